What follows belongs to an exercise in optimizing a design on an open flow for small area; a production flow would make more cautious choices. RTL that was checked went through simulation tests only; none was proved equivalent to the original. The runs stand in the order in which they began. Some may have run side by side, so a run need not build on the results above it, and the first need not be the original design. The series may have gaps, and a smaller design here may also do less where the tests do not look. No functional check of the RTL was part of runs 1 and 2. In runs 6 and 8 to 13 the design's own scripts or RTL, not TritonCTS, make the clock network. The flow treats the clock pin as an ideal source. Dropping or thinning the clock tree relies on that and would not hold on a real chip. Power figures rest on the tool's default switching activity, not on a simulated workload.

--- flow/run.sh ---
#!/bin/bash
# synth_recipe.tcl (not shown) runs the flow's synth.tcl, then flattens the netlist and writes it again
# the make line also repeats each setting of config.mk as NAME=value (left out here)
make -C /OpenROAD-flow-scripts/flow DESIGN_CONFIG=/design/flow/config.mk WORK_HOME=/design/flow/orfs CLKGATE_MAP_FILE= SYNTH_SCRIPT=/design/flow/synth_recipe.tcl finish
--- flow/config.mk ---
export PLATFORM = sky130hd
export DESIGN_NAME = fifo
export DESIGN_NICKNAME = fifo
export VERILOG_FILES = /design/flow/design.v
export SDC_FILE = /design/flow/constraint.sdc
export NUM_CORES = 4
export LEC_CHECK = 0
export CAP_MARGIN = 20
export CORE_MARGIN = 2
export CORE_UTILIZATION = 40
export SLEW_MARGIN = 20
export SYNTH_HIERARCHICAL = 1
export SYNTH_MINIMUM_KEEP_SIZE = 0
--- flow/constraint.sdc ---
create_clock -name core_clock -period 4.0 [get_ports {clk}]
set_input_delay 0.8000 -clock core_clock [delete_from_list [all_inputs] [get_ports {clk}]]
set_output_delay 0.8000 -clock core_clock [all_outputs]
set_load 0.01 [all_outputs]
--- flow/design.v ---
module fifo_rsel (
  input        rd,
  input  [3:0] rp,
  output [15:0] s,
  output       h
);
  genvar i;
  generate
    for (i = 0; i < 16; i = i + 1) begin : g
      assign s[i] = rd & (rp == i);
    end
  endgenerate
  assign h = ~rd;
endmodule
module fifo_rbit (
  input  [15:0] s,
  input         h,
  input  [15:0] d,
  input         q,
  output        y
);
  assign y = (|(s & d)) | (h & q);
endmodule
module fifo_wdec (
  input        wr,
  input  [3:0] wp,
  output [15:0] we
);
  genvar i;
  generate
    for (i = 0; i < 16; i = i + 1) begin : g
      assign we[i] = wr & (wp == i);
    end
  endgenerate
endmodule
module fifo_inc (
  input        en,
  input  [3:0] p,
  output [3:0] pn
);
  assign pn = p + {3'd0, en};
endmodule
module fifo_flags (
  input  [3:0] wpn,
  input  [3:0] rpn,
  input        wr,
  input        rd,
  input        full,
  input        empty,
  output       full_n,
  output       empty_n
);
  wire eq = (wpn == rpn);
  assign full_n  = eq & ~rd & (wr | full);
  assign empty_n = eq & ~wr & (rd | empty);
endmodule
module fifo (
  clk,
  resetN,
  write_en,
  read_en,
  data_in,
  data_out,
  full,
  empty
);
  input        clk;
  input        resetN;
  input        write_en;
  input        read_en;
  input  [7:0] data_in;
  output [7:0] data_out;
  output       full;
  output       empty;
  reg [7:0] data_out;
  reg       full;
  reg       empty;
  reg [127:0] ram;
  reg [3:0]   wp;
  reg [3:0]   rp;
  wire wr = write_en & ~full;
  wire rd = read_en & ~empty;
  wire [15:0] we;
  wire [15:0] s;
  wire        h;
  wire [3:0]  wpn;
  wire [3:0]  rpn;
  wire        full_n;
  wire        empty_n;
  wire [7:0]  dnext;
  fifo_wdec  u_wdec  (.wr(wr), .wp(wp), .we(we));
  fifo_rsel  u_rsel  (.rd(rd), .rp(rp), .s(s), .h(h));
  fifo_inc   u_winc  (.en(wr), .p(wp), .pn(wpn));
  fifo_inc   u_rinc  (.en(rd), .p(rp), .pn(rpn));
  fifo_flags u_flags (.wpn(wpn), .rpn(rpn), .wr(wr), .rd(rd), .full(full), .empty(empty),
                      .full_n(full_n), .empty_n(empty_n));
  genvar i, b;
  generate
    for (b = 0; b < 8; b = b + 1) begin : g_bit
      wire [15:0] col;
      for (i = 0; i < 16; i = i + 1) begin : g_col
        assign col[i] = ram[8*i + b];
      end
      fifo_rbit u_rbit (.s(s), .h(h), .d(col), .q(data_out[b]), .y(dnext[b]));
    end
    for (i = 0; i < 16; i = i + 1) begin : g_row
      always @(posedge clk) begin
        if (we[i]) ram[8*i +: 8] <= data_in;
      end
    end
  endgenerate
  always @(posedge clk or negedge resetN) begin
    if (!resetN) begin
      data_out <= 8'd0;
      full     <= 1'b0;
      empty    <= 1'b1;
      wp       <= 4'd0;
      rp       <= 4'd0;
    end else begin
      data_out <= dnext;
      full     <= full_n;
      empty    <= empty_n;
      wp       <= wpn;
      rp       <= rpn;
    end
  end
endmodule
==> results.txt, run 1 <==
Core area: 13200 sq um
WP data arrival: 3080 ps
CP Max Fanout: 8
Period utilization: 68.6%
Count leader, synth: edfxtp_1
Nets: 364
Final hold violation count: 0
Top_reg_cell synth: edfxtp_1
Critical path launch point type: input port
DR vias/cell: 5.58
Worst-Skew Late Latency: 410 ps
Max H-tree Level: 4
Initial Utilization: 41.0%
Num rows: 42
CTS Buf Count: 17
Leakage: 2.11 nW
Antenna violations before repair: 0
Required time of the critical path: 4340 ps
Avg WL per Cell: 22.5 um
Seq cells post-synth: 146
# hold bufs at CTS: 0
Peak supply drop: 0.304 mV
Post-CTS setup repair buffer count: 0
RSZ-0062 raised after global routing: false
Synth warn: 7
CP max stage cell: nor2_1
TritonCTS clock tree: done
Final min period: 2740 ps
Synth top area cells: edfxtp_1 71%, dfrtp_1 7.8%, a22oi_1 4.4%
Vias: 2997
Die W: 120 um
Antenna viol nets, final: 0
Mapped Cells: 302
# clock sinks: 146
Placer Congestion: 0.787
IO Port Bufs: 21
Post-Syn Nets: 318
DP HPWL: 7790 um
Placed Area: 5900 sq um
Final instance area: 6460 sq um
Worst setup EP type: flip-flop
EDFF count, synth: 128
Slew headroom: 28.0%
Final Max Slew Viols: 0
Final WS setup: 1260 ps
Post-synth cell types: 24
Max Buffers Root-to-Sink: 2
Post-Syn Area per Cell: 18.0 sq um
Diodes inserted: 0
Syn-to-layout area delta: 19.1%
Status: complete, no violations
Max-Cap Viols: 0
Synth async-reset ratio: 12.3%
I/O pins: 22
Gr ovfl total: 0
Top cells by count, synth: 128 x edfxtp_1, 32 x a22oi_1, 26 x nor2_1, 17 x dfrtp_1
GRT Total Usage: 17.9%
Iter 0 DRT Violations: 310
Register area share after synthesis: 79.2%
Buf+Inv Stages, Crit Path: 1
Final setup fails: 0
Largest net degree at the start of global routing: 19
Synth area leader: edfxtp_1
Routed WL: 12100 um
Die ar.: 14500 sq um
CP top delay family: simple AND/OR/NAND/NOR gates
Setup tns final: 0 ps
Vias in the first global route: 3002
Drt pass-1 iters: 5
Least-Margin Pin Slew: 1070 ps
Crit-path cells: clkdlybuf4s50_1 -> nor2b_4 -> or3b_4 -> nor2_1 -> a22oi_1 -> and3_1 -> nand3_1
Synth top area share: 70.8%
Die extent in y: 120 um
CTS Root Cell: clkbuf_16
CP max stage delay: 610 ps
Power density over cell area: 680 nW/um^2
Final Skew: 12.3 ps
Achievable Freq: 365 MHz
Post-cts resize count: 0
Crit Path Class: input port to flip-flop
Dpl ws: 858 ps
Hold Crit Class: flip-flop to flip-flop
Share of layout cells above drive strength 1: 14.4%
Global-route wire length before repair: 18400 um
Drt drc: 0
Synthesized cell area: 5430 sq um
Clock transition at the registers of the reported paths: 60 ps
==> worst paths after layout <==
kind | from | to | slack (ps) | cells after the start
min | ram[113] | data_out[1] | 490 | 2
min reg2reg | ram[113] | data_out[1] | 490 | 2
max | read_en | data_out[5] | 1260 | 7
min in group asynchronous | resetN | wp[2] | 930 | 1
max reg2reg | empty | data_out[5] | 1750 | 6
max in group asynchronous | resetN | data_out[1] | 2470 | 1
==> per-layer routing <==
layer / GRT usage, % / wire [um] / vias to the layer above
li1: - / - / 1351
met1: 23.7 / 5410 / 1548
met2: 29.2 / 5990 / 89
met3: 4.76 / 554 / 9
met4: 5.23 / 95 / 0
met5: 0 / 0 / -
==> flip-flops by register name, summed over array words and instances, names as in the netlist <==
name / flops
full: 1
wp: 4
rp: 4
empty: 1
ram: 128
data_out: 8
==> modules after synthesis (local to each module, per instance) <==
module	flip-flops and latches	cells inside	copies in the design
fifo_rsel	0	24	1
fifo_inc	0	5	2
fifo	146	148	1
fifo_wdec	0	23	1
fifo_flags	0	9	1
fifo_rbit	0	11	8
==> final cells by class <==
cell class,count,area (sq um)
clock inverters,9,83.8
repair buffers,27,255
flip-flops and latches,146,4300
fillers,1131,6780
well taps,176,220
multi-input cells,155,1130
inverters,1,3.75
clock buffers,23,478
==> per-stage QoR <==
step                hold WS, ps  util [%]  total power, W  std cells
CTS                         490      48.8         0.00442        537
detailed placement          478      44.6         0.00295        505
global placement            473      44.6         0.00293        505
global route                520      48.8         0.00459        537
floorplan                   447         -         0.00258        302
finish                      491      48.8         0.00439        537
==> placed cells by master, fill, tap and decap left out, types with 3 or more instances in the layout <==
master,Yosys,routed
a221oi_2,8,8
a222oi_1,8,8
a22oi_1,32,32
xnor2_1,6,6
a22o_1,8,8
nand3_1,10,10
buf_4,0,6
nand3b_1,4,4
clkinv_2,0,3
clkinvlp_4,0,4
dfrtp_1,17,17
clkbuf_8,0,3
edfxtp_1,128,128
a221oi_1,8,8
nor2_1,26,26
clkbuf_1,0,3
nor3_1,8,8
and3_1,8,8
clkbuf_16,0,17
clkdlybuf4s50_1,0,21
ha_1,4,4
nand2b_1,4,4
nand2_1,10,10
==> tightest hold or removal path: stages (launching register included) <==
cell,delay [ps]
edfxtp_1,320
a221oi_1,70
nand3_1,70
==> where the power goes <==
group / internal, W / switching, W
Combinational: 0.000363 / 0.000497
Sequential: 0.00190 / 0.000153
Clock: 0.000902 / 0.000579
==> cell families after synthesis <==
logic type | after synthesis | synth area share [%]
flops | 146 | 79.2
simple gates | 79 | 7.86
compound gates | 64 | 10.7
xor+xnor | 8 | 1.29
fa+ha+maj | 4 | 0.922
buf+inv | 1 | 0.0691
==> run 2, diff against run 1 <==
--- a/flow/config.mk
+++ b/flow/config.mk
@@ -10,2 +10,5 @@
 export CORE_UTILIZATION = 40
+export CTS_BUF_LIST = sky130_fd_sc_hd__clkbuf_4 sky130_fd_sc_hd__clkbuf_8
+export CTS_CLUSTER_DIAMETER = 100
+export CTS_CLUSTER_SIZE = 40
 export SLEW_MARGIN = 20
==> results.txt, run 2 <==
Status: complete, no violations
# clock sinks: 146 (unchanged)
Max-Cap Viols: 0 (unchanged)
# hold bufs at CTS: 0 (unchanged)
Hold Path Depth: 2 (unchanged)
Initial Utilization: 41.0% (unchanged)
WHS: 487 ps (-4.68 ps)
Worst r2r src: empty
CP most frequent cell: nand3_1
CP max stage delay: 920 ps (+310 ps)
Final Skew: 11.7 ps (-0.657 ps)
CTS Buf Count: 17 (unchanged)
Post-Syn Area per Cell: 18.0 sq um (unchanged)
GRT Total Usage: 17.7% (-0.19 points)
Post-CTS setup repair buffer count: 0 (unchanged)
Mapped Cells: 302 (unchanged)
Iter 0 DRT Violations: 319 (+2.9%)
Synth top area cells: edfxtp_1 71%, dfrtp_1 7.8%, a22oi_1 4.4%
Clock transition at the registers of the reported paths: 80 ps (+20 ps)
CTS Root Cell: clkbuf_8
Most frequent cells in the layout: 128 x edfxtp_1, 32 x a22oi_1, 26 x nor2_1, 21 x clkdlybuf4s50_1, 20 x clkbuf_8
Max H-tree Level: 4 (unchanged)
Final setup fails: 0 (unchanged)
Synth top area share: 70.8% (unchanged)
Reg2reg path depth: 7 (+1)
Top_reg_cell synth: edfxtp_1
Crit-path cells: clkdlybuf4s50_1 -> nor2b_4 -> nand3_1 -> nor3_1 -> a22oi_1 -> nand2_1 -> a221oi_1 -> nand3_1
Largest net degree at the start of global routing: 19 (unchanged)
Achievable Freq: 365 MHz (about the same)
Antenna viol nets, final: 0 (unchanged)
Nets: 364 (unchanged)
Die W: 120 um (unchanged)
CP top delay family: simple AND/OR/NAND/NOR gates
Final hold violation count: 0 (unchanged)
Post-synth cell types: 24 (unchanged)
Leakage: 2.03 nW (-3.6%)
Register area share after synthesis: 79.2% (unchanged)
Drt pass-1 iters: 5 (unchanged)
Period utilization: 68.5% (about the same)
Hold path start: ram[114]
Die extent in y: 120 um (unchanged)
Top cells by count, synth: 128 x edfxtp_1, 32 x a22oi_1, 26 x nor2_1, 17 x dfrtp_1
Final min period: 2740 ps (-1.93 ps)
EDFF count, synth: 128 (unchanged)
TritonCTS clock tree: done
Synth area leader: edfxtp_1
Placed Area: 5900 sq um (unchanged)
Syn-to-layout area delta: 15.8%
Num rows: 42 (unchanged)
Required time of the critical path: 4370 ps (+30 ps)
Worst setup EP type: flip-flop
Biggest register: ram
DP HPWL: 7790 um (unchanged)
Synth warn: 7 (unchanged)
Top Registers: ram: 128 flops, data_out: 8 flops
Met2 usage: 28.7% (-0.46 points)
Routed WL: 12100 um (+0.60%)
Worst-Skew Late Latency: 430 ps (+20 ps)
Peak supply drop: 0.282 mV (-7.2%)
WHS Endpoint: data_out[2]
Drt drc: 0 (unchanged)
Most Crowded Layer GR: met2
Placer Congestion: 0.787 (unchanged)
CP max stage cell: nor3_1
Synthesized cell area: 5430 sq um (unchanged)
Final Max Slew Viols: 0 (unchanged)
Setup tns final: 0 ps (unchanged)
Synth async-reset ratio: 12.3% (unchanged)
Diodes inserted: 0 (unchanged)
Antenna violations before repair: 0 (unchanged)
Share of layout cells above drive strength 1: 15.2% (+0.83 points)
Vias: 3007 (+0.33%)
Worst Setup SP: read_en
Power density over cell area: 637 nW/um^2 (-6.3%)
Least-Margin Pin Slew: 1170 ps (+100 ps)
Gr ovfl total: 0 (unchanged)
CP Max Fanout: 8 (unchanged)
I/O pins: 22 (unchanged)
Seq cells post-synth: 146 (unchanged)
Core area: 13200 sq um (unchanged)
Count leader, synth: edfxtp_1
RSZ-0062 raised after global routing: false
Critical path launch point type: input port
IO Port Bufs: 21 (unchanged)
GR met1 Demand/Resource: 23.9% (+0.22 points)
Die ar.: 14500 sq um (unchanged)
Avg WL per Cell: 22.6 um (+0.60%)
Commonest non-fill, non-tap cell in the layout: edfxtp_1
R2r setup slk: 1720 ps (-30 ps)
Hold Crit Class: flip-flop to flip-flop
DR vias/cell: 5.60 (+0.33%)
Slew headroom: 21.3% (-6.7 points)
Crit Path Class: input port to flip-flop
Max Buffers Root-to-Sink: 2 (unchanged)
WP data arrival: 3110 ps (+30 ps)
Vias in the first global route: 2974 (-0.93%)
Overall Power: 0.00400 W (-9.0%)
Post-Syn Nets: 318 (unchanged)
Max FFs per register: 128 (unchanged)
FF-to-FF End: data_out[6]
GR Util met3: 4.20% (-0.57 points)
Buf+Inv Stages, Crit Path: 1 (unchanged)
Post-cts resize count: 0 (unchanged)
Final instance area: 6280 sq um (-2.8%)
Global-route wire length before repair: 18300 um (-0.75%)
run 2: cell counts after synthesis:
Identical to the previous run, type by type.
run 2: worst max-delay path by stage:
stage / endpoint / slack [ps] / cells after the start
floorplan: data_out[0] / 1540 / 6
global placement: data_out[5] / 860 / 7
detailed placement: data_out[5] / 860 / 7
CTS: data_out[5] / 1320 / 7
global route: data_out[3] / 1200 / 8
finish: data_out[6] / 1260 / 8
run 2: kinds of logic (layout without fill, tap and decap cells):
family,after synthesis,count (layout),share of synthesized area [%]
flip-flops,146,146,79.2
XOR/XNOR,8,8,1.29
adder cells (fa/ha/maj),4,4,0.922
AO/OA/AOI/OAI,64,64,10.7
AND/OR/NAND/NOR,79,79,7.86
buffers and inverters,1,60,0.0691
run 2: per-stage QoR:
step / setup WS (ps) / utilization [%] / std cells
floorplan: 1540 / - / 302
global placement: 861 / 44.6 / 505
detailed placement: 858 / 44.6 / 505
CTS: 1320 / 47.4 / 537
global route: 1200 / 47.4 / 537
finish: 1260 / 47.4 / 537
run 2: per-module statistics from Yosys (local to each module, per instance):
module | cell area (sq um) | flip-flops and latches | cells inside
fifo | 4320 | 146 | 148
fifo_flags | 58.8 | 0 | 9
fifo_inc | 52.6 | 0 | 5
fifo_rbit | 87.6 | 0 | 11
fifo_rsel | 121 | 0 | 24
fifo_wdec | 118 | 0 | 23
run 2: final cells by class:
class	count	area, sq um
Timing Repair Buffer	27	255
Inverter	1	3.75
Sequential cell	146	4300
Fill cell	1146	6960
Clock buffer	23	298
Tap cell	176	220
Clock inverter	9	83.8
Multi-Input combinational cell	155	1130
run 2: where the power goes:
part	internal, W	total, W	switching (W)	leakage (nW)
logic	0.000363	0.000864	0.000501	0.473
clock network	0.000559	0.00109	0.000527	0.188
registers	0.00190	0.00205	0.000153	1.37
total	0.00282	0.00400	0.00118	2.03
run 2: worst reg2reg max path, cell delays in order, from the launching register on:
cell      delay (ps)
dfstp_2          390
nor2b_4          200
nand3_1          170
nor3_1           920
a22oi_1          220
nand2_1          120
a221oi_1          50
nand3_1          140
run 2: metal layers:
metal / wire, um / part of all wire, %
met5: 0 / 0
met1: 5380 / 44
met3: 714 / 5.9
met2: 5930 / 49
met4: 102 / 0.84
==> run 3, diff against run 2 <==
--- a/flow/design.v
+++ b/flow/design.v
@@ -14,2 +14,20 @@
 endmodule
+module fifo_aoi222 (
+  input  a1, a2, b1, b2, c1, c2,
+  output y
+);
+  assign y = ~((a1 & a2) | (b1 & b2) | (c1 & c2));
+endmodule
+module fifo_aoi22 (
+  input  a1, a2, b1, b2,
+  output y
+);
+  assign y = ~((a1 & a2) | (b1 & b2));
+endmodule
+module fifo_nand6 (
+  input  [5:0] a,
+  output       y
+);
+  assign y = ~&a;
+endmodule
 module fifo_rbit (
@@ -21,3 +39,12 @@
 );
-  assign y = (|(s & d)) | (h & q);
+  wire [5:0] n;
+  genvar k;
+  generate
+    for (k = 0; k < 5; k = k + 1) begin : g
+      fifo_aoi222 u_aoi (.a1(s[3*k]), .a2(d[3*k]), .b1(s[3*k+1]), .b2(d[3*k+1]),
+                         .c1(s[3*k+2]), .c2(d[3*k+2]), .y(n[k]));
+    end
+  endgenerate
+  fifo_aoi22 u_last (.a1(s[15]), .a2(d[15]), .b1(h), .b2(q), .y(n[5]));
+  fifo_nand6 u_or (.a(n), .y(y));
 endmodule
@@ -35,2 +62,9 @@
 endmodule
+module fifo_ha (
+  input  a, b,
+  output s, c
+);
+  assign s = a ^ b;
+  assign c = a & b;
+endmodule
 module fifo_inc (
@@ -40,3 +74,7 @@
 );
-  assign pn = p + {3'd0, en};
+  wire c0, c1, c2;
+  fifo_ha u0 (.a(p[0]), .b(en), .s(pn[0]), .c(c0));
+  fifo_ha u1 (.a(p[1]), .b(c0), .s(pn[1]), .c(c1));
+  fifo_ha u2 (.a(p[2]), .b(c1), .s(pn[2]), .c(c2));
+  assign pn[3] = p[3] ^ c2;
 endmodule
--- a/flow/config.mk
+++ b/flow/config.mk
@@ -9,6 +9,3 @@
 export CORE_MARGIN = 2
-export CORE_UTILIZATION = 40
-export CTS_BUF_LIST = sky130_fd_sc_hd__clkbuf_4 sky130_fd_sc_hd__clkbuf_8
-export CTS_CLUSTER_DIAMETER = 100
-export CTS_CLUSTER_SIZE = 40
+export CORE_UTILIZATION = 60
 export SLEW_MARGIN = 20
==> results.txt, run 3 <==
I/O pins: 22 (unchanged)
Switching Share: 27.7% (-1.8 points)
Iter 0 DRT Violations: 427 (+34%)
Synth area leader: edfxtp_1
Syn-to-layout area delta: 18.2%
Post-CTS setup repair buffer count: 0 (unchanged)
Buf+Inv Stages, Crit Path: 1 (unchanged)
Die extent in y: 98.2 um (-18%)
WP data arrival: 2980 ps (-130 ps)
Top_reg_cell synth: edfxtp_1
Post-Syn Nets: 294 (-7.5%)
Vias in the first global route: 2967 (-0.24%)
CP most frequent cell: nand3_1
Max FFs per register: 128 (unchanged)
Flop pwr share: 46.4% (-4.8 points)
Worst-Skew Late Latency: 510 ps (+80 ps)
Power density over cell area: 702 nW/um^2 (+10%)
Initial Utilization: 61.3% (+20 points)
Status: complete, no violations
Share of layout cells above drive strength 1: 15.0% (-0.27 points)
Max Buffers Root-to-Sink: 2 (unchanged)
Final min period: 2540 ps (-203 ps)
Critical path launch point type: input port
RSZ-0062 raised after global routing: false
Crit Path Class: input port to flip-flop
TritonCTS clock tree: done
Final setup fails: 0 (unchanged)
Synth top area cells: edfxtp_1 72%, dfrtp_1 8.0%, a222oi_1 7.5%
Synth top area share: 72.2% (+1.4 points)
Die ar.: 9640 sq um (-34%)
DR vias/cell: 6.76 (+21%)
Post-Syn Area per Cell: 19.3 sq um (+7.4%)
DP HPWL: 7400 um (-5.0%)
Final Max Slew Viols: 0 (unchanged)
CTS Buf Count: 17 (unchanged)
Final hold violation count: 0 (unchanged)
Register area share after synthesis: 80.7% (+1.5 points)
Largest net degree at the start of global routing: 19 (unchanged)
Achievable Freq: 394 MHz (+8.0%)
Internal Pwr Total: 0.00320 W (+13%)
CTS Root Cell: clkbuf_8
Period utilization: 63.4% (-5.1 points)
Least-Margin Pin Slew: 960 ps (-211 ps)
Vias: 2987 (-0.67%)
Max-Cap Viols: 0 (unchanged)
Die W: 98.2 um (-18%)
Synth async-reset ratio: 12.3% (unchanged)
Routed WL: 11600 um (-4.4%)
Worst setup EP type: flip-flop
Final instance area: 6290 sq um (+0.18%)
CP top delay family: simple AND/OR/NAND/NOR gates
CP max stage cell: nor2_1
Mapped Cells: 276 (-8.6%)
Layout fillers: 560 (-51%)
Global-route wire length before repair: 17400 um (-4.8%)
Biggest register: ram
Slew headroom: 35.8% (+14 points)
Leakage: 2.05 nW (+0.68%)
Gr ovfl total: 0 (unchanged)
Top cells by count, synth: 128 x edfxtp_1, 40 x a222oi_1, 26 x nor2_1, 17 x dfrtp_1, 10 x nand3_1
Drt drc: 0 (unchanged)
Antenna viol nets, final: 0 (unchanged)
Num rows: 34 (-19%)
Required time of the critical path: 4440 ps (+70 ps)
Peak supply drop: 0.384 mV (+36%)
Hold Crit Class: flip-flop to flip-flop
Antenna violations before repair: 0 (unchanged)
Nets: 339 (-6.9%)
Seq cells post-synth: 146 (unchanged)
CP Max Fanout: 8 (unchanged)
Post-cts resize count: 0 (unchanged)
Setup tns final: 0 ps (unchanged)
EDFF count, synth: 128 (unchanged)
Clock transition at the registers of the reported paths: 60 ps (-20 ps)
GRT Total Usage: 25.5% (+7.8 points)
Crit-path cells: clkdlybuf4s50_1 -> nor2b_4 -> nand3_1 -> nor2_1 -> a22oi_2 -> and4_1 -> nand3_1
Synthesized cell area: 5320 sq um (-1.9%)
Top Registers: ram: 128 flops, data_out: 8 flops
Net load switching power: 0.00123 W (+3.7%)
Avg WL per Cell: 26.2 um (+16%)
Logic pwr share: 18.9% (-2.7 points)
Drt pass-1 iters: 6 (+1)
Commonest non-fill, non-tap cell in the layout: edfxtp_1
Final Skew: 5.17 ps (-6.50 ps)
Count leader, synth: edfxtp_1
Clock power share: 34.7% (+7.5 points)
Most frequent cells in the layout: 128 x edfxtp_1, 40 x a222oi_1, 26 x nor2_1, 21 x clkdlybuf4s50_1, 17 x dfrtp_1
CP max stage delay: 720 ps (-200 ps)
Post-synth cell types: 20 (-17%)
# hold bufs at CTS: 0 (unchanged)
Synth warn: 7 (unchanged)
Core area: 8680 sq um (-34%)
IO Port Bufs: 21 (unchanged)
Placed Area: 5710 sq um (-3.3%)
# clock sinks: 146 (unchanged)
Diodes inserted: 0 (unchanged)
Placer Congestion: 0.817 (+3.7%)
Max H-tree Level: 4 (unchanged)
[run 3: cell type report]
| cell class | count | area [sq um] | share of cell area, % |
|---|---|---|---|
| Clock buffer | 19 | 422 | 6.70 |
| Inverter | 1 | 3.75 | 0.0596 |
| Timing Repair Buffer | 26 | 248 | 3.94 |
| Clock inverter | 13 | 161 | 2.56 |
| Tap cell | 108 | 135 | 2.15 |
| Multi-Input combinational cell | 129 | 1030 | 16.4 |
| Sequential cell | 146 | 4300 | 68.2 |
[run 3: worst paths after layout]
| kind | startpoint | end | slack [ps] | cells after the start |
|---|---|---|---|---|
| min in group asynchronous | resetN | data_out[6] | 820 | 1 |
| worst max register to register | empty | data_out[4] | 1830 | 7 |
| worst min-delay path | ram[33] | data_out[1] | 470 | 2 |
| worst min register to register | ram[33] | data_out[1] | 470 | 2 |
| worst max-delay path | read_en | data_out[1] | 1460 | 7 |
| max in group asynchronous | resetN | wp[3] | 2590 | 1 |
[run 3: cells by family (layout without fill, tap and decap cells)]
| logic type | count (synthesis) | after routing | synth area share [%] |
|---|---|---|---|
| fa+ha+maj | 6 | 6 | 1.41 |
| simple gates | 69 | 69 | 7.45 |
| flops | 146 | 146 | 80.7 |
| xor+xnor | 6 | 6 | 0.987 |
| buf+inv | 1 | 59 | 0.0704 |
| compound gates | 48 | 48 | 9.40 |
[run 3: per-layer routing]
metal / wire [um] / global-route usage, %
met1: 4560 / 36.8
met2: 5650 / 38.0
met3: 1120 / 7.59
met4: 265 / 8.85
met5: 0 / 0
[run 3: modules after synthesis, one instance, submodules excluded, a selection]
module       cells  flip-flops and latches  area [sq um]  times used
fifo_rsel       24                       0           121           1
fifo_aoi222      1                       0          10.0          40
fifo_ha          1                       0          12.5           6
fifo_flags       9                       0          58.8           1
fifo_inc         1                       0          8.76           2
fifo_aoi22       1                       0          12.5           8
fifo_nand6       2                       0          13.8           8
fifo           148                     146          4320           1
fifo_wdec       23                       0           118           1
[run 3: power groups by stage]
stage / clock [W] / sequential [W] / combinational (W)
final: 0.00154 / 0.00205 / 0.000835
after global routing: 0.00161 / 0.00207 / 0.000902
after CTS: 0.00155 / 0.00205 / 0.000834
after detailed placement: 0 / 0.00207 / 0.000831
after global placement: 0 / 0.00207 / 0.000821
after floorplan: 0 / 0.00205 / 0.000486
[run 3: tightest hold or removal path: stages, from the launching register on]
cell,delay [ps]
edfxtp_1,320
a222oi_1,50
nand3_1,70
[run 3: stage by stage]
stage / power [W] / std cells / utilization [%] / setup WS, ps / hold slack (ps)
final: 0.00442 / 442 / 72.5 / 1460 / 474
after global placement: 0.00289 / 410 / 65.8 / 929 / 455
after detailed placement: 0.00290 / 410 / 65.8 / 817 / 465
after CTS: 0.00443 / 442 / 72.5 / 1340 / 477
after global routing: 0.00459 / 442 / 72.5 / 1410 / 499
after floorplan: 0.00254 / 276 / - / 1850 / 447
==> run 4, diff against run 3 <==
==> flow/flow/run.sh (new file) <==
#!/bin/bash
# Standard ORFS layout, with single-size port buffers and a clock tree
# built without dummy loads.
set -euo pipefail
bash standard.sh \
  BUFFER_PORTS_ARGS="-buffer_cell sky130_fd_sc_hd__buf_1" \
  CTS_ARGS="-sink_clustering_enable -repair_clock_nets -dont_use_dummy_load -buf_list {sky130_fd_sc_hd__clkbuf_4 sky130_fd_sc_hd__clkbuf_8} -sink_clustering_size 40 -sink_clustering_max_diameter 150" \
  finish > orfs_flow.log 2>&1
==> flow/standard.sh (new file) <==
#!/bin/bash
# synth_recipe.tcl (not shown) runs the flow's synth.tcl, then flattens the netlist and writes it again
# the make line also repeats each setting of config.mk as NAME=value (left out here)
make -C /OpenROAD-flow-scripts/flow DESIGN_CONFIG=/design/flow/config.mk WORK_HOME=/design/flow/orfs CLKGATE_MAP_FILE= SYNTH_SCRIPT=/design/flow/synth_recipe.tcl "${@:-finish}"
--- a/flow/config.mk
+++ b/flow/config.mk
@@ -9,3 +9,3 @@
 export CORE_MARGIN = 2
-export CORE_UTILIZATION = 60
+export CORE_UTILIZATION = 75
 export SLEW_MARGIN = 20
removed: flow/run.sh
==> results.txt, run 4 <==
DP HPWL: 7960 um (+7.6%)
Die W: 88.3 um (-10%)
Final setup fails: 0 (unchanged)
Final min period: 2320 ps (-219 ps)
Required time of the critical path: 4340 ps (-100 ps)
Syn-to-layout area delta: 8.53%
Drt pass-1 iters: 8 (+2)
Global-route wire length before repair: 17300 um (-0.56%)
CP max stage cell: nor3_1
Net load switching power: 0.00106 W (-14%)
Avg WL per Cell: 28.1 um (+7.1%)
Crit-path cells: buf_1 -> nor2b_4 -> nand3b_1 -> nor3_1 -> a222oi_1 -> and4_1 -> nand3_1
Iter 0 DRT Violations: 644 (+51%)
Final Skew: 19.3 ps (+14.2 ps)
Antenna viol nets, final: 0 (unchanged)
Post-Syn Nets: 294 (unchanged)
RSZ-0062 raised after global routing: false
CP top delay family: simple AND/OR/NAND/NOR gates
Seq cells post-synth: 146 (unchanged)
CTS Buf Count: 17 (unchanged)
Post-Syn Area per Cell: 19.3 sq um (unchanged)
Mapped Cells: 276 (unchanged)
# clock sinks: 146 (unchanged)
Register area share after synthesis: 80.7% (unchanged)
Max-Cap Viols: 0 (unchanged)
Peak supply drop: 0.530 mV (+38%)
Synthesized cell area: 5320 sq um (unchanged)
Buf+Inv Stages, Crit Path: 1 (unchanged)
Post-route insts no fill: 412 (-6.8%)
Clock transition at the registers of the reported paths: 60 ps (about the same)
Die ar.: 7790 sq um (-19%)
IO Port Bufs: 21 (unchanged)
Synth warn: 7 (unchanged)
Vias: 3060 (+2.4%)
Post-cts resize count: 0 (unchanged)
Diodes inserted: 0 (unchanged)
Power density over cell area: 626 nW/um^2 (-11%)
Synth async-reset ratio: 12.3% (unchanged)
Achievable Freq: 431 MHz (+9.4%)
Overall Power: 0.00362 W (-18%)
Gr ovfl total: 0 (unchanged)
Internal Pwr Total: 0.00256 W (-20%)
Max FFs per register: 128 (unchanged)
Top Registers: ram: 128 flops, data_out: 8 flops
# hold bufs at CTS: 0 (unchanged)
Final hold violation count: 0 (unchanged)
TritonCTS clock tree: done
I/O pins: 22 (unchanged)
Top_reg_cell synth: edfxtp_1
Leakage: 1.83 nW (-11%)
Largest net degree at the start of global routing: 19 (unchanged)
Core area: 6830 sq um (-21%)
Num rows: 30 (-12%)
Drt drc: 0 (unchanged)
Antenna violations before repair: 0 (unchanged)
CP Max Fanout: 8 (unchanged)
Final instance area: 5780 sq um (-8.2%)
Synth top area cells: edfxtp_1 72%, dfrtp_1 8.0%, a222oi_1 7.5%
CTS Root Cell: clkbuf_8
Count leader, synth: edfxtp_1
Worst setup EP type: flip-flop
Placed cell count: 395 (-3.7%)
DR vias/cell: 7.43 (+9.9%)
Flop pwr share: 57.0% (+11 points)
Logic pwr share: 20.9% (+2.0 points)
Placed Area: 5540 sq um (-3.0%)
Routed WL: 11600 um (-0.21%)
Max H-tree Level: 4 (unchanged)
Final Max Slew Viols: 0 (unchanged)
Status: complete, no violations
GRT Total Usage: 33.0% (+7.5 points)
Die extent in y: 88.3 um (-10%)
Post-synth cell types: 20 (unchanged)
Setup tns final: 0 ps (unchanged)
Worst-Skew Late Latency: 430 ps (-80 ps)
EDFF count, synth: 128 (unchanged)
Synth area leader: edfxtp_1
Synth top area share: 72.2% (unchanged)
Most frequent cells in the layout: 128 x edfxtp_1, 40 x a222oi_1, 26 x nor2_1, 20 x buf_1
WP data arrival: 2660 ps (-320 ps)
Share of layout cells above drive strength 1: 11.4% (-3.6 points)
Clock power share: 22.1% (-13 points)
Biggest register: ram
Period utilization: 58.0% (-5.5 points)
Switching Share: 29.3% (+1.6 points)
Placer Congestion: 0.972 (+19%)
Critical path launch point type: input port
Slew headroom: 24.1% (-12 points)
Initial Utilization: 77.9% (+17 points)
Nets: 336 (-0.88%)
Layout fillers: 343 (-39%)
Hold Crit Class: input port to async pin
Top cells by count, synth: 128 x edfxtp_1, 40 x a222oi_1, 26 x nor2_1, 17 x dfrtp_1, 10 x nand3_1
Least-Margin Pin Slew: 1130 ps (+170 ps)
Max Buffers Root-to-Sink: 2 (unchanged)
Crit Path Class: input port to flip-flop
CP max stage delay: 790 ps (+70 ps)
Vias in the first global route: 2931 (-1.2%)
Post-CTS setup repair buffer count: 0 (unchanged)
Commonest non-fill, non-tap cell in the layout: edfxtp_1
run 4: cell count changes in the layout (fill, tap and decap cells not counted), sizes merged:
cell,change
bufinv,-3
buf,+17
clkinvlp,-3
clkdlybuf4s50,-21
clkinv,-6
inv,-1
clkbuf,-1
run 4: through the flow:
stage	hold slack (ps)	utilization [%]	worst slack, ps
floorplan	447	-	1850
global placement	467	81.1	1420
detailed placement	474	81.1	1350
CTS	511	84.5	1730
global route	351	84.6	1540
finish	328	84.6	1680
run 4: worst register-to-register path, cell delays in order, from the launching register on:
cell	delay (ps)
dfstp_2	390
nor2b_4	200
nand3b_1	160
nor3_1	790
a222oi_1	250
and4_1	270
nand3_1	80
run 4: power by group through the flow:
stage / Combinational (W) / Clock, W / Sequential [W]
floorplan: 0.000486 / 0 / 0.00205
CTS: 0.000748 / 0.000807 / 0.00205
global route: 0.000815 / 0.000863 / 0.00208
finish: 0.000755 / 0.000801 / 0.00206
detailed placement: 0.000739 / 0 / 0.00208
global placement: 0.000709 / 0 / 0.00208
run 4: cell families (layout without fill, tap and decap cells):
logic type | after synthesis | after routing | share of synthesized area (%)
adders and majority gates | 6 | 6 | 1.41
buffers and inverters | 1 | 41 | 0.0704
and+or+nand+nor | 69 | 69 | 7.45
AOI/OAI and AO/OA | 48 | 48 | 9.40
DFF | 146 | 146 | 80.7
xor gates and xnor gates | 6 | 6 | 0.987
run 4: area by class of cell:
cell class | count | area, sq um | area share (%)
clock buffers | 17 | 234 | 4.05
multi-input cells | 129 | 1030 | 17.8
inverters | 1 | 3.75 | 0.0650
repair buffers | 23 | 95.1 | 1.65
well taps | 96 | 120 | 2.08
flip-flops and latches | 146 | 4300 | 74.3
run 4: layer usage:
layer / share of wire [%] / GRT usage (%) / up-vias
met5: 0 / 0 / -
met4: 2.5 / 11.7 / 0
met3: 12 / 11.2 / 38
met2: 50 / 50.6 / 239
met1: 36 / 45.6 / 1512
li1: - / - / 1271
run 4: path summary, 6_finish.rpt:
| check | from | slack [ps] | to | depth (start not counted) |
|---|---|---|---|---|
| min in group core_clock | ram[39] | 500 | data_out[7] | 2 |
| max | read_en | 1680 | data_out[0] | 7 |
| max in group asynchronous | resetN | 3310 | empty | 1 |
| min | resetN | 330 | data_out[3] | 1 |
| min reg2reg | ram[39] | 500 | data_out[7] | 2 |
| max reg2reg | empty | 1780 | data_out[0] | 6 |
run 4: per-module statistics from Yosys (local to each module, per instance), excerpt:
module	cells inside	flip-flops and latches
fifo_inc	1	0
fifo_flags	9	0
fifo_ha	1	0
fifo_wdec	23	0
fifo_aoi222	1	0
fifo_aoi22	1	0
fifo_nand6	2	0
==> run 5, diff against run 4 <==
==> flow/flow/run.sh (replaced) <==
#!/bin/bash
# Standard ORFS layout, with single-size port buffers and a clock tree
# built without dummy loads.
set -euo pipefail
bash standard.sh \
  BUFFER_PORTS_ARGS="-buffer_cell sky130_fd_sc_hd__buf_1" \
  CTS_ARGS="-sink_clustering_enable -repair_clock_nets -dont_use_dummy_load -buf_list sky130_fd_sc_hd__clkbuf_8 -sink_clustering_size 40 -sink_clustering_max_diameter 150" \
  finish > orfs_flow.log 2>&1
--- a/flow/config.mk
+++ b/flow/config.mk
@@ -9,3 +9,3 @@
 export CORE_MARGIN = 2
-export CORE_UTILIZATION = 75
+export CORE_UTILIZATION = 60
 export SLEW_MARGIN = 20
==> results.txt, run 5 <==
Status: complete, no violations
CP Max Fanout: 8 (unchanged)
Initial Utilization: 61.3% (-17 points)
Iter 0 DRT Violations: 337 (-48%)
Critical path launch point type: input port
Gr ovfl total: 0 (unchanged)
Max-Cap Viols: 0 (unchanged)
Core area: 8680 sq um (+27%)
Worst-Skew Late Latency: 440 ps (about the same)
Required time of the critical path: 4350 ps (about the same)
Top cells by count, synth: 128 x edfxtp_1, 40 x a222oi_1, 26 x nor2_1, 17 x dfrtp_1, 10 x nand3_1
Final Skew: 28.6 ps (+9.24 ps)
Max Buffers Root-to-Sink: 2 (unchanged)
Setup tns final: 0 ps (unchanged)
CP max stage cell: nor3_1
Largest net degree at the start of global routing: 19 (unchanged)
Post-synth cell types: 20 (unchanged)
Clock transition at the registers of the reported paths: 90 ps (+30 ps)
Post-Syn Area per Cell: 19.3 sq um (unchanged)
Period utilization: 59.4% (+1.4 points)
Switching Share: 29.6% (+0.31 points)
Register area share after synthesis: 80.7% (unchanged)
Buf+Inv Stages, Crit Path: 1 (unchanged)
Achievable Freq: 421 MHz (-2.4%)
Least-Margin Pin Slew: 1080 ps (-49.6 ps)
Crit-path cells: buf_1 -> nor2b_4 -> nand3b_1 -> nor3_1 -> a222oi_1 -> and4_1 -> nand3_1
Final hold violation count: 0 (unchanged)
Final setup fails: 0 (unchanged)
Share of layout cells above drive strength 1: 11.6% (+0.24 points)
Syn-to-layout area delta: 9.00%
# hold bufs at CTS: 0 (unchanged)
Mapped Cells: 276 (unchanged)
Count leader, synth: edfxtp_1
Net load switching power: 0.00107 W (+1.5%)
Die ar.: 9640 sq um (+24%)
Highest routed layer: met4
Num rows: 34 (+13%)
IO Port Bufs: 21 (unchanged)
I/O pins: 22 (unchanged)
WP data arrival: 2730 ps (+70 ps)
Seq cells post-synth: 146 (unchanged)
Worst setup EP type: flip-flop
Placer Congestion: 0.798 (-18%)
Routed WL: 11400 um (-1.1%)
Met3 wire length: 1150 um (-18%)
Met2 wire len: 5480 um (-4.5%)
Logic pwr share: 21.2% (+0.3 points)
Post-cts resize count: 0 (unchanged)
Top_reg_cell synth: edfxtp_1
Synthesized cell area: 5320 sq um (unchanged)
Synth area leader: edfxtp_1
CTS Root Cell: clkbuf_8
CP max stage delay: 850 ps (+60 ps)
Die W: 98.2 um (+11%)
TritonCTS clock tree: done
Top Registers: ram: 128 flops, data_out: 8 flops
Synth async-reset ratio: 12.3% (unchanged)
Antenna viol nets, final: 0 (unchanged)
Crit Path Class: input port to flip-flop
DR vias/cell: 6.94 (-6.5%)
Synth top area share: 72.2% (unchanged)
Biggest register: ram
Hold Crit Class: input port to async pin
Internal Pwr Total: 0.00256 W (about the same)
Final Max Slew Viols: 0 (unchanged)
Vias in the first global route: 2854 (-2.6%)
EDFF count, synth: 128 (unchanged)
DP HPWL: 7360 um (-7.5%)
Peak supply drop: 0.369 mV (-30%)
Synth top area cells: edfxtp_1 72%, dfrtp_1 8.0%, a222oi_1 7.5%
CTS Buf Count: 17 (unchanged)
Drt drc: 0 (unchanged)
Synth warn: 7 (unchanged)
Die extent in y: 98.2 um (+11%)
Drt pass-1 iters: 5 (-3)
Diodes inserted: 0 (unchanged)
WHS: 321 ps (-7.07 ps)
Post-CTS setup repair buffer count: 0 (unchanged)
Most frequent cells in the layout: 128 x edfxtp_1, 40 x a222oi_1, 26 x nor2_1, 20 x buf_1
Final instance area: 5800 sq um (+0.43%)
Finished Core Util: 66.9% (-18 points)
Placed Area: 5570 sq um (+0.56%)
Max H-tree Level: 4 (unchanged)
Slew headroom: 27.4% (+3.3 points)
Power density over cell area: 626 nW/um^2 (about the same)
Commonest non-fill, non-tap cell in the layout: edfxtp_1
Global-route wire length before repair: 17200 um (-0.76%)
Antenna violations before repair: 0 (unchanged)
Post-Syn Nets: 294 (unchanged)
Vias: 2957 (-3.4%)
CP top delay family: simple AND/OR/NAND/NOR gates
GRT Total Usage: 25.3% (-7.7 points)
Max FFs per register: 128 (unchanged)
Avg WL per Cell: 26.9 um (-4.4%)
Nets: 338 (+0.60%)
Flop pwr share: 56.6% (-0.4 points)
Leakage: 1.84 nW (+0.51%)
Clock power share: 22.2% (about the same)
RSZ-0062 raised after global routing: false
Routed met1 length: 4620 um (+12%)
# clock sinks: 146 (unchanged)
Final min period: 2370 ps (+56.3 ps)
run 5: cell counts after synthesis:
Identical to the previous run, type by type.
run 5: final cells by class:
cell class / count / area, sq um
flip-flops and latches: 146 / 4300
fillers: 619 / 2880
multi-input cells: 129 / 1020
clock buffers: 17 / 234
well taps: 108 / 135
repair buffers: 25 / 110
inverters: 1 / 3.75
run 5: Yosys stat by module, one instance, submodules excluded, excerpt:
module       cell area (sq um)  cells inside
fifo_nand6                13.8             2
fifo_inc                  8.76             1
fifo_ha                   12.5             1
fifo_flags                58.8             9
fifo_aoi22                12.5             1
fifo_rsel                  121            24
fifo_wdec                  118            23
fifo                      4320           148
fifo_aoi222               10.0             1
run 5: per-layer routing:
metal / vias up / GRT usage [%]
met5: - / 0
met4: 0 / 7.69
met1: 1518 / 38.1
met3: 19 / 7.09
li1: 1274 / -
met2: 146 / 36.8
run 5: worst paths after layout:
kind	start	endpoint	slack [ps]	depth (start not counted)
max	read_en	data_out[3]	1630	7
min	resetN	rp[2]	320	1
max reg2reg	empty	data_out[3]	1720	6
min reg2reg	ram[32]	data_out[0]	470	2
max in group asynchronous	resetN	empty	3310	1
min in group core_clock	ram[32]	data_out[0]	470	2
run 5: cell families (layout without fill, tap and decap cells):
| family | Yosys count | after routing | share of synthesized area, % |
|---|---|---|---|
| buf+inv | 1 | 43 | 0.0704 |
| compound gates | 48 | 48 | 9.40 |
| simple gates | 69 | 69 | 7.45 |
| flops | 146 | 146 | 80.7 |
| fa+ha+maj | 6 | 6 | 1.41 |
| xor+xnor | 6 | 6 | 0.987 |
run 5: power by group through the flow:
| stage | clock [W] | sequential (W) | combinational, W |
|---|---|---|---|
| final | 0.000806 | 0.00206 | 0.000770 |
| after floorplan | 0 | 0.00205 | 0.000486 |
| after CTS | 0.000822 | 0.00205 | 0.000778 |
| after global routing | 0.000882 | 0.00207 | 0.000843 |
| after global placement | 0 | 0.00208 | 0.000767 |
| after detailed placement | 0 | 0.00209 | 0.000771 |
run 5: through the flow:
step,std cells,setup slack (ps),power (W)
after global placement,409,1240,0.00285
after global routing,426,1490,0.00380
after CTS,426,1650,0.00366
after detailed placement,409,1240,0.00286
final,426,1630,0.00363
after floorplan,276,1850,0.00254
==> run 6, diff against run 5 <==
==> flow/design.v (replaced) <==
module fifo_inv (input a, output y);
  assign y = ~a;
endmodule
module fifo_nor2 (input a, b, output y);
  assign y = ~(a | b);
endmodule
module fifo_nand2 (input a, b, output y);
  assign y = ~(a & b);
endmodule
module fifo_or2 (input a, b, output y);
  assign y = a | b;
endmodule
module fifo_nand2b (input an, b, output y);
  assign y = ~(~an & b);
endmodule
module fifo_nand3 (input a, b, c, output y);
  assign y = ~(a & b & c);
endmodule
module fifo_nand3b (input an, b, c, output y);
  assign y = ~(~an & b & c);
endmodule
module fifo_or3b (input a, b, cn, output y);
  assign y = a | b | ~cn;
endmodule
module fifo_and4 (input a, b, c, d, output y);
  assign y = a & b & c & d;
endmodule
module fifo_nand4 (input a, b, c, d, output y);
  assign y = ~(a & b & c & d);
endmodule
module fifo_aoi222 (input a1, a2, b1, b2, c1, c2, output y);
  assign y = ~((a1 & a2) | (b1 & b2) | (c1 & c2));
endmodule
module fifo_ha (input a, b, output s, c);
  assign s = a ^ b;
  assign c = a & b;
endmodule
module fifo_xor2 (input a, b, output y);
  assign y = a ^ b;
endmodule
module fifo_dec (
  input         en,
  input  [3:0]  p,
  output [15:0] o
);
  wire [3:0] a;   
  wire [3:0] b;   
  fifo_or2    u_a0 (.a(p[1]), .b(p[0]), .y(a[0]));
  fifo_nand2b u_a1 (.an(p[1]), .b(p[0]), .y(a[1]));
  fifo_nand2b u_a2 (.an(p[0]), .b(p[1]), .y(a[2]));
  fifo_nand2  u_a3 (.a(p[1]), .b(p[0]), .y(a[3]));
  fifo_or3b   u_b0 (.a(p[3]), .b(p[2]), .cn(en), .y(b[0]));
  fifo_nand3b u_b1 (.an(p[3]), .b(p[2]), .c(en), .y(b[1]));
  fifo_nand3b u_b2 (.an(p[2]), .b(p[3]), .c(en), .y(b[2]));
  fifo_nand3  u_b3 (.a(p[3]), .b(p[2]), .c(en), .y(b[3]));
  genvar k, j;
  generate
    for (k = 0; k < 4; k = k + 1) begin : g_k
      for (j = 0; j < 4; j = j + 1) begin : g_j
        fifo_nor2 u_o (.a(a[j]), .b(b[k]), .y(o[4*k + j]));
      end
    end
  endgenerate
endmodule
module fifo_rbit (
  input  [15:0] s,
  input         h,
  input  [15:0] d,
  input         q,
  output        y
);
  wire [4:0] n;
  wire       n15, nh, m;
  genvar k;
  generate
    for (k = 0; k < 5; k = k + 1) begin : g
      fifo_aoi222 u_aoi (.a1(s[3*k]), .a2(d[3*k]), .b1(s[3*k+1]), .b2(d[3*k+1]),
                         .c1(s[3*k+2]), .c2(d[3*k+2]), .y(n[k]));
    end
  endgenerate
  fifo_nand2 u_n15 (.a(s[15]), .b(d[15]), .y(n15));
  fifo_nand2 u_nh  (.a(h), .b(q), .y(nh));
  fifo_and4  u_m   (.a(n[0]), .b(n[1]), .c(n[2]), .d(n[3]), .y(m));
  fifo_nand4 u_y   (.a(m), .b(n[4]), .c(n15), .d(nh), .y(y));
endmodule
module fifo_inc (
  input        en,
  input  [3:0] p,
  output [3:0] pn
);
  wire c0, c1, c2;
  fifo_ha   u0 (.a(p[0]), .b(en), .s(pn[0]), .c(c0));
  fifo_ha   u1 (.a(p[1]), .b(c0), .s(pn[1]), .c(c1));
  fifo_ha   u2 (.a(p[2]), .b(c1), .s(pn[2]), .c(c2));
  fifo_xor2 u3 (.a(p[3]), .b(c2), .y(pn[3]));
endmodule
module fifo_flags (
  input  [3:0] wpn,
  input  [3:0] rpn,
  input        write_en,
  input        read_en,
  input        nwr,       
  input        nrd,       
  input        full,
  input        empty,
  output       full_n,
  output       empty_n
);
  wire eq = (wpn == rpn);
  assign full_n  = eq & nrd & (write_en | full);
  assign empty_n = eq & nwr & (read_en | empty);
endmodule
module fifo (
  clk,
  resetN,
  write_en,
  read_en,
  data_in,
  data_out,
  full,
  empty
);
  input        clk;
  input        resetN;
  input        write_en;
  input        read_en;
  input  [7:0] data_in;
  output [7:0] data_out;
  output       full;
  output       empty;
  reg [7:0] data_out;
  reg       full;
  reg       empty;
  reg [127:0] ram;    
  reg [3:0]   wp;
  reg [3:0]   rp;
  wire        nwr, wr;    
  wire        nrd, rd;    
  wire [15:0] we;
  wire [15:0] s;
  wire [3:0]  wpn;
  wire [3:0]  rpn;
  wire        full_n;
  wire        empty_n;
  wire [7:0]  dnext;
  fifo_nand2b u_nwr (.an(full), .b(write_en), .y(nwr));
  fifo_inv    u_wr  (.a(nwr), .y(wr));
  fifo_nand2b u_nrd (.an(empty), .b(read_en), .y(nrd));
  fifo_inv    u_rd  (.a(nrd), .y(rd));
  fifo_dec   u_wdec (.en(wr), .p(wp), .o(we));
  fifo_dec   u_rdec (.en(rd), .p(rp), .o(s));
  fifo_inc   u_winc (.en(wr), .p(wp), .pn(wpn));
  fifo_inc   u_rinc (.en(rd), .p(rp), .pn(rpn));
  fifo_flags u_flags (.wpn(wpn), .rpn(rpn), .write_en(write_en), .read_en(read_en),
                      .nwr(nwr), .nrd(nrd), .full(full), .empty(empty),
                      .full_n(full_n), .empty_n(empty_n));
  genvar i, b;
  generate
    for (b = 0; b < 8; b = b + 1) begin : g_bit
      wire [15:0] col;
      for (i = 0; i < 16; i = i + 1) begin : g_col
        assign col[i] = ram[8*i + b];
      end
      fifo_rbit u_rbit (.s(s), .h(nrd), .d(col), .q(data_out[b]), .y(dnext[b]));
    end
    for (i = 0; i < 16; i = i + 1) begin : g_row
      always @(posedge clk) begin
        if (we[i]) ram[8*i +: 8] <= data_in;
      end
    end
  endgenerate
  always @(posedge clk or negedge resetN) begin
    if (!resetN) begin
      data_out <= 8'd0;
      full     <= 1'b0;
      empty    <= 1'b1;
      wp       <= 4'd0;
      rp       <= 4'd0;
    end else begin
      data_out <= dnext;
      full     <= full_n;
      empty    <= empty_n;
      wp       <= wpn;
      rp       <= rpn;
    end
  end
endmodule
==> flow/flow/run.sh (replaced) <==
#!/bin/bash
# ORFS layout with single-size port buffers and a hand-built clock tree
# (flow/cts.tcl) in place of ORFS's clock tree step.
set -euo pipefail
here=$(pwd)
ARGS=(BUFFER_PORTS_ARGS="-buffer_cell sky130_fd_sc_hd__buf_1")
bash standard.sh "${ARGS[@]}" place > orfs_place.log 2>&1
RESULTS_DIR=$here/orfs/results/sky130hd/fifo/base \
CTS_LEAF_CELL=sky130_fd_sc_hd__clkbuf_4 CTS_LEAF_DEPTH=4 \
CTS_ROOT_CELL=sky130_fd_sc_hd__clkbuf_8 CTS_ROOT_DEPTH=1 \
  openroad -no_init -exit flow/cts.tcl > openroad_cts.log 2>&1
bash standard.sh "${ARGS[@]}" finish > orfs_finish.log 2>&1
==> flow/flow/cts.tcl (new file) <==
# Clock tree step, in place of ORFS's 4_1_cts: reads the placed design, builds
# the clock tree of manual_cts.tcl, legalizes, repairs timing, and writes the
# files ORFS's cts step writes.
set results $::env(RESULTS_DIR)
set platform_dir $::env(FLOW_HOME)/platforms/sky130hd
read_lib $platform_dir/lib/sky130_fd_sc_hd__tt_025C_1v80.lib
read_db $results/3_place.odb
read_sdc $results/3_place.sdc
source $platform_dir/setRC.tcl
source [file dirname [info script]]/manual_cts.tcl

manual_cts clk $::env(CTS_LEAF_CELL) $::env(CTS_LEAF_DEPTH) $::env(CTS_ROOT_CELL) $::env(CTS_ROOT_DEPTH)

set_propagated_clock [all_clocks]
detailed_placement
estimate_parasitics -placement
report_clock_skew
repair_timing -setup -hold
detailed_placement
check_placement -verbose
estimate_parasitics -placement
report_worst_slack -min
report_worst_slack -max
report_check_types -max_slew -max_capacitance -violators

write_db $results/4_1_cts.odb
write_sdc -no_timestamp $results/4_cts.sdc
file copy -force $results/4_1_cts.odb $results/4_cts.odb
==> flow/flow/manual_cts.tcl (new file) <==
# Manual clock tree. The flip-flops are split into 2^LEAF_DEPTH groups at the
# median of x or y (whichever spread is larger), recursively; each group gets a
# leaf clock buffer at its centroid. The leaf buffers are split the same way
# into 2^ROOT_DEPTH groups, each driven by a root buffer that the clock port
# drives.
proc cts_split {items depth} {
  if {$depth == 0 || [llength $items] < 2} { return [list $items] }
  set xs [lsort -real [lmap i $items {lindex $i 1}]]
  set ys [lsort -real [lmap i $items {lindex $i 2}]]
  set dx [expr {[lindex $xs end] - [lindex $xs 0]}]
  set dy [expr {[lindex $ys end] - [lindex $ys 0]}]
  set k [expr {$dx >= $dy ? 1 : 2}]
  set s [lsort -real -index $k $items]
  set h [expr {[llength $s] / 2}]
  return [concat [cts_split [lrange $s 0 [expr {$h - 1}]] [expr {$depth - 1}]] \
                 [cts_split [lrange $s $h end] [expr {$depth - 1}]]]
}

proc cts_pin_items {net} {
  set items {}
  foreach it [$net getITerms] {
    set bb [[$it getInst] getBBox]
    lappend items [list $it [expr {([$bb xMin] + [$bb xMax]) / 2.0}] [expr {([$bb yMin] + [$bb yMax]) / 2.0}]]
  }
  return $items
}

# Drive each group of items from a new buffer on net; returns the buffers' A pins
proc cts_level {net groups master prefix} {
  set block [ord::get_db_block]
  set i 0
  foreach g $groups {
    set inst [odb::dbInst_create $block $master "${prefix}_$i"]
    set n [odb::dbNet_create $block "${prefix}_net_$i"]
    $n setSigType CLOCK
    set sx 0; set sy 0
    foreach item $g {
      set it [lindex $item 0]
      $it disconnect
      $it connect $n
      set sx [expr {$sx + [lindex $item 1]}]
      set sy [expr {$sy + [lindex $item 2]}]
    }
    [$inst findITerm A] connect $net
    [$inst findITerm X] connect $n
    set cnt [llength $g]
    set w [[$inst getMaster] getWidth]
    set hgt [[$inst getMaster] getHeight]
    $inst setLocation [expr {int($sx / $cnt - $w / 2)}] [expr {int($sy / $cnt - $hgt / 2)}]
    $inst setPlacementStatus PLACED
    puts "${prefix}_$i drives $cnt pins"
    incr i
  }
}

proc manual_cts {clk_name leaf_cell leaf_depth root_cell root_depth} {
  set block [ord::get_db_block]
  set db [ord::get_db]
  set net [$block findNet $clk_name]
  cts_level $net [cts_split [cts_pin_items $net] $leaf_depth] [$db findMaster $leaf_cell] cts_leaf
  if {$root_depth >= 0} {
    cts_level $net [cts_split [cts_pin_items $net] $root_depth] [$db findMaster $root_cell] cts_root
  }
}
--- a/flow/config.mk
+++ b/flow/config.mk
@@ -9,3 +9,3 @@
 export CORE_MARGIN = 2
-export CORE_UTILIZATION = 60
+export CORE_UTILIZATION = 75
 export SLEW_MARGIN = 20
==> results.txt, run 6 <==
EDFF count, synth: 128 (unchanged)
GRT Total Usage: 29.7% (+4.5 points)
Setup tns final: 0 ps (unchanged)
Vias in the first global route: 2888 (+1.2%)
Biggest register: ram
Worst Setup SP: empty
Max FFs per register: 128 (unchanged)
Post-synth cell types: 18 (-10%)
Peak supply drop: 0.314 mV (-15%)
Final hold violation count: 0 (unchanged)
Max-Cap Viols: 0 (unchanged)
WHS: 484 ps (+164 ps)
Post-Syn Nets: 305 (+3.7%)
Synthesized cell area: 5270 sq um (-1.0%)
Placer Congestion: 0.968 (+21%)
Vias: 3010 (+1.8%)
Final setup fails: 0 (unchanged)
Slew headroom: 38.0% (+11 points)
Antenna violations before repair: 0 (unchanged)
Placed cell count: 404 (-1.2%)
Layout fillers: 349 (-44%)
Synth async-reset ratio: 12.3% (unchanged)
Drt pass-1 iters: 6 (+1)
Top Registers: ram: 128 flops, data_out: 8 flops
Initial Utilization: 77.6% (+16 points)
Diodes inserted: 0 (unchanged)
Critical path launch point type: flip-flop
DP HPWL: 7390 um (+0.33%)
Synth top area share: 72.9% (+0.74 points)
Worst r2r src: empty
Top cells by count, synth: 128 x edfxtp_1, 40 x a222oi_1, 34 x nor2_1, 18 x nand2_1, 17 x dfrtp_1
Final instance area: 5620 sq um (-3.2%)
Count leader, synth: edfxtp_1
Iter 0 DRT Violations: 682 (+100%)
Drt drc: 0 (unchanged)
DR vias/cell: 7.13 (+2.8%)
Finished Core Util: 82.7% (+16 points)
IO Port Bufs: 21 (unchanged)
Clock transition at the registers of the reported paths: 100 ps (about the same)
Least-Margin Pin Slew: 930 ps (-150 ps)
Most frequent cells in the layout: 128 x edfxtp_1, 40 x a222oi_1, 34 x nor2_1, 21 x buf_1, 18 x nand2_1
Placed Area: 5470 sq um (-1.8%)
Worst-Skew Late Latency: 350 ps (-90 ps)
Die W: 87.8 um (-11%)
Post-Syn Area per Cell: 18.4 sq um (-4.8%)
Hold path start: ram[121]
Synth warn: 7 (unchanged)
Synth top area cells: edfxtp_1 73%, dfrtp_1 8.1%, a222oi_1 7.6%
Required time of the critical path: 4210 ps (-140 ps)
Die extent in y: 87.8 um (-11%)
Gr ovfl total: 0 (unchanged)
Synth area leader: edfxtp_1
Mapped Cells: 287 (+4.0%)
Leakage: 1.77 nW (-3.8%)
CP Max Fanout: 10 (+2)
Avg WL per Cell: 25.5 um (-4.9%)
Die ar.: 7710 sq um (-20%)
Routed WL: 10800 um (-5.8%)
Core area: 6790 sq um (-22%)
Nets: 346 (+2.4%)
Final Max Slew Viols: 0 (unchanged)
Commonest non-fill, non-tap cell in the layout: edfxtp_1
Power density over cell area: 605 nW/um^2 (-3.3%)
Final min period: 2600 ps (+222 ps)
Achievable Freq: 385 MHz (-8.5%)
Post-route insts no fill: 422 (-0.94%)
Status: complete, no violations
Syn-to-layout area delta: 6.58%
Top_reg_cell synth: edfxtp_1
Global-route wire length before repair: 16500 um (-3.7%)
Seq cells post-synth: 146 (unchanged)
Share of layout cells above drive strength 1: 5.83% (-5.8 points)
Period utilization: 64.9% (+5.5 points)
WP data arrival: 2810 ps (+80 ps)
Antenna viol nets, final: 0 (unchanged)
RSZ-0062 raised after global routing: false
Worst setup EP type: flip-flop
Num rows: 30 (-12%)
Hold Crit Class: flip-flop to flip-flop
Register area share after synthesis: 81.5% (+0.82 points)
I/O pins: 22 (unchanged)
Largest net degree at the start of global routing: 19 (unchanged)
Crit Path Class: flip-flop to flip-flop
Final Skew: 20.5 ps (-8.05 ps)
## run 6: cell types whose count changed after synthesis, sizes merged, moves of 8 or more
cell,before,now
nand3,10,2
nand4,1,9
nor2,26,34
nor3,10,0
a22oi,8,0
nand2,2,18
## run 6: per-stage QoR
stage               power, W  setup WS [ps]
floorplan            0.00250           1710
global placement     0.00274           1220
detailed placement   0.00277           1100
global route         0.00355           1310
finish               0.00340           1400
## run 6: modules after synthesis, one instance, submodules excluded, excerpt
module / flip-flops and latches / cell area [sq um] / cells inside / copies in the design
fifo_nand2: 0 / 3.75 / 1 / 18
fifo_or2: 0 / 6.26 / 1 / 2
fifo_inv: 0 / 3.75 / 1 / 2
fifo_nand4: 0 / 6.26 / 1 / 8
fifo_aoi222: 0 / 10.0 / 1 / 40
fifo_nor2: 0 / 3.75 / 1 / 32
fifo_flags: 0 / 58.8 / 9 / 1
fifo_xor2: 0 / 8.76 / 1 / 2
fifo_and4: 0 / 8.76 / 1 / 8
fifo_ha: 0 / 12.5 / 1 / 6
fifo_nand2b: 0 / 6.26 / 1 / 6
fifo_nand3b: 0 / 7.51 / 1 / 4
## run 6: final cells by class
type                       count  area [sq um]  area share, %
sequential                   146          4300           76.5
multi-input combinational    139           967           17.2
buffer                        18           148           2.63
tap                           96           120           2.14
timing repair buffer          21          78.8           1.40
inverter                       2          7.51          0.134
## run 6: where the power goes
| group | total (W) | switching (W) | internal [W] |
|---|---|---|---|
| clock | 0.000642 | 0.000410 | 0.000233 |
| combinational | 0.000739 | 0.000478 | 0.000262 |
| sequential | 0.00201 | 0.000119 | 0.00190 |
| total | 0.00340 | 0.00101 | 0.00239 |
## run 6: per-layer routing
metal	track usage (%)	vias to the layer above	part of all wire (%)	wire length, um
met5	0	-	0	0
met4	6.71	0	2.4	263
met3	4.90	31	13	1420
met2	45.9	253	47	5060
met1	46.4	1439	37	4040
li1	-	1287	-	-
## run 6: path summary, 6_finish.rpt
path | to | slack (ps) | cells past startpoint
hold / removal | data_out[1] | 480 | 2
setup / recovery | data_out[2] | 1400 | 7
hold reg to reg | data_out[1] | 480 | 2
min in group asynchronous | data_out[3] | 560 | 1
max in group asynchronous | wp[3] | 2870 | 1
setup reg to reg | data_out[2] | 1400 | 7
## run 6: logic make-up (layout without fill, tap and decap cells)
logic type / count (synthesis) / count (layout) / share of synthesized area [%]
flops: 146 / 146 / 81.5
simple gates: 85 / 85 / 8.14
buf+inv: 2 / 41 / 0.143
fa+ha+maj: 6 / 6 / 1.42
xor+xnor: 6 / 6 / 0.997
compound gates: 42 / 42 / 7.79
## run 6: critical path, stage by stage, from the launching register on
cell and delay [ps]:
dfstp_2 550, nand2b_1 350, inv_1 170, nand3b_1 190, nor2_1 190, a222oi_1 610, and4_1 300, nand4_1 100
==> run 7, diff against run 6 <==
==> flow/flow/run.sh (replaced) <==
#!/bin/bash
# Standard ORFS layout, with single-size port buffers and a clock tree
# built without dummy loads.
set -euo pipefail
bash standard.sh \
  BUFFER_PORTS_ARGS="-buffer_cell sky130_fd_sc_hd__buf_1" \
  CTS_ARGS="-sink_clustering_enable -repair_clock_nets -dont_use_dummy_load -buf_list {sky130_fd_sc_hd__clkbuf_4 sky130_fd_sc_hd__clkbuf_8} -sink_clustering_size 40 -sink_clustering_max_diameter 150" \
  finish > orfs_flow.log 2>&1
removed: flow/flow/cts.tcl
removed: flow/flow/manual_cts.tcl
==> results.txt, run 7 <==
Num rows: 30 (unchanged)
Routed WL: 10800 um (+0.63%)
# hold bufs at CTS: 0
Global-route wire length before repair: 16700 um (+0.84%)
CP max stage cell: a222oi_1
IO Port Bufs: 21 (unchanged)
Synth warn: 7 (unchanged)
# clock sinks: 146
CTS Buf Count: 17
Main combinational cell family by area after synthesis: simple AND/OR/NAND/NOR gates
Post-synth cell types: 18 (unchanged)
Worst-Skew Late Latency: 420 ps (+70 ps)
Xor/xnor cell area share of the yosys netlist: 0.997% (unchanged)
Synth Area in Simple Gates: 8.14% (unchanged)
Achievable Freq: 377 MHz (-2.1%)
Commonest non-fill, non-tap cell in the layout: edfxtp_1
Peak supply drop: 0.415 mV (+32%)
Mapped Cells: 287 (unchanged)
Setup tns final: 0 ps (unchanged)
Gr ovfl total: 0 (unchanged)
Post-CTS setup repair buffer count: 0
Fraction of synthesized area in multiplexers: 0% (unchanged)
Synth top area share: 72.9% (unchanged)
Avg WL per Cell: 25.8 um (+0.87%)
Final setup fails: 0 (unchanged)
Slew headroom: 36.4% (-1.6 points)
Die extent in y: 87.8 um (unchanged)
Drt pass-1 iters: 7 (+1)
Leakage: 1.80 nW (+1.9%)
Most frequent cells in the layout: 128 x edfxtp_1, 40 x a222oi_1, 34 x nor2_1, 21 x buf_1, 18 x nand2_1
Least-Margin Pin Slew: 954 ps (+23.8 ps)
Synth async-reset ratio: 12.3% (unchanged)
Top cells by count, synth: 128 x edfxtp_1, 40 x a222oi_1, 34 x nor2_1, 18 x nand2_1, 17 x dfrtp_1
Register area share after synthesis: 81.5% (unchanged)
Overall Power: 0.00356 W (+4.8%)
Crit-path cells: nand2b_1 -> inv_1 -> nand3b_1 -> nor2_1 -> a222oi_1 -> and4_1 -> nand4_1
WP data arrival: 2900 ps (+90 ps)
Placed cell count: 404 (unchanged)
Core area: 6790 sq um (unchanged)
Synth area leader: edfxtp_1
Final instance area: 5700 sq um (+1.5%)
Syn-to-layout area delta: 8.21%
RSZ-0062 raised after global routing: false
Compound-cell area share of the yosys netlist: 7.79% (unchanged)
CP top delay family: simple AND/OR/NAND/NOR gates
CP Max Fanout: 10 (unchanged)
Crit Path Class: flip-flop to flip-flop
Max H-tree Level: 4
Critical path launch point type: flip-flop
Post-route insts no fill: 421 (-0.24%)
Largest net degree at the start of global routing: 19 (unchanged)
Final Max Slew Viols: 0 (unchanged)
Nets: 345 (-0.29%)
CP max stage delay: 640 ps (+30 ps)
TritonCTS clock tree: done
Hold Crit Class: flip-flop to flip-flop
Vias in the first global route: 2915 (+0.93%)
Initial Utilization: 77.6% (unchanged)
EDFF count, synth: 128 (unchanged)
Count leader, synth: edfxtp_1
Final min period: 2650 ps (+55.5 ps)
Post-Syn Area per Cell: 18.4 sq um (unchanged)
Die ar.: 7710 sq um (unchanged)
Buf+Inv Stages, Crit Path: 1 (unchanged)
Final hold violation count: 0 (unchanged)
I/O pins: 22 (unchanged)
Status: complete, no violations
Top_reg_cell synth: edfxtp_1
WHS: 469 ps (-15.1 ps)
Power density over cell area: 624 nW/um^2 (+3.2%)
Diodes inserted: 0 (unchanged)
Max Buffers Root-to-Sink: 2
Synthesized cell area: 5270 sq um (unchanged)
DP HPWL: 7390 um (unchanged)
Placer Congestion: 0.968 (unchanged)
Max-Cap Viols: 0 (unchanged)
Worst setup EP type: flip-flop
Vias: 3105 (+3.2%)
Placed Area: 5470 sq um (unchanged)
Required time of the critical path: 4240 ps (+30 ps)
Share of layout cells above drive strength 1: 5.54% (-0.29 points)
Antenna viol nets, final: 0 (unchanged)
Biggest register: ram
Post-cts resize count: 0
Die W: 87.8 um (unchanged)
Synth top area cells: edfxtp_1 73%, dfrtp_1 8.1%, a222oi_1 7.6%
DR vias/cell: 7.38 (+3.4%)
Antenna violations before repair: 0 (unchanged)
Adder-Cell Fraction of Synth Area: 1.42% (unchanged)
Iter 0 DRT Violations: 682 (unchanged)
CTS Root Cell: clkbuf_8
Post-Syn Nets: 305 (unchanged)
Drt drc: 0 (unchanged)
Top Registers: ram: 128 flops, data_out: 8 flops
GRT Total Usage: 31.1% (+1.4 points)
Period utilization: 66.3% (+1.4 points)
Seq cells post-synth: 146 (unchanged)
Max FFs per register: 128 (unchanged)
Final Skew: 36.4 ps (+15.9 ps)
Clock transition at the registers of the reported paths: 70 ps (-30 ps)
[run 7: cell counts after synthesis]
No cell type changed its count.
[run 7: final timing paths]
kind,start,cells past startpoint,to,slack (ps)
worst min register to register,ram[126],2,data_out[6],470
worst max-delay path,empty,7,data_out[2],1350
max in group asynchronous,resetN,1,data_out[7],2870
worst min-delay path,ram[126],2,data_out[6],470
worst max register to register,empty,7,data_out[2],1350
min in group asynchronous,resetN,1,data_out[6],520
[run 7: cell type report]
type | instances | area, sq um
flip-flops and latches | 146 | 4300
fillers | 328 | 1090
multi-input cells | 139 | 967
well taps | 96 | 120
clock buffers | 17 | 234
repair buffers | 21 | 78.8
inverters | 2 | 7.51
[run 7: per-module statistics from Yosys, one instance, submodules excluded, a selection]
module	times used	cells inside
fifo_nand2b	6	1
fifo_or2	2	1
fifo_nor2	32	1
fifo_nand3b	4	1
fifo_flags	1	9
fifo_nand3	2	1
fifo_nand4	8	1
fifo_and4	8	1
fifo_or3b	2	1
[run 7: per-stage QoR]
step	util (%)	worst slack [ps]
finish	83.9	1350
global placement	80.5	1220
floorplan	-	1710
detailed placement	80.5	1100
CTS	83.9	1390
global route	83.9	1260
[run 7: layer usage]
layer,global-route usage [%],up-vias,wire length (um)
li1,-,1281,-
met1,44.9,1498,4030
met2,46.4,295,5030
met3,9.33,31,1440
met4,11.3,0,344
met5,0,-,0
[run 7: report_power, final]
group / switching, W / internal (W)
Combinational: 0.000487 / 0.000262
Sequential: 0.000122 / 0.00190
Clock: 0.000414 / 0.000374
Total: 0.00102 / 0.00254
[run 7: cell families after synthesis]
group                    Yosys count
AO/OA/AOI/OAI                     42
XOR/XNOR                           6
adder cells (fa/ha/maj)            6
buffers and inverters              2
flip-flops                       146
AND/OR/NAND/NOR                   85
[run 7: worst reg2reg max path, cell delays in order (launching register included)]
cell and delay [ps]:
dfstp_2 540, nand2b_1 350, inv_1 180, nand3b_1 190
nor2_1 180, a222oi_1 640, and4_1 300, nand4_1 110
==> run 8, diff against run 7 <==
==> flow/flow/run.sh (replaced) <==
#!/bin/bash
# ORFS layout with single-size port buffers and a hand-built clock tree
# (flow/cts.tcl) in place of ORFS's clock tree step.
set -euo pipefail
here=$(pwd)
ARGS=(BUFFER_PORTS_ARGS="-buffer_cell sky130_fd_sc_hd__buf_1")
bash standard.sh "${ARGS[@]}" place > orfs_place.log 2>&1
RESULTS_DIR=$here/orfs/results/sky130hd/fifo/base \
CTS_LEAF_CELL=sky130_fd_sc_hd__buf_4 CTS_LEAF_COUNT=12 \
CTS_ROOT_CELL=sky130_fd_sc_hd__clkbuf_4 CTS_ROOT_COUNT=2 \
  openroad -no_init -exit flow/cts.tcl > openroad_cts.log 2>&1
bash standard.sh "${ARGS[@]}" finish > orfs_finish.log 2>&1
==> flow/flow/cts.tcl (new file) <==
# Clock tree step, in place of ORFS's 4_1_cts: reads the placed design, builds
# the clock tree of manual_cts.tcl, legalizes, repairs timing, and writes the
# files ORFS's cts step writes.
set results $::env(RESULTS_DIR)
set platform_dir $::env(FLOW_HOME)/platforms/sky130hd
read_lib $platform_dir/lib/sky130_fd_sc_hd__tt_025C_1v80.lib
read_db $results/3_place.odb
read_sdc $results/3_place.sdc
source $platform_dir/setRC.tcl
source [file dirname [info script]]/manual_cts.tcl

manual_cts clk $::env(CTS_LEAF_CELL) $::env(CTS_LEAF_COUNT) $::env(CTS_ROOT_CELL) $::env(CTS_ROOT_COUNT)

set_propagated_clock [all_clocks]
detailed_placement
estimate_parasitics -placement
report_clock_skew
repair_timing -setup -hold
detailed_placement
check_placement -verbose
estimate_parasitics -placement
report_worst_slack -min
report_worst_slack -max
report_check_types -max_slew -max_capacitance -violators

write_db $results/4_1_cts.odb
write_sdc -no_timestamp $results/4_cts.sdc
file copy -force $results/4_1_cts.odb $results/4_cts.odb
==> flow/flow/manual_cts.tcl (new file) <==
# Manual clock tree. The flip-flops are split into leaf_count groups of near
# equal size by cutting across the longer side of their spread, recursively;
# each group gets a leaf clock buffer at its centroid. The leaf buffers are
# split the same way into root_count groups, each driven by a root buffer that
# the clock port drives (root_count 0: the port drives the leaf buffers).
proc cts_split {items k} {
  if {$k <= 1 || [llength $items] < 2} { return [list $items] }
  set xs [lsort -real [lmap i $items {lindex $i 1}]]
  set ys [lsort -real [lmap i $items {lindex $i 2}]]
  set dx [expr {[lindex $xs end] - [lindex $xs 0]}]
  set dy [expr {[lindex $ys end] - [lindex $ys 0]}]
  set axis [expr {$dx >= $dy ? 1 : 2}]
  set s [lsort -real -index $axis $items]
  set k1 [expr {$k / 2}]
  set h [expr {([llength $s] * $k1 + $k / 2) / $k}]
  return [concat [cts_split [lrange $s 0 [expr {$h - 1}]] $k1] \
                 [cts_split [lrange $s $h end] [expr {$k - $k1}]]]
}

proc cts_pin_items {net} {
  set items {}
  foreach it [$net getITerms] {
    set bb [[$it getInst] getBBox]
    lappend items [list $it [expr {([$bb xMin] + [$bb xMax]) / 2.0}] [expr {([$bb yMin] + [$bb yMax]) / 2.0}]]
  }
  return $items
}

# Drive each group of items from a new buffer on net; returns the buffers' A pins
proc cts_level {net groups master prefix} {
  set block [ord::get_db_block]
  set i 0
  foreach g $groups {
    set inst [odb::dbInst_create $block $master "${prefix}_$i"]
    set n [odb::dbNet_create $block "${prefix}_net_$i"]
    $n setSigType CLOCK
    set sx 0; set sy 0
    foreach item $g {
      set it [lindex $item 0]
      $it disconnect
      $it connect $n
      set sx [expr {$sx + [lindex $item 1]}]
      set sy [expr {$sy + [lindex $item 2]}]
    }
    [$inst findITerm A] connect $net
    [$inst findITerm X] connect $n
    set cnt [llength $g]
    set w [[$inst getMaster] getWidth]
    set hgt [[$inst getMaster] getHeight]
    $inst setLocation [expr {int($sx / $cnt - $w / 2)}] [expr {int($sy / $cnt - $hgt / 2)}]
    $inst setPlacementStatus PLACED
    puts "${prefix}_$i drives $cnt pins"
    incr i
  }
}

proc manual_cts {clk_name leaf_cell leaf_count root_cell root_count} {
  set block [ord::get_db_block]
  set db [ord::get_db]
  set net [$block findNet $clk_name]
  cts_level $net [cts_split [cts_pin_items $net] $leaf_count] [$db findMaster $leaf_cell] cts_leaf
  if {$root_count > 0} {
    cts_level $net [cts_split [cts_pin_items $net] $root_count] [$db findMaster $root_cell] cts_root
  }
}
==> results.txt, run 8 <==
Drt pass-1 iters: 8 (+1)
Commonest non-fill, non-tap cell in the layout: edfxtp_1
Crit-path cells: nand2b_1 -> inv_1 -> nand3b_1 -> nor2_1 -> a222oi_1 -> and4_1 -> nand4_1
Dpl ws: 1100 ps (unchanged)
Peak supply drop: 0.407 mV (-2.1%)
EDFF count, synth: 128 (unchanged)
Core area: 6790 sq um (unchanged)
IO Port Bufs: 21 (unchanged)
CP endpoint: data_out[2]
Max-Cap Viols: 0 (unchanged)
Final setup fails: 0 (unchanged)
I/O pins: 22 (unchanged)
Seq cells post-synth: 146 (unchanged)
Synth area leader: edfxtp_1
CP max stage delay: 650 ps (about the same)
Die ar.: 7710 sq um (unchanged)
Register area share after synthesis: 81.5% (unchanged)
Initial Utilization: 77.6% (unchanged)
Final WS setup: 1360 ps (+14.8 ps)
Antenna violations before repair: 1 (+1)
Num rows: 30 (unchanged)
Hold Path Depth: 2 (unchanged)
Drt drc: 0 (unchanged)
Synth warn: 7 (unchanged)
Slew headroom: 36.4% (about the same)
Iter 0 DRT Violations: 612 (-10%)
Largest net degree at the start of global routing: 19 (unchanged)
Syn-to-layout area delta: 5.77%
Post-synth cell types: 18 (unchanged)
Nets: 342 (-0.87%)
Antenna viol nets, final: 0 (unchanged)
Worst setup EP type: flip-flop
Global-route wire length before repair: 16500 um (-0.74%)
WHS: 491 ps (+21.5 ps)
Final min period: 2640 ps (-14.8 ps)
Finished Core Util: 82.0% (-1.9 points)
Mapped Cells: 287 (unchanged)
Gr ovfl total: 0 (unchanged)
Diodes inserted: 0 (unchanged)
Routed WL: 10700 um (-1.2%)
CP Max Fanout: 10 (unchanged)
Period utilization: 65.9% (-0.37 points)
Final hold violation count: 0 (unchanged)
Achievable Freq: 379 MHz (+0.56%)
Top_reg_cell synth: edfxtp_1
DR vias/cell: 7.15 (-3.0%)
Final Skew: 10.3 ps (-26.1 ps)
Placer Congestion: 0.968 (unchanged)
Leakage: 1.74 nW (-3.1%)
Placed Area: 5470 sq um (unchanged)
Top Registers: ram: 128 flops, data_out: 8 flops
Count leader, synth: edfxtp_1
CP max stage cell: a222oi_1
Hold Crit Class: flip-flop to flip-flop
Synth async-reset ratio: 12.3% (unchanged)
Synth top area share: 72.9% (unchanged)
Final instance area: 5570 sq um (-2.3%)
Synth top area cells: edfxtp_1 73%, dfrtp_1 8.1%, a222oi_1 7.6%
GRT Total Usage: 29.6% (-1.5 points)
RSZ-0062 raised after global routing: false
Required time of the critical path: 4220 ps (-20 ps)
R2r setup slk: 1360 ps (about the same)
Reg2reg path depth: 7 (unchanged)
Top cells by count, synth: 128 x edfxtp_1, 40 x a222oi_1, 34 x nor2_1, 18 x nand2_1, 17 x dfrtp_1
Biggest register: ram
Vias: 2990 (-3.7%)
Worst Setup SP: empty
Clock transition at the registers of the reported paths: 110 ps (+40 ps)
Post-Syn Area per Cell: 18.4 sq um (unchanged)
Critical path launch point type: flip-flop
Avg WL per Cell: 25.6 um (-0.52%)
DP HPWL: 7390 um (unchanged)
Crit Path Class: flip-flop to flip-flop
Power density over cell area: 597 nW/um^2 (-4.3%)
Synthesized cell area: 5270 sq um (unchanged)
Max FFs per register: 128 (unchanged)
Final Max Slew Viols: 0 (unchanged)
Setup tns final: 0 ps (unchanged)
Post-Syn Nets: 305 (unchanged)
Die extent in y: 87.8 um (unchanged)
Layout fillers: 356 (+8.5%)
Worst r2r src: empty
FF-to-FF End: data_out[2]
Least-Margin Pin Slew: 954 ps (+0.0721 ps)
Share of layout cells above drive strength 1: 4.66% (-0.88 points)
Worst-Skew Late Latency: 360 ps (-60 ps)
Status: complete, no violations
Most frequent cells in the layout: 128 x edfxtp_1, 40 x a222oi_1, 34 x nor2_1, 21 x buf_1, 18 x nand2_1
Vias in the first global route: 2848 (-2.3%)
WP data arrival: 2860 ps (-40 ps)
Die W: 87.8 um (unchanged)
-- run 8: cell counts after synthesis --
No cell type changed its count.
-- run 8: report_power, final --
group | internal (W) | total (W) | switching [W]
Clock | 0.000178 | 0.000572 | 0.000395
Sequential | 0.00190 | 0.00202 | 0.000120
Combinational | 0.000262 | 0.000740 | 0.000478
-- run 8: cell type report --
cell class | instances | area [sq um] | area share [%]
Sequential cell | 146 | 4300 | 77.1
Multi-Input combinational cell | 139 | 967 | 17.4
Tap cell | 96 | 120 | 2.15
Buffer | 14 | 105 | 1.89
Timing Repair Buffer | 21 | 78.8 | 1.41
Inverter | 2 | 7.51 | 0.135
-- run 8: metal layers --
layer | track usage, % | vias to the layer above | routed length (um)
met1 | 46.2 | 1445 | 4160
met2 | 46.5 | 242 | 5000
li1 | - | 1275 | -
met5 | 0 | - | 16
met3 | 4.05 | 26 | 1240
met4 | 6.71 | 2 | 301
-- run 8: Yosys stat by module (local to each module, per instance), a selection --
module	cells inside	area, sq um
fifo	146	4300
fifo_nand2b	1	6.26
fifo_flags	9	58.8
fifo_nand3	1	5.00
fifo_ha	1	12.5
fifo_inv	1	3.75
-- run 8: logic make-up after synthesis --
| kind of cell | share of synthesized area [%] |
|---|---|
| AND/OR/NAND/NOR | 8.14 |
| XOR/XNOR | 0.997 |
| adder cells (fa/ha/maj) | 1.42 |
| buffers and inverters | 0.143 |
| flip-flops | 81.5 |
| AO/OA/AOI/OAI | 7.79 |
-- run 8: stage by stage --
stage	cells	total power, W
floorplan	287	0.00250
global placement	404	0.00274
detailed placement	404	0.00277
global route	418	0.00348
finish	418	0.00333
-- run 8: how the worst min path moves through the flow --
stage,startpoint,to
finish,ram[121],data_out[1]
global placement,ram[124],data_out[4]
global route,ram[120],data_out[0]
floorplan,ram[120],data_out[0]
detailed placement,ram[121],data_out[1]
-- run 8: critical path: cells and delay by family (launching register included) --
family | cells | cell delay (ps)
AOI/OAI and AO/OA | 1 | 650
buffers and inverters | 1 | 170
DFF | 1 | 550
and+or+nand+nor | 5 | 1120
==> run 9, diff against run 8 <==
--- a/flow/design.v
+++ b/flow/design.v
@@ -32,2 +32,5 @@
   assign y = ~((a1 & a2) | (b1 & b2) | (c1 & c2));
+endmodule
+module fifo_a22o (input a1, a2, b1, b2, output y);
+  assign y = (a1 & a2) | (b1 & b2);
 endmodule
@@ -138,3 +141,5 @@
   wire        nrd, rd;    
-  wire [15:0] we;
+  wire [15:0] we;      
+  wire [15:0] nwe;     
+  wire [127:0] ram_d;  
   wire [15:0] s;
@@ -150,2 +155,8 @@
   fifo_dec   u_wdec (.en(wr), .p(wp), .o(we));
+  genvar i, b;
+  generate
+    for (i = 0; i < 16; i = i + 1) begin : g_nwe
+      fifo_inv u_nwe (.a(we[i]), .y(nwe[i]));
+    end
+  endgenerate
   fifo_dec   u_rdec (.en(rd), .p(rp), .o(s));
@@ -156,3 +167,2 @@
                       .full_n(full_n), .empty_n(empty_n));
-  genvar i, b;
   generate
@@ -166,4 +176,5 @@
     for (i = 0; i < 16; i = i + 1) begin : g_row
-      always @(posedge clk) begin
-        if (we[i]) ram[8*i +: 8] <= data_in;
+      for (b = 0; b < 8; b = b + 1) begin : g_col
+        fifo_a22o u_sel (.a1(we[i]), .a2(data_in[b]), .b1(nwe[i]), .b2(ram[8*i + b]),
+                         .y(ram_d[8*i + b]));
       end
@@ -171,2 +182,3 @@
   endgenerate
+  always @(posedge clk) ram <= ram_d;
   always @(posedge clk or negedge resetN) begin
==> results.txt, run 9 <==
Synth top area share: 49.6% (-23 points)
Crit Path Class: input port to flip-flop
Flop pwr share: 57.3% (-3.3 points)
Post-synth cell types: 19 (+1)
Initial Utilization: 76.9% (-0.62 points)
GR met1 Demand/Resource: 57.5% (+11 points)
CP max stage cell: nor2_1
Met2 usage: 55.9% (+9.4 points)
GR Util met3: 5.88% (+1.8 points)
Num rows: 30 (unchanged)
Die W: 87.0 um (-0.91%)
Synthesized cell area: 5170 sq um (-1.9%)
Die extent in y: 87.0 um (-0.91%)
Syn-to-layout area delta: 5.71% (about the same)
Seq cells post-synth: 146 (unchanged)
Routed WL: 14500 um (+35%)
Power density over cell area: 845 nW/um^2 (+42%)
Vias: 4246 (+42%)
Net load switching power: 0.00161 W (+62%)
CP top delay family: simple AND/OR/NAND/NOR gates
Worst Setup SP: read_en
Synth area leader: dfxtp_1
GRT Total Usage: 38.3% (+8.6 points)
Largest net degree at the start of global routing: 19 (unchanged)
Register area share after synthesis: 58.3% (-23 points)
Top cells by count, synth: 128 x a22o_1, 128 x dfxtp_1, 40 x a222oi_1, 34 x nor2_1
Leakage: 2.27 nW (+30%)
Critical path launch point type: input port
Finished Core Util: 81.3% (-0.70 points)
Most Crowded Layer GR: met1
DP HPWL: 9730 um (+32%)
Synth warn: 7 (unchanged)
Final Skew: 25.0 ps (+14.7 ps)
Buf+Inv Stages, Crit Path: 2 (+1)
R2r setup slk: 1420 ps (+60 ps)
Number of stages on the worst setup path: 8 (+1)
Internal Pwr Total: 0.00301 W (+29%)
Flip-flop and latch area: 3010 sq um (-30%)
CP max stage delay: 520 ps (-130 ps)
Nets: 487 (+42%)
RSZ-0062 raised after global routing: false
Achievable Freq: 380 MHz (+0.30%)
Final instance area: 5470 sq um (-2.0%)
Crit-path cells: buf_1 -> nand2b_1 -> inv_1 -> or3b_1 -> nor2_1 -> a222oi_1 -> and4_1 -> nand4_1
Clock transition at the registers of the reported paths: 110 ps (about the same)
Top Registers: ram: 128 flops, data_out: 8 flops
Period utilization: 65.7% (-0.19 points)
Final Max Slew Viols: 0 (unchanged)
I/O pins: 22 (unchanged)
Most frequent cells in the layout: 128 x a22o_1, 128 x dfxtp_1, 40 x a222oi_1, 34 x nor2_1, 21 x buf_1
Antenna violations before repair: 0 (-1)
Switching Share: 34.8% (+4.9 points)
Drt pass-1 iters: 8 (unchanged)
Post-Syn Nets: 449 (+47%)
Required time of the critical path: 4320 ps (+100 ps)
Slew headroom: 22.0% (-14 points)
FF-to-FF End: data_out[0]
WHS: 247 ps (-244 ps)
Peak supply drop: 0.488 mV (+20%)
Final setup fails: 0 (unchanged)
Max FFs per register: 128 (unchanged)
CP endpoint: data_out[6]
Top_reg_cell synth: dfxtp_1
Post-Syn Area per Cell: 12.0 sq um (-35%)
Synth async-reset ratio: 12.3% (unchanged)
CP Max Fanout: 10 (unchanged)
Worst-Skew Late Latency: 380 ps (+20 ps)
Setup tns final: 0 ps (unchanged)
Diodes inserted: 0 (unchanged)
Worst setup EP type: flip-flop
Status: complete, no violations
DR vias/cell: 7.76 (+8.5%)
Layout fillers: 418 (+17%)
Mapped Cells: 431 (+50%)
Drt drc: 0 (unchanged)
Global-route wire length before repair: 22400 um (+36%)
Multi-input gate area: 2090 sq um (+120%)
Iter 0 DRT Violations: 611 (-0.16%)
Logic pwr share: 29.8% (+7.6 points)
Clock power share: 12.9% (-4.3 points)
Least-Margin Pin Slew: 1170 ps (+216 ps)
Placer Congestion: 0.955 (-1.4%)
Final min period: 2630 ps (-7.77 ps)
Avg WL per Cell: 26.5 um (+3.4%)
Placed Area: 5350 sq um (-2.2%)
Core area: 6720 sq um (-1.1%)
Biggest register: ram
Antenna viol nets, final: 0 (unchanged)
WP data arrival: 2950 ps (+90 ps)
Share of layout cells above drive strength 1: 3.43% (-1.2 points)
Die ar.: 7570 sq um (-1.8%)
Max-Cap Viols: 0 (unchanged)
IO Port Bufs: 21 (unchanged)
Vias in the first global route: 4027 (+41%)
Gr ovfl total: 0 (unchanged)
Reg2reg path depth: 7 (unchanged)
EDFF count, synth: 0 (-100%)
Final hold violation count: 0 (unchanged)
Synth top area cells: dfxtp_1 50%, a22o_1 22%, dfrtp_1 8.2%
Hold Crit Class: input port to async pin
Worst r2r src: empty
Overall Power: 0.00462 W (+39%)
==> run 9: metrics by stage <==
stage	setup slack, ps	cells
floorplan	1710	431
global placement	1110	532
detailed placement	1110	532
global route	1290	547
finish	1370	547
==> run 9: cells by family (layout without fill, tap and decap cells) <==
logic type | after synthesis | after routing | synth area share [%]
compound gates | 170 | 170 | 29.6
flops | 146 | 146 | 58.3
simple gates | 85 | 85 | 8.30
buf+inv | 18 | 54 | 1.31
fa+ha+maj | 6 | 6 | 1.45
xor+xnor | 6 | 6 | 1.02
==> run 9: power groups by stage <==
stage               Clock, W  Sequential [W]  Combinational, W
finish              0.000595         0.00264           0.00138
global route        0.000653         0.00270           0.00148
detailed placement         0         0.00263           0.00133
global placement           0         0.00261           0.00125
floorplan                  0         0.00247          0.000994
==> run 9: modules after synthesis, one instance, submodules excluded, a selection <==
module       copies in the design  flops+latches  cells inside
fifo_or3b                       2              0             1
fifo_nand4                      8              0             1
fifo_ha                         6              0             1
fifo_nand2b                     6              0             1
fifo_and4                       8              0             1
fifo_or2                        2              0             1
fifo_flags                      1              0             9
fifo_nand2                     18              0             1
fifo_inv                       18              0             1
fifo_nand3b                     4              0             1
fifo_xor2                       2              0             1
==> run 9: final cells by class <==
cell class                 instances  share of cell area, %
sequential                       146                   55.2
buffer                            14                   1.92
timing repair buffer              22                   1.65
inverter                          18                   1.24
multi-input combinational        267                   38.2
tap                               80                   1.83
==> run 9: worst min-delay path by stage <==
stage | startpoint | endpoint | slack, ps
floorplan | ram[0] | ram[0] | 440
global placement | ram[119] | ram[119] | 450
detailed placement | ram[71] | ram[71] | 450
global route | resetN | full | 250
finish | resetN | data_out[7] | 250
==> run 9: worst register-to-register path, stage by stage, from the launching register on <==
cell      delay (ps)
dfstp_2          550
nand2b_1         370
inv_1            190
nand3b_1         190
nor2_1           150
a222oi_1         560
and4_1           320
nand4_1          110
==> run 9: metal layers <==
| metal | wire, um | vias to the layer above | share of wire [%] |
|---|---|---|---|
| met5 | 0 | - | 0 |
| met4 | 659 | 0 | 4.5 |
| met3 | 1690 | 58 | 12 |
| met2 | 6190 | 341 | 43 |
| met1 | 5960 | 2006 | 41 |
| li1 | - | 1841 | - |
==> run 10, diff against run 9 <==
--- a/flow/design.v
+++ b/flow/design.v
@@ -33,4 +33,7 @@
 endmodule
-module fifo_a22o (input a1, a2, b1, b2, output y);
-  assign y = (a1 & a2) | (b1 & b2);
+module fifo_oai22 (input a1, a2, b1, b2, output y);
+  assign y = ~((a1 | a2) & (b1 | b2));
+endmodule
+module fifo_and2 (input a, b, output y);
+  assign y = a & b;
 endmodule
@@ -72,2 +75,3 @@
   input         q,
+  input         f,
   output        y
@@ -75,3 +79,3 @@
   wire [4:0] n;
-  wire       n15, nh, m;
+  wire       n15, nh, m, z;
   genvar k;
@@ -86,3 +90,4 @@
   fifo_and4  u_m   (.a(n[0]), .b(n[1]), .c(n[2]), .d(n[3]), .y(m));
-  fifo_nand4 u_y   (.a(m), .b(n[4]), .c(n15), .d(nh), .y(y));
+  fifo_nand4 u_z   (.a(m), .b(n[4]), .c(n15), .d(nh), .y(z));
+  fifo_xor2  u_y   (.a(z), .b(f), .y(y));
 endmodule
@@ -137,2 +142,3 @@
   reg [127:0] ram;    
+  reg         p;      
   reg [3:0]   wp;
@@ -144,2 +150,5 @@
   wire [127:0] ram_d;  
+  wire [7:0]  x;       
+  wire        np;      
+  wire        pr;      
   wire [15:0] s;
@@ -161,2 +170,9 @@
   endgenerate
+  fifo_inv   u_np (.a(p), .y(np));
+  fifo_and2  u_pr (.a(p), .b(rd), .y(pr));
+  generate
+    for (b = 0; b < 8; b = b + 1) begin : g_x
+      fifo_xor2 u_x (.a(data_in[b]), .b(p), .y(x[b]));
+    end
+  endgenerate
   fifo_dec   u_rdec (.en(rd), .p(rp), .o(s));
@@ -173,3 +189,3 @@
       end
-      fifo_rbit u_rbit (.s(s), .h(nrd), .d(col), .q(data_out[b]), .y(dnext[b]));
+      fifo_rbit u_rbit (.s(s), .h(nrd), .d(col), .q(data_out[b]), .f(pr), .y(dnext[b]));
     end
@@ -177,4 +193,4 @@
       for (b = 0; b < 8; b = b + 1) begin : g_col
-        fifo_a22o u_sel (.a1(we[i]), .a2(data_in[b]), .b1(nwe[i]), .b2(ram[8*i + b]),
-                         .y(ram_d[8*i + b]));
+        fifo_oai22 u_sel (.a1(nwe[i]), .a2(x[b]), .b1(ram[8*i + b]), .b2(we[i]),
+                          .y(ram_d[8*i + b]));
       end
@@ -186,2 +202,3 @@
       data_out <= 8'd0;
+      p        <= 1'b0;
       full     <= 1'b0;
@@ -192,2 +209,3 @@
       data_out <= dnext;
+      p        <= np;
       full     <= full_n;
==> flow/flow/run.sh (replaced) <==
#!/bin/bash
# ORFS layout with single-size port buffers and a hand-built clock tree
# (flow/cts.tcl) in place of ORFS's clock tree step. The clock tree uses the
# fewest leaf buffers whose estimated flip-flop clock-pin slew is at most
# SLEW_LIMIT ns.
set -euo pipefail
here=$(pwd)
ARGS=(BUFFER_PORTS_ARGS="-buffer_cell sky130_fd_sc_hd__buf_1")
bash standard.sh "${ARGS[@]}" place > orfs_place.log 2>&1

export RESULTS_DIR=$here/orfs/results/sky130hd/fifo/base
export CTS_ROOT_CELL=sky130_fd_sc_hd__clkbuf_4 CTS_ROOT_COUNT=2
SLEW_LIMIT=0.105
leaf_cell=sky130_fd_sc_hd__clkbuf_8
leaf_count=16
: > openroad_cts_trials.log
for n in 10 11 12 13 14 15 16; do
  s=$(CTS_TRIAL=1 CTS_LEAF_CELL=sky130_fd_sc_hd__buf_4 CTS_LEAF_COUNT=$n \
      openroad -no_init -exit flow/cts.tcl 2>&1 | tee -a openroad_cts_trials.log \
      | awk '/^CTS_TRIAL_SLEW/ {print $2}')
  echo "buf_4 x $n: $s" >> cts_choice.log
  if [[ -n "$s" ]] && awk -v s="$s" -v l="$SLEW_LIMIT" 'BEGIN {exit !(s <= l)}'; then
    leaf_cell=sky130_fd_sc_hd__buf_4
    leaf_count=$n
    break
  fi
done
echo "chosen: $leaf_cell x $leaf_count" >> cts_choice.log
CTS_LEAF_CELL=$leaf_cell CTS_LEAF_COUNT=$leaf_count \
  openroad -no_init -exit flow/cts.tcl > openroad_cts.log 2>&1
bash standard.sh "${ARGS[@]}" finish > orfs_finish.log 2>&1
--- a/flow/flow/cts.tcl
+++ b/flow/flow/cts.tcl
@@ -2,3 +2,5 @@
 # the clock tree of manual_cts.tcl, legalizes, repairs timing, and writes the
-# files ORFS's cts step writes.
+# files ORFS's cts step writes. With CTS_TRIAL set it only prints the largest
+# flip-flop clock-pin slew the tree gives (estimated from placement) and
+# writes nothing.
 set results $::env(RESULTS_DIR)
@@ -16,2 +18,17 @@
 estimate_parasitics -placement
+
+proc max_clk_pin_slew {} {
+  set worst 0
+  foreach pin [get_pins -hierarchical */CLK] {
+    set sl [get_property $pin slew_max]
+    if {$sl > $worst} { set worst $sl }
+  }
+  return $worst
+}
+
+if {[info exists ::env(CTS_TRIAL)]} {
+  puts "CTS_TRIAL_SLEW [max_clk_pin_slew]"
+  exit
+}
+
 report_clock_skew
@@ -21,2 +38,3 @@
 estimate_parasitics -placement
+report_clock_skew
 report_worst_slack -min
@@ -24,2 +42,3 @@
 report_check_types -max_slew -max_capacitance -violators
+puts "largest flip-flop clock-pin slew (placement estimate): [max_clk_pin_slew]"
 
==> results.txt, run 10 <==
Net load switching power: 0.00183 W (+14%)
Global-route wire length before repair: 23000 um (+2.6%)
CP max stage cell: dfstp_2
Diodes inserted: 0 (unchanged)
Final hold violation count: 0 (unchanged)
Crit Path Class: flip-flop to flip-flop
Placer Congestion: 1.07 (+12%)
Register area share after synthesis: 60.5% (+2.2 points)
Gr ovfl total: 0 (unchanged)
Final Max Slew Viols: 0 (unchanged)
Internal Pwr Total: 0.00304 W (+0.96%)
Slew headroom: 54.2% (+32 points)
GRT Total Usage: 40.4% (+2.2 points)
DP HPWL: 10200 um (+5.0%)
Top Registers: ram: 128 flops, data_out: 8 flops
Initial Utilization: 78.2% (+1.3 points)
Vias: 4455 (+4.9%)
Least-Margin Pin Slew: 685 ps (-486 ps)
Clock power share: 12.8% (about the same)
Final WS setup: 1280 ps (-95.0 ps)
Power density over cell area: 906 nW/um^2 (+7.2%)
IO Port Bufs: 21 (unchanged)
Syn-to-layout area delta: 7.10%
Crit-path cells: nand2b_1 -> inv_1 -> or3b_1 -> nor2_1 -> a222oi_1 -> and4_1 -> nand4_1 -> xor2_1
Top_reg_cell synth: dfxtp_1
CP max stage delay: 550 ps (+30 ps)
Drt pass-1 iters: 12 (+4)
Routed WL: 15000 um (+3.6%)
Fraction of synthesized area in multiplexers: 0% (unchanged)
Iter 0 DRT Violations: 908 (+49%)
Finished Core Util: 83.8% (+2.5 points)
Die ar.: 7370 sq um (-2.7%)
Adder-Cell Fraction of Synth Area: 1.49% (+0.042 points)
Max-Cap Viols: 0 (unchanged)
Main combinational cell family by area after synthesis: compound AO/OA/AOI/OAI gates
Synth async-reset ratio: 12.9% (+0.60 points)
Synth top area share: 51.0% (+1.4 points)
WP data arrival: 2970 ps (+20 ps)
Synth top area cells: dfxtp_1 51%, o22ai_1 16%, dfrtp_1 9.0%
Leakage: 1.95 nW (-14%)
Die extent in y: 85.9 um (-1.4%)
Critical path launch point type: flip-flop
Logic pwr share: 28.6% (-1.2 points)
EDFF count, synth: 0 (unchanged)
Final min period: 2720 ps (+95.0 ps)
Antenna viol nets, final: 0 (unchanged)
Dpl ws: 983 ps (-128 ps)
Flop pwr share: 58.6% (+1.3 points)
Synth warn: 7 (unchanged)
Die W: 85.9 um (-1.4%)
Compound-cell area share of the yosys netlist: 24.1% (-5.5 points)
Switching Share: 37.6% (+2.9 points)
Required time of the critical path: 4250 ps (-70 ps)
DR vias/cell: 7.79 (+0.34%)
Synthesized cell area: 5020 sq um (-2.8%)
Mapped Cells: 450 (+4.4%)
Clock transition at the registers of the reported paths: 100 ps (about the same)
Most frequent cells in the layout: 128 x o22ai_1, 128 x dfxtp_1, 40 x a222oi_1, 34 x nor2_1, 22 x buf_4
Top cells by count, synth: 128 x dfxtp_1, 128 x o22ai_1, 40 x a222oi_1, 34 x nor2_1, 19 x inv_1
Peak supply drop: 0.556 mV (+14%)
Antenna violations before repair: 1 (+1)
Status: complete, no violations
I/O pins: 22 (unchanged)
Biggest register: ram
Hold Crit Class: input port to async pin
Synth area leader: dfxtp_1
RSZ-0062 raised after global routing: false
Drt drc: 0 (unchanged)
Xor/xnor cell area share of the yosys netlist: 3.83% (+2.8 points)
Synth Area in Simple Gates: 8.67% (+0.36 points)
Buf+Inv Stages, Crit Path: 1 (-1)
Seq cells post-synth: 147 (+0.68%)
Post-Syn Area per Cell: 11.2 sq um (-6.9%)
Vias in the first global route: 4236 (+5.2%)
Core area: 6420 sq um (-4.4%)
Share of layout cells above drive strength 1: 5.25% (+1.8 points)
Max FFs per register: 128 (unchanged)
Final Skew: 15.4 ps (-9.63 ps)
Nets: 515 (+5.7%)
Worst-Skew Late Latency: 390 ps (about the same)
Setup tns final: 0 ps (unchanged)
Avg WL per Cell: 26.2 um (-0.95%)
Post-synth cell types: 20 (+1)
Final setup fails: 0 (unchanged)
Period utilization: 68.1% (+2.4 points)
CP top delay family: simple AND/OR/NAND/NOR gates
CP Max Fanout: 10 (unchanged)
Achievable Freq: 367 MHz (-3.5%)
Post-Syn Nets: 468 (+4.2%)
Worst setup EP type: flip-flop
Num rows: 29 (-3.3%)
Largest net degree at the start of global routing: 20 (+1)
run 10: cell count changes after synthesis, sizes merged:
cell	previous run	this run
o22ai	0	128
xor2	2	18
and2	0	1
dfrtp	17	18
a22o	128	0
inv	18	19
run 10: Yosys stat by module (local to each module, per instance), a selection:
module / copies in the design / flip-flops and latches / area [sq um]
fifo: 1 / 147 / 3040
fifo_flags: 1 / 0 / 58.8
fifo_ha: 6 / 0 / 12.5
fifo_aoi222: 40 / 0 / 10.0
fifo_or3b: 2 / 0 / 8.76
fifo_and4: 8 / 0 / 8.76
fifo_nand3b: 4 / 0 / 7.51
fifo_nand2b: 6 / 0 / 6.26
fifo_oai22: 128 / 0 / 6.26
fifo_or2: 2 / 0 / 6.26
fifo_nand3: 2 / 0 / 5.00
fifo_nor2: 32 / 0 / 3.75
run 10: worst paths after layout:
check,start,endpoint,slack (ps),depth (start not counted)
setup / recovery,empty,data_out[5],1280,8
hold / removal,resetN,data_out[4],350,1
setup reg to reg,empty,data_out[5],1280,8
hold reg to reg,ram[24],ram[24],440,1
max in group asynchronous,resetN,empty,3290,1
min in group core_clock,ram[24],ram[24],440,1
run 10: kinds of logic after synthesis:
group           count (synthesis)
fa+ha+maj                       6
xor+xnor                       22
buf+inv                        19
compound gates                170
flops                         147
simple gates                   86
run 10: final cells by class:
cell class | instances | area [sq um]
plain buffers | 16 | 120
repair buffers | 29 | 140
multi-input cells | 284 | 1910
fillers | 370 | 1040
flip-flops and latches | 147 | 3040
inverters | 19 | 71.3
well taps | 77 | 96.3
run 10: metrics by stage:
step | hold slack [ps] | power, W | instance area [sq um] | instances
2_1_floorplan | 411 | 0.00358 | 5020 | 450
3_3_place_gp | 418 | 0.00405 | 5260 | 556
3_5_place_dp | 428 | 0.00417 | 5260 | 556
5_1_grt | 382 | 0.00507 | 5380 | 572
6_report | 353 | 0.00488 | 5380 | 572
run 10: power by group through the flow:
stage | combinational, W | clock [W] | sequential, W
final | 0.00140 | 0.000625 | 0.00286
after global routing | 0.00149 | 0.000680 | 0.00290
after global placement | 0.00124 | 0 | 0.00281
after detailed placement | 0.00135 | 0 | 0.00282
after floorplan | 0.000962 | 0 | 0.00262
run 10: layer usage:
metal	routed length, um	track usage, %
met5	0	0
met4	697	15.9
met3	2080	7.80
met2	6700	62.6
met1	5530	56.7
==> run 11, diff against run 10 <==
--- a/flow/design.v
+++ b/flow/design.v
@@ -35,5 +35,2 @@
   assign y = ~((a1 | a2) & (b1 | b2));
-endmodule
-module fifo_and2 (input a, b, output y);
-  assign y = a & b;
 endmodule
@@ -171,3 +168,3 @@
   fifo_inv   u_np (.a(p), .y(np));
-  fifo_and2  u_pr (.a(p), .b(rd), .y(pr));
+  fifo_nor2  u_pr (.a(np), .b(nrd), .y(pr));
   generate
--- a/flow/flow/run.sh
+++ b/flow/flow/run.sh
@@ -11,3 +11,3 @@
 export RESULTS_DIR=$here/orfs/results/sky130hd/fifo/base
-export CTS_ROOT_CELL=sky130_fd_sc_hd__clkbuf_4 CTS_ROOT_COUNT=2
+export CTS_ROOT_CELL=sky130_fd_sc_hd__clkbuf_4 CTS_ROOT_COUNT=1
 SLEW_LIMIT=0.105
==> results.txt, run 11 <==
Status: complete, no violations
Die extent in y: 85.8 um (about the same)
Power density over cell area: 901 nW/um^2 (-0.54%)
Routed met1 length: 5180 um (-6.4%)
Antenna violations before repair: 0 (-1)
RSZ-0062 raised after global routing: false
Flop pwr share: 58.1% (-0.5 points)
Largest net degree at the start of global routing: 20 (unchanged)
Period utilization: 70.8% (+2.7 points)
Synth top area share: 51.0% (about the same)
Top Registers: ram: 128 flops, data_out: 8 flops
Peak supply drop: 0.546 mV (-1.7%)
Diodes inserted: 0 (unchanged)
Clock power share: 12.9% (about the same)
Met3 wire length: 1950 um (-6.1%)
Leakage: 1.95 nW (about the same)
Clock transition at the registers of the reported paths: 100 ps (about the same)
Nets: 515 (unchanged)
Final Max Slew Viols: 0 (unchanged)
Placer Congestion: 0.998 (-6.4%)
CP Max Fanout: 11 (+1)
Worst setup EP type: flip-flop
Post-synth cell types: 19 (-5.0%)
EDFF count, synth: 0 (unchanged)
Critical path launch point type: flip-flop
Synth top area cells: dfxtp_1 51%, o22ai_1 16%, dfrtp_1 9.0%
Iter 0 DRT Violations: 565 (-38%)
Biggest register: ram
Final Skew: 13.8 ps (-1.56 ps)
Net load switching power: 0.00181 W (-1.4%)
Final hold violation count: 0 (unchanged)
Core area: 6420 sq um (unchanged)
Layout fillers: 380 (+2.7%)
Logic pwr share: 29.1% (+0.5 points)
IO Port Bufs: 21 (unchanged)
Setup tns final: 0 ps (unchanged)
WHS: 220 ps (-133 ps)
DR vias/cell: 7.72 (-0.83%)
Seq cells post-synth: 147 (unchanged)
Syn-to-layout area delta: 7.10% (about the same)
Die W: 85.8 um (about the same)
Num rows: 29 (unchanged)
Slew headroom: 39.7% (-14 points)
Most frequent cells in the layout: 128 x o22ai_1, 128 x dfxtp_1, 40 x a222oi_1, 35 x nor2_1, 23 x buf_4
Mapped Cells: 450 (unchanged)
Max-Cap Viols: 0 (unchanged)
Worst r2r src: empty
Share of layout cells above drive strength 1: 5.25% (unchanged)
Max FFs per register: 128 (unchanged)
Top_reg_cell synth: dfxtp_1
Vias: 4418 (-0.83%)
Vias in the first global route: 4447 (+5.0%)
I/O pins: 22 (unchanged)
Final min period: 2830 ps (+108 ps)
Reg2reg path depth: 8 (unchanged)
Avg WL per Cell: 25.9 um (-1.5%)
Switching Share: 37.3% (-0.33 points)
Internal Pwr Total: 0.00304 W (about the same)
Register area share after synthesis: 60.5% (about the same)
Required time of the critical path: 4370 ps (+120 ps)
Achievable Freq: 353 MHz (-3.8%)
GRT Total Usage: 39.6% (-0.81 points)
Global-route wire length before repair: 22800 um (-1.1%)
Worst Setup SP: empty
Hold Crit Class: input port to async pin
Drt drc: 0 (unchanged)
Antenna viol nets, final: 0 (unchanged)
Synthesized cell area: 5020 sq um (about the same)
Overall Power: 0.00485 W (-0.58%)
R2r setup slk: 1170 ps (-110 ps)
CP endpoint: data_out[7]
Met2 wire len: 6970 um (+4.0%)
Highest routed layer: met4
Initial Utilization: 78.2% (about the same)
Crit Path Class: flip-flop to flip-flop
DP HPWL: 10200 um (+0.30%)
Post-Syn Nets: 468 (unchanged)
Post-Syn Area per Cell: 11.2 sq um (about the same)
Least-Margin Pin Slew: 901 ps (+217 ps)
Top cells by count, synth: 128 x dfxtp_1, 128 x o22ai_1, 40 x a222oi_1, 35 x nor2_1, 19 x inv_1
FF-to-FF End: data_out[7]
Worst-Skew Late Latency: 510 ps (+120 ps)
Synth area leader: dfxtp_1
WP data arrival: 3200 ps (+230 ps)
Die ar.: 7370 sq um (about the same)
Synth warn: 7 (unchanged)
Drt pass-1 iters: 6 (-6)
Routed WL: 14800 um (-1.5%)
Gr ovfl total: 0 (unchanged)
Synth async-reset ratio: 12.9% (unchanged)
Final setup fails: 0 (unchanged)
## run 11: cell count changes after synthesis
cell	before	now
and2_1	1	0
nor2_1	34	35
## run 11: per-module statistics from Yosys, one instance, submodules excluded, excerpt
| module | flops+latches | cells inside |
|---|---|---|
| fifo_flags | 0 | 9 |
| fifo_nor2 | 0 | 1 |
| fifo_ha | 0 | 1 |
| fifo_or3b | 0 | 1 |
| fifo_oai22 | 0 | 1 |
| fifo_and4 | 0 | 1 |
| fifo | 147 | 147 |
| fifo_xor2 | 0 | 1 |
| fifo_aoi222 | 0 | 1 |
| fifo_inv | 0 | 1 |
| fifo_nand4 | 0 | 1 |
| fifo_nand3b | 0 | 1 |
| fifo_nand2 | 0 | 1 |
| fifo_or2 | 0 | 1 |
## run 11: worst min-delay path by stage
stage,start,to,slack (ps),depth (start not counted)
floorplan,ram[0],ram[0],410,1
finish,resetN,data_out[0],220,1
global placement,ram[108],ram[108],420,1
detailed placement,ram[5],ram[5],430,1
global route,resetN,data_out[3],240,1
## run 11: area by class of cell
cell class / count / area, sq um / area share (%)
Timing Repair Buffer: 29 / 140 / 2.61
Tap cell: 77 / 96.3 / 1.79
Multi-Input combinational cell: 284 / 1910 / 35.5
Inverter: 19 / 71.3 / 1.33
Buffer: 16 / 120 / 2.23
Sequential cell: 147 / 3040 / 56.5
## run 11: kinds of logic after synthesis
group | Yosys count | synth area share (%)
AO/OA/AOI/OAI | 170 | 24.1
XOR/XNOR | 22 | 3.84
AND/OR/NAND/NOR | 86 | 8.62
adder cells (fa/ha/maj) | 6 | 1.49
buffers and inverters | 19 | 1.42
flip-flops | 147 | 60.5
## run 11: metal layers
metal  up-vias  global-route usage [%]
li1       1920                       -
met1      2057                    51.5
met2       357                    65.1
met3        84                    8.08
met4         0                    16.5
met5         -                       0
## run 11: stage by stage
stage                     util [%]  area [sq um]  cells  worst slack, ps
after floorplan                  -          5020    450             1530
after global placement        81.9          5260    556              960
after detailed placement      81.9          5260    556              897
after global routing          83.8          5380    572             1010
final                         83.8          5380    572             1170
## run 11: critical path, stage by stage (launching register included)
cell and delay, ps:
dfstp_2 540, nand2b_1 360, inv_1 190, or3b_1 260, nor2_1 150, a222oi_1 570
and4_1 310, nand4_1 120, xor2_1 180
## run 11: power by group through the flow
stage,combinational [W],clock (W),sequential (W)
finish,0.00141,0.000623,0.00281
floorplan,0.000962,0,0.00262
global placement,0.00126,0,0.00277
detailed placement,0.00136,0,0.00279
global route,0.00150,0.000688,0.00286
==> run 12, diff against run 11 <==
--- a/flow/design.v
+++ b/flow/design.v
@@ -42,2 +42,5 @@
   assign y = a ^ b;
+endmodule
+module fifo_xnor2 (input a, b, output y);
+  assign y = ~(a ^ b);
 endmodule
@@ -171,3 +174,5 @@
     for (b = 0; b < 8; b = b + 1) begin : g_x
-      fifo_xor2 u_x (.a(data_in[b]), .b(p), .y(x[b]));
+      wire xn;
+      fifo_xnor2 u_xn (.a(data_in[b]), .b(p), .y(xn));
+      fifo_inv   u_x  (.a(xn), .y(x[b]));
     end
--- a/flow/flow/run.sh
+++ b/flow/flow/run.sh
@@ -12,3 +12,3 @@
 export CTS_ROOT_CELL=sky130_fd_sc_hd__clkbuf_4 CTS_ROOT_COUNT=1
-SLEW_LIMIT=0.105
+SLEW_LIMIT=0.110
 leaf_cell=sky130_fd_sc_hd__clkbuf_8
==> results.txt, run 12 <==
Drt pass-1 iters: 8 (+2)
Synth warn: 7 (unchanged)
Top cells by count, synth: 128 x dfxtp_1, 128 x o22ai_1, 40 x a222oi_1, 35 x nor2_1, 27 x inv_1
Register area share after synthesis: 60.2% (-0.36 points)
Most frequent cells in the layout: 128 x o22ai_1, 128 x dfxtp_1, 40 x a222oi_1, 35 x nor2_1, 27 x inv_1
GRT Total Usage: 38.1% (-1.5 points)
Synth top area cells: dfxtp_1 51%, o22ai_1 16%, dfrtp_1 8.9%
Clock transition at the registers of the reported paths: 110 ps (about the same)
Vias: 4347 (-1.6%)
Dpl ws: 950 ps (+52.8 ps)
Initial Utilization: 78.7% (+0.47 points)
Crit Path Class: flip-flop to flip-flop
Layout fillers: 387 (+1.8%)
Final min period: 2790 ps (-43.7 ps)
Reg2reg path depth: 8 (unchanged)
Critical path launch point type: flip-flop
Required time of the critical path: 4370 ps (about the same)
Seq cells post-synth: 147 (unchanged)
Die W: 86.1 um (+0.29%)
Worst-Skew Late Latency: 520 ps (about the same)
Final instance area: 5340 sq um (-0.70%)
Final Max Slew Viols: 0 (unchanged)
Antenna violations before repair: 0 (unchanged)
Final Skew: 17.4 ps (+3.57 ps)
Largest net degree at the start of global routing: 20 (unchanged)
CP Max Fanout: 11 (unchanged)
Achievable Freq: 359 MHz (+1.6%)
Synth top area share: 50.7% (-0.30 points)
Switching Share: 36.9% (-0.35 points)
Die extent in y: 86.1 um (+0.29%)
Synthesized cell area: 5050 sq um (+0.60%)
FF-to-FF End: data_out[4]
Final setup fails: 0 (unchanged)
Drt drc: 0 (unchanged)
Flop pwr share: 58.8% (+0.7 points)
Synth area leader: dfxtp_1
Syn-to-layout area delta: 5.72%
EDFF count, synth: 0 (unchanged)
Max-Cap Viols: 0 (unchanged)
Clock power share: 12.8% (about the same)
Overall Power: 0.00479 W (-1.1%)
Leakage: 1.96 nW (+0.18%)
Core area: 6420 sq um (unchanged)
Hold Crit Class: input port to async pin
Post-synth cell types: 19 (unchanged)
Placed Area: 5230 sq um (-0.57%)
RSZ-0062 raised after global routing: false
Synth async-reset ratio: 12.9% (unchanged)
Worst r2r src: empty
Post-Syn Nets: 476 (+1.7%)
Final WS setup: 1210 ps (+43.7 ps)
Net load switching power: 0.00177 W (-2.0%)
Final hold violation count: 0 (unchanged)
Slew headroom: 41.2% (+1.5 points)
Avg WL per Cell: 24.4 um (-5.5%)
Diodes inserted: 0 (unchanged)
Peak supply drop: 0.558 mV (+2.2%)
Internal Pwr Total: 0.00302 W (-0.55%)
Worst setup EP type: flip-flop
R2r setup slk: 1210 ps (+40 ps)
Global-route wire length before repair: 22000 um (-3.2%)
Post-Syn Area per Cell: 11.0 sq um (-1.2%)
Least-Margin Pin Slew: 879 ps (-22.0 ps)
DP HPWL: 9680 um (-5.5%)
Post-route insts no fill: 571 (-0.17%)
Period utilization: 69.7% (-1.1 points)
Vias in the first global route: 4127 (-7.2%)
Placed cell count: 556 (unchanged)
Biggest register: ram
WP data arrival: 3160 ps (-40 ps)
Num rows: 29 (unchanged)
DR vias/cell: 7.61 (-1.4%)
Mapped Cells: 458 (+1.8%)
Iter 0 DRT Violations: 635 (+12%)
Power density over cell area: 897 nW/um^2 (-0.41%)
Status: complete, no violations
Share of layout cells above drive strength 1: 3.44% (-1.8 points)
Top_reg_cell synth: dfxtp_1
Gr ovfl total: 0 (unchanged)
Top Registers: ram: 128 flops, data_out: 8 flops
Setup tns final: 0 ps (unchanged)
Nets: 514 (-0.19%)
Placer Congestion: 0.947 (-5.0%)
Die ar.: 7410 sq um (+0.57%)
IO Port Bufs: 21 (unchanged)
I/O pins: 22 (unchanged)
Logic pwr share: 28.4% (-0.7 points)
Max FFs per register: 128 (unchanged)
Routed WL: 13900 um (-5.7%)
Antenna viol nets, final: 0 (unchanged)
run 12: cell types whose count changed after synthesis, sizes merged:
| cell | previous run | this run |
|---|---|---|
| inv | 19 | 27 |
| xor2 | 18 | 10 |
| xnor2 | 4 | 12 |
run 12: cell type report:
| class | instances | area (sq um) | area share (%) |
|---|---|---|---|
| multi-input combinational | 284 | 1910 | 35.8 |
| sequential | 147 | 3040 | 56.9 |
| buffer | 15 | 113 | 2.11 |
| inverter | 27 | 101 | 1.90 |
| tap | 77 | 96.3 | 1.80 |
| timing repair buffer | 21 | 80.1 | 1.50 |
run 12: kinds of logic (layout without fill, tap and decap cells):
family | after synthesis | count (layout) | synth area share, %
compound gates | 170 | 170 | 24.0
flops | 147 | 147 | 60.2
simple gates | 86 | 86 | 8.57
buf+inv | 27 | 63 | 2.01
xor+xnor | 22 | 22 | 3.81
fa+ha+maj | 6 | 6 | 1.49
run 12: critical path: stages, from the launching register on:
cell	delay, ps
dfstp_2	550
nand2b_1	380
inv_1	180
or3b_1	290
nor2_1	160
a222oi_1	480
and4_1	300
nand4_1	110
xor2_1	170
run 12: modules after synthesis (local to each module, per instance), a selection:
module       cells inside  times used  cell area, sq um  flip-flops and latches
fifo_nand2              1          18              3.75                       0
fifo_nand4              1           8              6.26                       0
fifo_nor2               1          33              3.75                       0
fifo_xnor2              1           8              8.76                       0
fifo_ha                 1           6              12.5                       0
fifo_oai22              1         128              6.26                       0
fifo_and4               1           8              8.76                       0
fifo_or2                1           2              6.26                       0
fifo_nand2b             1           6              6.26                       0
run 12: worst max path at each step:
stage	from	end	slack [ps]	cells past startpoint
after detailed placement	read_en	data_out[3]	950	9
after floorplan	read_en	data_out[0]	1530	8
after global routing	empty	data_out[0]	1070	8
after global placement	read_en	data_out[3]	1020	9
final	empty	data_out[4]	1210	8
run 12: through the flow:
stage / util, % / hold WS, ps
finish: 83.2 / 221
detailed placement: 81.4 / 427
floorplan: - / 411
global route: 83.2 / 237
global placement: 81.4 / 419
run 12: power by group through the flow:
stage | Combinational, W | Clock (W) | Sequential [W]
floorplan | 0.000965 | 0 | 0.00262
finish | 0.00136 | 0.000612 | 0.00282
detailed placement | 0.00133 | 0 | 0.00280
global route | 0.00148 | 0.000674 | 0.00287
global placement | 0.00124 | 0 | 0.00279
run 12: metal layers:
| metal | share of wire, % | track usage [%] |
|---|---|---|
| met1 | 39 | 54.0 |
| met2 | 45 | 59.7 |
| met3 | 12 | 8.66 |
| met4 | 3.6 | 10.1 |
| met5 | 0 | 0 |
==> run 13, diff against run 12 <==
==> flow/flow/run.sh (replaced) <==
#!/bin/bash
# ORFS layout with single-size port buffers and a hand-built clock tree
# (flow/cts.tcl) in place of ORFS's clock tree step. The clock tree uses the
# fewest leaf buffers (and the first of a few ways of cutting the flip-flops
# into groups) whose estimated flip-flop clock-pin slew is at most SLEW_LIMIT
# ns.
set -euo pipefail
here=$(pwd)
ARGS=(BUFFER_PORTS_ARGS="-buffer_cell sky130_fd_sc_hd__buf_1")
bash standard.sh "${ARGS[@]}" place > orfs_place.log 2>&1

export RESULTS_DIR=$here/orfs/results/sky130hd/fifo/base
export CTS_ROOT_CELL=sky130_fd_sc_hd__clkbuf_4 CTS_ROOT_COUNT=1
SLEW_LIMIT=0.110
leaf_cell=sky130_fd_sc_hd__clkbuf_8
leaf_count=16
bias=1.0
: > openroad_cts_trials.log
found=0
for n in 11 12 13 14 15 16; do
  for b in 1.0 0.7 1.4 0.5 2.0; do
    s=$(CTS_TRIAL=1 CTS_SPLIT_BIAS=$b CTS_LEAF_CELL=sky130_fd_sc_hd__buf_4 CTS_LEAF_COUNT=$n \
        openroad -no_init -exit flow/cts.tcl 2>&1 | tee -a openroad_cts_trials.log \
        | awk '/^CTS_TRIAL_SLEW/ {print $2}')
    echo "buf_4 x $n, split bias $b: $s" >> cts_choice.log
    if [[ -n "$s" ]] && awk -v s="$s" -v l="$SLEW_LIMIT" 'BEGIN {exit !(s <= l)}'; then
      leaf_cell=sky130_fd_sc_hd__buf_4
      leaf_count=$n
      bias=$b
      found=1
      break
    fi
  done
  [[ $found == 1 ]] && break
done
echo "chosen: $leaf_cell x $leaf_count, split bias $bias" >> cts_choice.log
CTS_SPLIT_BIAS=$bias CTS_LEAF_CELL=$leaf_cell CTS_LEAF_COUNT=$leaf_count \
  openroad -no_init -exit flow/cts.tcl > openroad_cts.log 2>&1
bash standard.sh "${ARGS[@]}" finish > orfs_finish.log 2>&1
--- a/flow/flow/manual_cts.tcl
+++ b/flow/flow/manual_cts.tcl
@@ -11,3 +11,5 @@
   set dy [expr {[lindex $ys end] - [lindex $ys 0]}]
-  set axis [expr {$dx >= $dy ? 1 : 2}]
+  # CTS_SPLIT_BIAS > 1 favours cutting across y, < 1 across x
+  set bias [expr {[info exists ::env(CTS_SPLIT_BIAS)] ? $::env(CTS_SPLIT_BIAS) : 1.0}]
+  set axis [expr {$dx >= $dy * $bias ? 1 : 2}]
   set s [lsort -real -index $axis $items]
==> results.txt, run 13 <==
Synth area leader: dfxtp_1
WHS: 225 ps (+3.99 ps)
Placer Congestion: 0.947 (unchanged)
WP data arrival: 3170 ps (about the same)
FF-to-FF End: data_out[6]
Status: complete, no violations
Diodes inserted: 0 (unchanged)
Leakage: 1.95 nW (-0.25%)
DP HPWL: 9680 um (unchanged)
I/O pins: 22 (unchanged)
Main combinational cell family by area after synthesis: compound AO/OA/AOI/OAI gates
Synthesized cell area: 5050 sq um (unchanged)
Required time of the critical path: 4370 ps (about the same)
Antenna violations before repair: 0 (unchanged)
Biggest register: ram
Layout fillers: 389 (+0.52%)
Largest net degree at the start of global routing: 20 (unchanged)
Placed Area: 5230 sq um (unchanged)
RSZ-0062 raised after global routing: false
Synth warn: 7 (unchanged)
Power density over cell area: 894 nW/um^2 (-0.43%)
Top cells by count, synth: 128 x dfxtp_1, 128 x o22ai_1, 40 x a222oi_1, 35 x nor2_1, 27 x inv_1
Vias in the first global route: 4155 (+0.68%)
Worst setup EP type: flip-flop
Die W: 86.1 um (unchanged)
Flip-flop and latch area: 3040 sq um (unchanged)
Seq cells post-synth: 147 (unchanged)
Global-route wire length before repair: 22000 um (-0.28%)
Synth Area in Simple Gates: 8.57% (unchanged)
Max-Cap Viols: 0 (unchanged)
Post-Syn Area per Cell: 11.0 sq um (unchanged)
Peak supply drop: 0.627 mV (+12%)
Hold Crit Class: input port to async pin
Multi-input gate area: 1910 sq um (unchanged)
Least-Margin Pin Slew: 875 ps (-4.17 ps)
Worst r2r src: empty
Drt pass-1 iters: 6 (-2)
Reg2reg path depth: 8 (unchanged)
Top_reg_cell synth: dfxtp_1
IO Port Bufs: 21 (unchanged)
GRT Total Usage: 37.9% (-0.21 points)
Iter 0 DRT Violations: 740 (+17%)
Antenna viol nets, final: 0 (unchanged)
Initial Utilization: 78.7% (unchanged)
Post-Syn Nets: 476 (unchanged)
Vias: 4347 (unchanged)
Critical path launch point type: flip-flop
Avg WL per Cell: 24.3 um (-0.58%)
Synth async-reset ratio: 12.9% (unchanged)
Syn-to-layout area delta: 5.57%
Slew headroom: 41.4% (+0.28 points)
Final instance area: 5330 sq um (-0.14%)
Drt drc: 0 (unchanged)
Crit Path Class: flip-flop to flip-flop
Core area: 6420 sq um (unchanged)
Die ar.: 7410 sq um (unchanged)
Most frequent cells in the layout: 128 x o22ai_1, 128 x dfxtp_1, 40 x a222oi_1, 35 x nor2_1, 27 x inv_1
Setup tns final: 0 ps (unchanged)
Synth top area share: 50.7% (unchanged)
Mapped Cells: 458 (unchanged)
Worst-Skew Late Latency: 510 ps (about the same)
Final Skew: 16.0 ps (-1.37 ps)
Top Registers: ram: 128 flops, data_out: 8 flops
DR vias/cell: 7.63 (+0.18%)
Synth top area cells: dfxtp_1 51%, o22ai_1 16%, dfrtp_1 8.9%
Routed WL: 13800 um (-0.75%)
Compound-cell area share of the yosys netlist: 24.0% (unchanged)
EDFF count, synth: 0 (unchanged)
Achievable Freq: 357 MHz (-0.59%)
Nets: 513 (-0.19%)
R2r setup slk: 1200 ps (-20 ps)
Final setup fails: 0 (unchanged)
Register area share after synthesis: 60.2% (unchanged)
Gr ovfl total: 0 (unchanged)
Fraction of synthesized area in multiplexers: 0% (unchanged)
Clock transition at the registers of the reported paths: 110 ps (about the same)
CP Max Fanout: 11 (unchanged)
Max FFs per register: 128 (unchanged)
Final hold violation count: 0 (unchanged)
Final Max Slew Viols: 0 (unchanged)
Period utilization: 70.1% (+0.41 points)
Worst Setup SP: empty
Num rows: 29 (unchanged)
Post-synth cell types: 19 (unchanged)
Adder-Cell Fraction of Synth Area: 1.49% (unchanged)
Share of layout cells above drive strength 1: 3.25% (-0.20 points)
Final min period: 2800 ps (+16.4 ps)
Xor/xnor cell area share of the yosys netlist: 3.81% (unchanged)
Die extent in y: 86.1 um (unchanged)
## run 13: worst max-delay path by stage
stage	cells past startpoint	slack, ps	endpoint
floorplan	8	1530	data_out[0]
global placement	9	1020	data_out[3]
detailed placement	9	950	data_out[3]
global route	8	1090	data_out[0]
finish	8	1200	data_out[6]
## run 13: layer usage
metal	wire length (um)	track usage (%)
met4	540	9.81
met1	5420	53.3
met5	0	0
met3	1700	8.08
met2	6170	60.3
## run 13: modules after synthesis, one instance, submodules excluded, excerpt
module	cells inside	flip-flops and latches	copies in the design
fifo_and4	1	0	8
fifo_xor2	1	0	10
fifo_nor2	1	0	33
fifo_or3b	1	0	2
fifo_ha	1	0	6
fifo_nand3b	1	0	4
fifo_xnor2	1	0	8
fifo_or2	1	0	2
fifo_aoi222	1	0	40
fifo	147	147	1
fifo_oai22	1	0	128
fifo_nand3	1	0	2
fifo_inv	1	0	27
fifo_flags	9	0	1
fifo_nand4	1	0	8
fifo_nand2b	1	0	6
## run 13: final cells by class
cell class | count | area share [%]
buffer | 14 | 1.97
inverter | 27 | 1.90
multi-input combinational | 284 | 35.8
sequential | 147 | 57.0
tap | 77 | 1.81
timing repair buffer | 21 | 1.50
## run 13: stage by stage
stage / cells / utilization [%] / worst slack [ps] / total power, W
after floorplan: 458 / - / 1530 / 0.00358
after global placement: 556 / 81.4 / 1020 / 0.00403
after detailed placement: 556 / 81.4 / 950 / 0.00413
after global routing: 570 / 83.1 / 1090 / 0.00501
final: 570 / 83.1 / 1200 / 0.00477
## run 13: critical path: stages (launching register included)
cell      delay (ps)
dfstp_2          550
nand2b_1         380
inv_1            190
or3b_1           300
nor2_1           170
a222oi_1         520
and4_1           300
nand4_1          110
xor2_1           170
## run 13: cells by family after synthesis
logic type	after synthesis
buffers and inverters	27
and+or+nand+nor	86
AOI/OAI and AO/OA	170
DFF	147
adders and majority gates	6
xor gates and xnor gates	22
## run 13: where the power goes
group	internal, W	leakage [nW]	switching (W)	total (W)
logic	0.000573	0.575	0.000787	0.00136
registers	0.00226	1.31	0.000554	0.00282
clock network	0.000175	0.0671	0.000416	0.000591
total	0.00301	1.95	0.00176	0.00477

afterwards: timing with drivers on the ports:
No port has a modelled driver above. Below, the same layouts with a new extraction and two added sets of constraints. Step 1 sets driving cells, clkbuf_16 on the clock port and buf_2 on the other inputs (assumed; they add their load-dependent delay and slew). Step 2 adds t to the input delays and takes it off the output delays; t is the mean of the earliest and latest rising clock arrival at the registers after step 1. Input paths then give back, and output paths get back, about the clock's delay inside the block. a / b / c = ideal ports / drivers / drivers and shift; a / b = the first two.
run | shift t [ns] | slack for setup (ns) | slew at the worst register clock pin (ns)
run 1 | 0.445 | 1.258 / 1.275 / 0.830 | 0.06 / 0.06
run 2 | 0.462 | 1.260 / 1.273 / 0.811 | 0.08 / 0.08
run 3 | 0.542 | 1.463 / 1.473 / 0.931 | 0.06 / 0.06
run 4 | 0.447 | 1.681 / 1.682 / 1.236 | 0.07 / 0.07
run 5 | 0.450 | 1.625 / 1.635 / 1.185 | 0.09 / 0.09
run 6 | 0.374 | 1.403 / 1.403 / 1.089 | 0.10 / 0.10
run 7 | 0.427 | 1.348 / 1.348 / 1.030 | 0.08 / 0.08
run 8 | 0.396 | 1.363 / 1.363 / 1.055 | 0.11 / 0.11
run 9 | 0.406 | 1.370 / 1.378 / 0.972 | 0.12 / 0.12
run 10 | 0.421 | 1.275 / 1.275 / 0.882 | 0.10 / 0.10
run 11 | 0.542 | 1.168 / 1.168 / 0.806 | 0.10 / 0.10
run 12 | 0.538 | 1.212 / 1.212 / 0.881 | 0.11 / 0.11
run 13 | 0.528 | 1.195 / 1.195 / 0.844 | 0.11 / 0.11
After both steps every run listed still meets setup and hold. For run 3, which loses most, drivers alone change the setup slack by +0.010 ns; drivers and shift together by -0.532 ns.
